From an optimization exercise on the open Yosys and OpenROAD flow, aimed at small area; shortcuts taken in it are not production practice. RTL that was checked went through simulation tests only; none was proved equivalent to the original. Order is by start time. A run may have started before the one above it ended, and the first run may already hold edits. The series may have gaps, and a smaller design here may also do less where the tests do not look. Only the layout flow was run in runs 2 and 3; the RTL was not checked for function there. Power is estimated from default activity; no workload was simulated.

==> design.v <==
module bcdConterter
(
    input [15:0]in,
    output reg[3:0] tenThou,
    output reg[3:0] thou,
    output reg[3:0] hund,
    output reg[3:0] tens,
    output reg[3:0] ones
);
	integer i;
	reg [35:0]n;
	always@(in)
	begin
		n = 32'h00000000;
		n[15:0] = in;
		for(i = 0; i < 16; i = i + 1)
		begin
				if(n[19:16] > 4)
				begin
					n[19:16] = n[19:16] + 4'd3;
				end
				if(n[23:20] > 4)
				begin
					n[23:20] = n[23:20] + 4'd3;
				end
				if(n[27:24] > 4)
				begin
					n[27:24] = n[27:24] + 4'd3;
				end
				if(n[31:28] > 4)
				begin
					n[31:28] = n[31:28] + 4'd3;
				end
                if(n[35:32] > 4)
                begin
                    n[35:32] = n[35:32] + 4'd3;
                end
				n = n<<1;
		end
		ones = n[19:16];
		tens = n[23:20];
		hund = n[27:24];
		thou = n[31:28];
        tenThou = n[35:32];
	end
endmodule
module patternConverter
(
    input[3:0] bcdInput,
    output reg[7:0] lcdPattern
);
    localparam  zero = 4'b0000;
    localparam  one = 4'b0001;
    localparam  two = 4'b0010;
    localparam  three = 4'b0011;
    localparam  four = 4'b0100;
    localparam  five = 4'b0101;
    localparam  six = 4'b0110;
    localparam  seven = 4'b0111;
    localparam  eight = 4'b1000;
    localparam  nine = 4'b1001;
    localparam  outZero =  8'b00110000;
    localparam  outOne = 8'b00110001;
    localparam  outTwo = 8'b00110010;
    localparam  outThree = 8'b00110011;
    localparam  outFour = 8'b00110100;
    localparam  outFive = 8'b00110101;
    localparam  outSix = 8'b00110110;
    localparam  outSeven = 8'b00110111;
    localparam  outEight = 8'b00111000;
    localparam  outNine = 8'b00111001;
	localparam  error = 8'b00000000;
    always@(bcdInput)
    begin
        case(bcdInput)
            zero:
            begin
                lcdPattern = outZero;
            end
            one:
            begin
                lcdPattern = outOne;
            end
            two:
            begin
                lcdPattern = outTwo;
            end
            three:
            begin
                lcdPattern = outThree;
            end
            four:
            begin
                lcdPattern = outFour;
            end
            five:
            begin
                lcdPattern = outFive;
            end
            six:
            begin
                lcdPattern = outSix;
            end
            seven:
            begin
                lcdPattern = outSeven;
            end
            eight:
            begin
                lcdPattern = outEight;
            end
            nine:
            begin
                lcdPattern = outNine;
            end
            default:
            begin
                lcdPattern = error;
            end
        endcase
    end
endmodule
module lcdController
(
    input clk,
    input lcdOnIn,
    input[4:0] writeAddr,
    input[7:0] charCode,
    output[7:0] lcdBus,  
    output lcdOnOut,
    output lcdReadWriteSel,  
    output lcdRsSelect,  
    output lcdEnableOut,
    output errorLed
);
    wire[4:0] addrToRead_addrToRead;
    wire[7:0] dataIn_dataIn;
    lcdRegisterFile myRegisters(clk, writeAddr, charCode, addrToRead_addrToRead, dataIn_dataIn);
    lcdStateMachine myStateMachine(clk, lcdOnIn, dataIn_dataIn, lcdBus, addrToRead_addrToRead, lcdOnOut, lcdReadWriteSel, lcdRsSelect, lcdEnableOut, errorLed);
endmodule
module lcdRegisterFile
(
    input clk,
    input[4:0] writeAddr,
    input[7:0] dataIn,
    input[4:0] addrToRead,
    output reg[7:0] dataOut
);
    reg[7:0] charCode[31:0];  
    always@(posedge clk)
    begin
        charCode[writeAddr] <= dataIn;
        dataOut <= charCode[addrToRead];
    end
endmodule
module lcdStateMachine
(
    input clk,
    input lcdOnIn,  
    input[7:0] dataIn,
    output reg[7:0] lcdBus,  
    output reg[4:0] addrToRead,
    output lcdOnOut,
    output reg lcdReadWriteSel,  
    output reg lcdRsSelect,  
    output reg lcdEnableOut,
    output reg errorLed
);
    localparam  powerOn = 4'd0;
    localparam  functionSet = 4'd1;  
    localparam  displaySet = 4'd2;
    localparam  displayClear = 4'd3;
    localparam  entryModeSet = 4'd4;
    localparam  readBusyFlag = 4'd5;
    localparam  writeAddr = 4'd6;
    localparam  writeData = 4'd7;
    localparam  cursorShift = 4'd8;
    localparam  functionSet1 = 2'd0;
    localparam  functionSet2 = 2'd1;
    localparam  functionSet3 = 2'd2;
    localparam  functionSet4 = 2'd3;
    localparam  subState1 = 2'd0;
    localparam  subState2 = 2'd1;
    localparam  subState3 = 2'd2;
    localparam  FUNCTION_SET =  8'b00111000;
    localparam  DISPLAY_OFF = 8'b00001000;
    localparam  DISPLAY_ON = 8'b00001100;
    localparam  DISPLAY_CLEAR = 8'b00000001;
    localparam  ENTRY_MODE_SET = 8'b00000110;
    localparam  CURSOR_SHIFT = 8'b00010100;
    localparam  CURSOR_AT_HOME = 8'b00000010;
    localparam  wait100ms = 32'd5000000;
    localparam  wait20ms = 32'd1000000;
    localparam  wait5ms = 32'd250000;
    localparam  wait1ms = 32'd50000;
    localparam  wait50us = 32'd2500;
    localparam  wait100us = 32'd5000;
    localparam  wait150us = 32'd7500;
    localparam  wait260ns = 32'd26;
    localparam  wait40ns = 32'd2;
    reg[32:0] counter;
    reg[3:0] state;
    reg[1:0] subStates;
    reg[1:0] functionSetCase;
    reg displayOnOff;
    reg[6:0] addrCounter;
    assign lcdOnOut = lcdOnIn;
    always@(posedge clk, negedge lcdOnIn)
    begin
        if(lcdOnIn == 1'b0)
        begin
            state <= powerOn;
            counter <= 32'b0;
            displayOnOff <= 1'b0;
            lcdEnableOut <= 1'b0;
            functionSetCase <= 2'b00;
            errorLed <= 1'b0;
            lcdBus <= 8'h80;
            subStates <= 2'b00;
            addrCounter <= 7'h00;
        end
        else
        begin
            case(state)
                powerOn:
                begin
                    errorLed <= 1'b0;
                    lcdEnableOut <= 1'b0;
                    lcdRsSelect <= 1'b0;
                    lcdReadWriteSel <= 1'b0;
                    lcdBus <= lcdBus;  
                    if(counter == wait20ms)
                    begin
                        counter <= 32'b0;
                        state <= functionSet;
                    end
                    else
                    begin
                        counter <= counter + 1'b1;
                        state <= powerOn;
                    end
                end
                functionSet:
                begin
                    errorLed <= 1'b0;
                    case(functionSetCase)
                        functionSet1:
                        begin
                            lcdRsSelect <= 1'b0;
                            lcdReadWriteSel <= 1'b0;
                            case(subStates)
                                subState1:
                                begin
                                    lcdEnableOut <= 1'b0;
                                    lcdBus <= lcdBus;
                                    subStates <= subState2;
                                    functionSetCase <= functionSet1;
                                    state <= functionSet;
                                end
                                subState2:
                                begin
                                    lcdEnableOut <= 1'b1;
                                    lcdBus <= FUNCTION_SET;
                                    if(counter == wait260ns)
                                    begin
                                        counter <= 32'b0;
                                        subStates <= subState3;
                                        functionSetCase <= functionSet1;
                                        state <= functionSet;
                                    end
                                    else
                                    begin
                                        counter <= counter + 1'b1;
                                        subStates <= subState2;
                                        functionSetCase <= functionSet1;
                                        state <= functionSet;
                                    end
                                end
                                subState3:
                                begin
                                    lcdEnableOut <= 1'b0;
                                    lcdBus <= lcdBus;
                                    if(counter == wait5ms)
                                    begin
                                        counter <= 32'b0;
                                        subStates <= subState1;
                                        functionSetCase <= functionSet2;
                                        state <= functionSet;
                                    end
                                    else
                                    begin
                                        counter <= counter + 1'b1;
                                        subStates <= subState3;
                                        functionSetCase <= functionSet1;
                                        state <= functionSet;
                                    end
                                end
                            endcase
                        end
                        functionSet2:
                        begin
                            lcdRsSelect <= 1'b0;
                            lcdReadWriteSel <= 1'b0;
                            case(subStates)
                                subState1:
                                begin
                                    lcdEnableOut <= 1'b0;
                                    lcdBus <= lcdBus;
                                    subStates <= subState2;
                                    functionSetCase <= functionSet2;
                                    state <= functionSet;
                                end
                                subState2:
                                begin
                                    lcdEnableOut <= 1'b1;
                                    lcdBus <= FUNCTION_SET;
                                    if(counter == wait260ns)
                                    begin
                                        counter <= 32'b0;
                                        subStates <= subState3;
                                        functionSetCase <= functionSet2;
                                        state <= functionSet;
                                    end
                                    else
                                    begin
                                        counter <= counter + 1'b1;
                                        subStates <= subState2;
                                        functionSetCase <= functionSet2;
                                        state <= functionSet;
                                    end
                                end
                                subState3:
                                begin
                                    lcdEnableOut <= 1'b0;
                                    lcdBus <= lcdBus;
                                    if(counter == wait150us)
                                    begin
                                        counter <= 32'b0;
                                        subStates <= subState1;
                                        functionSetCase <= functionSet3;
                                        state <= functionSet;
                                    end
                                    else
                                    begin
                                        counter <= counter + 1'b1;
                                        subStates <= subState3;
                                        functionSetCase <= functionSet2;
                                        state <= functionSet;
                                    end
                                end
                            endcase
                        end
                        functionSet3:
                        begin
                            lcdRsSelect <= 1'b0;
                            lcdReadWriteSel <= 1'b0;
                            case(subStates)
                                subState1:
                                begin
                                    lcdEnableOut <= 1'b0;
                                    lcdBus <= lcdBus;
                                    subStates <= subState2;
                                    functionSetCase <= functionSet3;
                                    state <= functionSet;
                                end
                                subState2:
                                begin
                                    lcdEnableOut <= 1'b1;
                                    lcdBus <= FUNCTION_SET;
                                    if(counter == wait260ns)
                                    begin
                                        counter <= 32'b0;
                                        subStates <= subState3;
                                        functionSetCase <= functionSet3;
                                        state <= functionSet;
                                    end
                                    else
                                    begin
                                        counter <= counter + 1'b1;
                                        subStates <= subState2;
                                        functionSetCase <= functionSet3;
                                        state <= functionSet;
                                    end
                                end
                                subState3:
                                begin
                                    lcdEnableOut <= 1'b0;
                                    lcdBus <= lcdBus;
                                    if(counter == wait150us)
                                    begin
                                        counter <= 32'b0;
                                        subStates <= subState1;
                                        functionSetCase <= functionSet4;
                                        state <= functionSet;
                                    end
                                    else
                                    begin
                                        counter <= counter + 1'b1;
                                        subStates <= subState3;
                                        functionSetCase <= functionSet3;
                                        state <= functionSet;
                                    end
                                end
                            endcase
                        end
                        functionSet4:
                        begin
                            lcdRsSelect <= 1'b0;
                            lcdReadWriteSel <= 1'b0;
                            case(subStates)
                                subState1:
                                begin
                                    lcdEnableOut <= 1'b0;
                                    lcdBus <= lcdBus;
                                    subStates <= subState2;
                                    functionSetCase <= functionSet4;
                                    state <= functionSet;
                                end
                                subState2:
                                begin
                                    lcdEnableOut <= 1'b1;
                                    lcdBus <= FUNCTION_SET;
                                    if(counter == wait260ns)
                                    begin
                                        counter <= 32'b0;
                                        subStates <= subState3;
                                        functionSetCase <= functionSet4;
                                        state <= functionSet;
                                    end
                                    else
                                    begin
                                        counter <= counter + 1'b1;
                                        subStates <= subState2;
                                        functionSetCase <= functionSet4;
                                        state <= functionSet;
                                    end
                                end
                                subState3:
                                begin
                                    lcdEnableOut <= 1'b0;
                                    lcdBus <= lcdBus;
                                    if(counter == wait150us)
                                    begin
                                        counter <= 32'b0;
                                        state <= displaySet;
                                        subStates <= subState1;
                                    end
                                    else
                                    begin
                                        counter <= counter + 1'b1;
                                        subStates <= subState3;
                                        functionSetCase <= functionSet4;
                                        state <= functionSet;
                                    end
                                end
                            endcase
                        end
                    endcase
                end
                displaySet:
                begin
                    errorLed <= 1'b0;
                    lcdRsSelect <= 1'b0;
                    lcdReadWriteSel <= 1'b0;
                    if(displayOnOff == 1'b0)
                    begin
                        case(subStates)
                            subState1:
                            begin
                                lcdEnableOut <= 1'b0;
                                lcdBus <= lcdBus;
                                subStates <= subState2;
                                state <= displaySet;
                            end
                            subState2:
                            begin
                                lcdEnableOut <= 1'b1;
                                lcdBus <= DISPLAY_OFF;
                                if(counter == wait260ns)
                                begin
                                    counter <= 32'b0;
                                    subStates <= subState3;
                                    state <= displaySet;
                                end
                                else
                                begin
                                    counter <= counter + 1'b1;
                                    subStates <= subState2;
                                    state <= displaySet;
                                end
                            end
                            subState3:
                            begin
                                lcdEnableOut <= 1'b0;
                                lcdBus <= lcdBus;
                                if(counter == wait50us)
                                begin
                                    counter <= 32'b0;
                                    subStates <= subState1;
                                    state <= displayClear;
                                end
                                else
                                begin
                                    counter <= counter + 1'b1;
                                    subStates <= subState3;
                                    state <= displaySet;
                                end
                            end
                        endcase
                            end
                    else
                    begin
                        case(subStates)
                            subState1:
                            begin
                                lcdEnableOut <= 1'b0;
                                lcdBus <= lcdBus;
                                subStates <= subState2;
                                state <= displaySet;
                            end
                            subState2:
                            begin
                                lcdEnableOut <= 1'b1;
                                lcdBus <= DISPLAY_ON;
                                if(counter == wait260ns)
                                begin
                                    counter <= 32'b0;
                                    subStates <= subState3;
                                    state <= displaySet;
                                end
                                else
                                begin
                                    counter <= counter + 1'b1;
                                    subStates <= subState2;
                                    state <= displaySet;
                                end
                            end
                            subState3:
                            begin
                                lcdEnableOut <= 1'b0;
                                lcdBus <= lcdBus;
                                if(counter == wait50us)
                                begin
                                    counter <= 32'b0;
                                    subStates <= subState1;
                                    state <= displayClear;
                                end
                                else
                                begin
                                    counter <= counter + 1'b1;
                                    subStates <= subState3;
                                    state <= displaySet;
                                end
                            end
                        endcase
                    end
                end
                displayClear:
                begin
                    errorLed <= 1'b0;
                    lcdRsSelect <= 1'b0;
                    lcdReadWriteSel <= 1'b0;
                    if(displayOnOff == 1'b0)
                    begin
                        case(subStates)
                            subState1:
                            begin
                                lcdEnableOut <= 1'b0;
                                lcdBus <= lcdBus;
                                subStates <= subState2;
                                state <= displayClear;
                            end
                            subState2:
                            begin
                                lcdEnableOut <= 1'b1;
                                lcdBus <= DISPLAY_CLEAR;
                                if(counter == wait260ns)
                                begin
                                    counter <= 32'b0;
                                    subStates <= subState3;
                                    state <= displayClear;
                                end
                                else
                                begin
                                    counter <= counter + 1'b1;
                                    subStates <= subState2;
                                    state <= displayClear;
                                end
                            end
                            subState3:
                            begin
                                lcdEnableOut <= 1'b0;
                                lcdBus <= lcdBus;
                                if(counter == wait5ms)
                                begin
                                    counter <= 32'b0;
                                    subStates <= subState1;
                                    state <= entryModeSet;
                                end
                                else
                                begin
                                    counter <= counter + 1'b1;
                                    subStates <= subState3;
                                    state <= displayClear;
                                end
                            end
                        endcase
                    end
                    else
                        begin
                        case(subStates)
                            subState1:
                            begin
                                lcdEnableOut <= 1'b0;
                                lcdBus <= lcdBus;
                                subStates <= subState2;
                                state <= displayClear;
                            end
                            subState2:
                            begin
                                lcdEnableOut <= 1'b1;
                                lcdBus <= DISPLAY_CLEAR;
                                if(counter == wait260ns)
                                begin
                                    counter <= 32'b0;
                                    subStates <= subState3;
                                    state <= displayClear;
                                end
                                else
                                begin
                                    counter <= counter + 1'b1;
                                    subStates <= subState2;
                                    state <= displayClear;
                                end
                            end
                            subState3:
                            begin
                                lcdEnableOut <= 1'b0;
                                lcdBus <= lcdBus;
                                if(counter == wait5ms)
                                begin
                                    counter <= 32'b0;
                                    subStates <= subState1;
                                    state <= writeAddr;
                                end
                                else
                                begin
                                    counter <= counter + 1'b1;
                                    subStates <= subState3;
                                    state <= displayClear;
                                end
                            end
                        endcase
                    end
                end
                entryModeSet:
                begin
                    errorLed <= 1'b0;
                    lcdRsSelect <= 1'b0;
                    lcdReadWriteSel <= 1'b0;
                    case(subStates)
                        subState1:
                        begin
                            lcdEnableOut <= 1'b0;
                            lcdBus <= lcdBus;
                            subStates <= subState2;
                            state <= entryModeSet;
                        end
                        subState2:
                        begin
                            lcdEnableOut <= 1'b1;
                            lcdBus <= ENTRY_MODE_SET;
                            displayOnOff <= 1'b1;
                            if(counter == wait260ns)
                            begin
                                counter <= 32'b0;
                                subStates <= subState3;
                                state <= entryModeSet;
                            end
                            else
                            begin
                                counter <= counter + 1'b1;
                                subStates <= subState2;
                                state <= entryModeSet;
                            end
                        end
                        subState3:
                        begin
                            lcdEnableOut <= 1'b0;
                            lcdBus <= lcdBus;
                            if(counter == wait5ms)
                            begin
                                counter <= 32'b0;
                                subStates <= subState1;
                                state <= displaySet;
                            end
                            else
                            begin
                                counter <= counter + 1'b1;
                                subStates <= subState3;
                                state <= entryModeSet;
                            end
                        end
                    endcase
                end
                writeAddr:
                begin
                    errorLed <= 1'b0;
                    lcdRsSelect <= 1'b0;
                    lcdReadWriteSel <= 1'b0;
                    case(subStates)
                        subState1:
                        begin
                            lcdEnableOut <= 1'b0;
                            lcdBus <= lcdBus;
                            subStates <= subState2;
                            state <= writeAddr;
                        end
                        subState2:
                        begin
                            lcdEnableOut <= 1'b1;
                            addrToRead <= addrCounter[4:0];
                            if(addrCounter[4] == 1'b1)
                            begin
                                lcdBus <= {4'b1100, addrCounter[3:0]};
                                if(counter == wait260ns)
                                begin
                                    counter <= 32'b0;
                                    subStates <= subState3;
                                    state <= writeAddr;
                                end
                                else
                                begin
                                    counter <= counter + 1'b1;
                                    subStates <= subState2;
                                    state <= writeAddr;
                                end
                            end
                            else if(addrCounter[4] == 1'b0)
                            begin
                                lcdBus <= {1'b1, addrCounter};
                                if(counter == wait260ns)
                                begin
                                    counter <= 32'b0;
                                    subStates <= subState3;
                                    state <= writeAddr;
                                end
                                else
                                begin
                                    counter <= counter + 1'b1;
                                    subStates <= subState2;
                                    state <= writeAddr;
                                end
                            end
                        end
                        subState3:
                        begin
                            lcdEnableOut <= 1'b0;
                            lcdBus <= lcdBus;
                            if(counter == wait50us)
                            begin
                                counter <= 32'b0;
                                subStates <= subState1;
                                state <= writeData;
                            end
                            else
                            begin
                                counter <= counter + 1'b1;
                                subStates <= subState3;
                                state <= writeAddr;
                            end
                        end
                    endcase
                end
                writeData:
                begin
                    errorLed <= 1'b0;
                    lcdRsSelect <= 1'b1;
                    lcdReadWriteSel <= 1'b0;
                    case(subStates)
                        subState1:
                        begin
                            lcdEnableOut <= 1'b0;
                            lcdBus <= lcdBus;
                            subStates <= subState2;
                            state <= writeData;
                        end
                        subState2:
                        begin
                            lcdEnableOut <= 1'b1;
                            lcdBus <= dataIn;
                            if(counter == wait260ns)
                            begin
                                counter <= 32'b0;
                                subStates <= subState3;
                                state <= writeData;
                            end
                            else
                            begin
                                counter <= counter + 1'b1;
                                subStates <= subState2;
                                state <= writeData;
                            end
                        end
                        subState3:
                        begin
                            lcdEnableOut <= 1'b0;
                            lcdBus <= lcdBus;
                            if(counter == wait50us)
                            begin
                                counter <= 32'b0;
                                subStates <= subState1;
                                state <= cursorShift;
                            end
                            else
                            begin
                                counter <= counter + 1'b1;
                                subStates <= subState3;
                                state <= writeData;
                            end
                        end
                    endcase
                end
                cursorShift:
                begin
                    errorLed <= 1'b0;
                    if(addrCounter == 7'h1F)
                    begin
                        case(subStates)
                            subState1:
                            begin
                                lcdEnableOut <= 1'b0;
                                lcdBus <= lcdBus;
                                subStates <= subState2;
                                state <= cursorShift;
                            end
                            subState2:
                            begin
                                lcdEnableOut <= 1'b1;
                                lcdBus <= CURSOR_AT_HOME;
                                if(counter == wait260ns)
                                begin
                                    counter <= 32'b0;
                                    subStates <= subState3;
                                    state <= cursorShift;
                                end
                                else
                                begin
                                    counter <= counter + 1'b1;
                                    subStates <= subState2;
                                    state <= cursorShift;
                                end
                            end
                            subState3:
                            begin
                                lcdEnableOut <= 1'b0;
                                lcdBus <= lcdBus;
                                if(counter == wait50us)
                                begin
                                    counter <= 32'b0;
                                    addrCounter <= 7'h00;
                                    subStates <= subState1;
                                    state <= writeAddr;
                                end
                                else
                                begin
                                    counter <= counter + 1'b1;
                                    subStates <= subState3;
                                    state <= cursorShift;
                                end
                            end
                        endcase
                    end
                    else
                    begin
                        case(subStates)
                            subState1:
                            begin
                                lcdEnableOut <= 1'b0;
                                lcdBus <= lcdBus;
                                subStates <= subState2;
                                state <= cursorShift;
                            end
                            subState2:
                            begin
                                lcdEnableOut <= 1'b1;
                                lcdBus <= CURSOR_SHIFT;
                                if(counter == wait260ns)
                                begin
                                    counter <= 32'b0;
                                    subStates <= subState3;
                                    state <= cursorShift;
                                end
                                else
                                begin
                                    counter <= counter + 1'b1;
                                    subStates <= subState2;
                                    state <= cursorShift;
                                end
                            end
                            subState3:
                            begin
                                lcdEnableOut <= 1'b0;
                                lcdBus <= lcdBus;
                                if(counter == wait50us)
                                begin
                                    counter <= 32'b0;
                                    addrCounter <= addrCounter + 1'b1;
                                    subStates <= subState1;
                                    state <= writeAddr;
                                end
                                else
                                begin
                                    counter <= counter + 1'b1;
                                    subStates <= subState3;
                                    state <= cursorShift;
                                end
                            end
                        endcase
                    end
                end
                default:
                begin
                  errorLed <= 1'b1;
                end
            endcase
        end
    end
endmodule
module lcdControllerDemonstration
(
    input clk,
    input backLight,
    input lcdOnIn,
    input[15:0] in,
    output backLightOut,
    output[7:0] lcdBus,
    output lcdOnOut,
    output lcdReadWriteSel,
    output lcdRsSelect,
    output lcdEnableOut,
    output errorLed1,
    output errorLed2
);
    wire[3:0] tenThou_bcdInput1;
    wire[3:0] thou_bcdInput2;
    wire[3:0] hund_bcdInput3;
    wire[3:0] tens_bcdInput4;
    wire[3:0] ones_bcdInput5;
    wire[7:0] lcdPattern1_tenThou;
    wire[7:0] lcdPattern2_thou;
    wire[7:0] lcdPattern3_hund;
    wire[7:0] lcdPattern4_tens;
    wire[7:0] lcdPattern5_ones;
    wire[7:0] characterCode_charCode;
    wire[4:0] addr_writeAddr;
    assign backLightOut = backLight;
    bcdConterter myConverter(in, tenThou_bcdInput1, thou_bcdInput2, hund_bcdInput3, tens_bcdInput4, ones_bcdInput5);
    patternConverter converter1(tenThou_bcdInput1, lcdPattern1_tenThou);
    patternConverter converter2(thou_bcdInput2, lcdPattern2_thou);
    patternConverter converter3(hund_bcdInput3, lcdPattern3_hund);
    patternConverter converter4(tens_bcdInput4, lcdPattern4_tens);
    patternConverter converter5(ones_bcdInput5, lcdPattern5_ones);
    lcdInterface myInterface(clk, lcdOnIn, lcdPattern1_tenThou, lcdPattern2_thou, lcdPattern3_hund, lcdPattern4_tens, lcdPattern5_ones, characterCode_charCode, addr_writeAddr, errorLed1);
    lcdController myControler(clk, lcdOnIn, addr_writeAddr, characterCode_charCode, lcdBus, lcdOnOut, lcdReadWriteSel, lcdRsSelect, lcdEnableOut, errorLed2);
endmodule
module lcdInterface
(
    input clk,
    input rst,  
    input[7:0] tenThou,
    input[7:0] thou,
    input[7:0] hund,
    input[7:0] tens,
    input[7:0] ones,
    output reg[7:0] characterCode,
    output reg[4:0] addr,
    output reg errorLed
);
    localparam  tenThousand = 3'd0;
    localparam  thousand = 3'd1;
    localparam  hundred = 3'd2;
    localparam  ten = 3'd3;
    localparam  one = 3'd4;
    localparam  spin = 3'd5;
    reg[4:0] state;
    reg[4:0] counter;
    always @ (posedge clk, negedge rst)
    begin
        if(rst == 1'b0)
        begin
            state <= tenThousand;
            characterCode <= 8'h00;
            addr <= 5'd0;
            errorLed <= 1'b0;
        end
        else
        begin
            case(state)
                tenThousand:
                begin
                    errorLed <= 1'b0;
                    state <= thousand;
                    addr <= 5'd0;
                    characterCode <= tenThou;
                end
                thousand:
                begin
                    errorLed <= 1'b0;
                    state <= hundred;
                    addr <= 5'd1;
                    characterCode <= thou;
                end
                hundred:
                begin
                    errorLed <= 1'b0;
                    state <= ten;
                    addr <= 5'd2;
                    characterCode <= hund;
                end
                ten:
                begin
                    errorLed <= 1'b0;
                    state <= one;
                    addr <= 5'd3;
                    characterCode <= tens;
                end
                one:
                begin
                    errorLed <= 1'b0;
                    state <= spin;
                    addr <= 5'd4;
                    counter <= 5'd5;
                    characterCode <= ones;
                end
                spin:
                begin
                    if(counter == 5'd31)
                    begin
                        errorLed <= 1'b0;
                        state <= tenThousand;
                        addr <= counter;
                        characterCode <= 8'b10000000;
                    end
                    else
                    begin
                        errorLed <= 1'b0;
                        addr <= counter;
                        state <= spin;
                        counter <= counter + 1'b1;
                        characterCode <= 8'b10000000;
                    end
                end
                default:
                begin
                    errorLed <= 1'b1;
                end
            endcase
        end
    end
endmodule
==> run.sh <==
#!/bin/bash
# synth_recipe.tcl (not shown) runs the flow's synth.tcl, then flattens the netlist and writes it again
# the make line also repeats each setting of config.mk as NAME=value (left out here)
make -C /OpenROAD-flow-scripts/flow DESIGN_CONFIG=/design/flow/config.mk WORK_HOME=/design/flow/orfs CLKGATE_MAP_FILE= SYNTH_SCRIPT=/design/flow/synth_recipe.tcl finish
==> config.mk <==
export PLATFORM = sky130hd
export DESIGN_NAME = lcdControllerDemonstration
export DESIGN_NICKNAME = lcdControllerDemonstration
export VERILOG_FILES = /design/flow/design.v
export SDC_FILE = /design/flow/constraint.sdc
export NUM_CORES = 4
export LEC_CHECK = 0
export CAP_MARGIN = 20
export CORE_MARGIN = 2
export CORE_UTILIZATION = 35
export PLACE_DENSITY = 0.6
export SLEW_MARGIN = 20
==> constraint.sdc <==
create_clock -name core_clock -period 20.0 [get_ports {clk}]
set_input_delay 4.0000 -clock core_clock [delete_from_list [all_inputs] [get_ports {clk}]]
set_output_delay 4.0000 -clock core_clock [all_outputs]
set_load 0.01 [all_outputs]
==> impl_metrics.ini, run 1 <==
[run_status]
status = timing/DRC/antenna clean

[critical_path]
slowest_delay_ns = 0.80
cp_common_cell = ha_1
startpoint = in[13]
crit_slowest_cell = o22ai_1
reg2reg_slack_ns = 14.84
r2r_end = myControler.myStateMachine.counter[24]
crit_path_end_kind = register
start_kind = primary input
timing.critical_path.to = myInterface.characterCode[2]
r2r_cells = 15
critical_path_arrival_ns = 14.85
crit_type = in2reg
r2r-start = myControler.myStateMachine.counter[27]
critPathMaxFanout = 15
critPathRequiredTime_ns = 20.49

[timing]
setup_violations = 0
tightest_slew_ns = 1.04
whs_ns = 0.477
finalClockSkew_ns = 0.0211
period_needed_ns = 14.35
fin_setup_tns_ns = 0
hold_violations = 0
min_period_over_period_pct = 71.8
clock.fmax_mhz = 69.7
maxSlewViolCount = 0
rsz0062_at_grt = false
fin_ws_ns = 5.65
slew-limit-headroom_pct = 30.9

[hold_path]
hold_start = myControler.myStateMachine.lcdBus[7]
hp-class = reg2reg
min_path_cells = 2

[die]
die_x_um = 235
die_h_um = 235
rows = 84
start_util_pct = 35.4
fp.coreArea_mm2 = 0.0527
dieArea_mm2 = 0.0551
ios = 34

[synth]
post_synth_num_cell_types = 118
syn_area_mm2 = 0.0186
postSynth.asyncResetShare_pct = 26.1
seq_area_frac_synth_pct = 43.3
avgSynthCellArea_um2 = 10.2
synth_warnings = 5
syn_inst = 1825
synth_edf_count = 203
synth-main-ff-cell = edfxtp_1
ys_seq_elements = 283

[drt]
route.detailed.drc = 0
first_pass_iters = 8
num_vias = 14772
vias_per_cell = 5.91
antenna_left = 0
detail_route.wl_per_cell_um = 18.1
drt_iter0_markers = 1422
totalWireLength_mm = 45.4

[global_route]
grt_first_pass_wirelength_mm = 74.3
grtUsageTotal_pct = 16.0
overflow = 0
grt_pass1_vias = 14105
antenna_found_initial = 2
grt_start_max_net_pins = 51

[clock_network]
ctsLongestPathBuffers = 3
post_cts_resize_count = 0
cts_setup_buffers = 0
cts_tree = yes
cts.sinks = 283
clk_latency_ns = 0.57
root_buffer = clkbuf_16
htreeDepth = 1
clkTransAtPathRegs_ns = 0.06
cts_hold_buffers = 0
cts_buffers = 30

[layout]
synthToLayoutAreaGrowth_pct = 9.27
layout.nets = 1841
nFillCells = 5036
drive_gt1_share_pct = 11.3

[pwr]
p_per_area_mw_per_mm2 = 141
peakVddDrop_v = 0.0000854
p_leak_nw = 6.96

[placement]
dp_slack_ns = 5.15
hpwl_mm = 31.4
portBuffers = 30
place.gp.congestion = 0.847

[run]
drv_cap = 0
## layout by cell type (no fill, tap or decap), types with 20 or more instances in the layout
| master | instances |
|---|---|
| edfxtp_1 | 203 |
| nor2_1 | 176 |
| nand2_1 | 161 |
| o21ai_0 | 117 |
| a21oi_1 | 75 |
| dfrtp_1 | 68 |
| nand3_1 | 60 |
| mux4_2 | 60 |
| nor3_1 | 54 |
| inv_1 | 53 |
| and3_1 | 41 |
| ha_1 | 35 |
| o22ai_1 | 31 |
| clkbuf_16 | 30 |
| clkdlybuf4s50_1 | 29 |
| nand4_1 | 28 |
| mux2i_1 | 26 |
| a31oi_1 | 25 |
| xnor2_1 | 23 |
| a22oi_1 | 22 |
| nor2b_1 | 20 |
## critical path, delay by kind of cell
| family | cells | cell delay, ns |
|---|---|---|
| AND/OR/NAND/NOR | 6 | 1.51 |
| buffers and inverters | 7 | 1.21 |
| XOR/XNOR | 7 | 2.44 |
| adder cells (fa/ha/maj) | 7 | 1.79 |
| multiplexers | 1 | 0.36 |
| AO/OA/AOI/OAI | 12 | 3.54 |
## worst min path at each step
stage                                                endpoint  slack [ns]
floorplan           myControler.myStateMachine.addrCounter[6]        0.46
global placement         myControler.myStateMachine.lcdBus[6]        0.47
detailed placement       myControler.myStateMachine.lcdBus[7]        0.47
CTS                      myControler.myStateMachine.lcdBus[7]        0.48
global route             myControler.myStateMachine.lcdBus[7]        0.49
finish                   myControler.myStateMachine.lcdBus[7]        0.48
## cells in the mapped netlist (13+ instances only)
cell type	instances	area, um^2
mux4_2	60	1350
edfxtp_1	203	6100
inv_1	53	199
clkbuf_1	69	259
and3_1	41	257
o31ai_1	17	128
nor2_1	176	661
nor2b_1	20	125
dfrtp_1	73	1830
buf_2	25	125
and2_1	13	81.3
nand2_1	161	604
or3_1	16	100
nand3_1	60	300
o22ai_1	31	194
ha_1	35	438
xnor2_1	23	201
a22o_1	17	149
a21oi_1	75	375
a211oi_1	15	113
nand4_1	28	175
a22oi_1	22	165
nand2b_1	19	119
nor4_1	19	119
nor3_1	55	275
mux2i_1	26	260
o21ai_0	118	591
a31oi_1	25	156
## metal layers
metal  GRT usage [%]  wire (um)  share of wire (%)
met2            26.6      21700                 48
met1            22.5      21000                 46
met4            3.45        649                1.4
met3            1.66       2040                4.5
met5               0          0                  0
## logic make-up after synthesis
family / count (synthesis) / share of synthesized area [%]
buffers and inverters: 167 / 3.75
AOI/OAI and AO/OA: 524 / 20.4
muxes: 98 / 9.37
xor gates and xnor gates: 36 / 2.14
DFF: 283 / 43.3
and+or+nand+nor: 680 / 18.7
adders and majority gates: 36 / 2.41
other: 1 / 0.0201
## stage by stage
stage	instance area (um^2)	cells	total power [mW]	util (%)
final	20400	2501	2.87	38.7
after global routing	20400	2501	3.07	38.7
after CTS	20400	2499	2.86	38.7
after detailed placement	19400	2443	2.32	36.8
after global placement	19400	2443	2.29	36.8
after floorplan	18600	1825	2.01	-
## final cells by class
type                            count  area, um^2  share of cell area (%)
Clock buffer                       36         773                    3.80
Tap cell                          688         861                    4.23
Clock inverter                     20         183                   0.897
Sequential cell                   283        8080                    39.6
Multi-Input combinational cell   1375        9880                    48.5
Timing Repair Buffer               42         388                    1.90
Inverter                           55         206                    1.01
Antenna cell                        2        5.00                  0.0246
## registers in the layout, summed over array words and instances (netlist names)
signal,count
myControler.myRegisters.charCode,192
myControler.myStateMachine.lcdEnableOut,1
myInterface.errorLed,1
myInterface.characterCode,6
myControler.myStateMachine.counter,33
myControler.myStateMachine.addrToRead,5
myInterface.state,3
myInterface.addr,5
myInterface.counter,5
myControler.myStateMachine.subStates,2
myControler.myStateMachine.functionSetCase,2
myControler.myStateMachine.lcdRsSelect,1
myControler.myStateMachine.addrCounter,7
myControler.myRegisters.dataOut,6
myControler.myStateMachine.lcdBus,8
myControler.myStateMachine.state,4
myControler.myStateMachine.errorLed,1
myControler.myStateMachine.displayOnOff,1
## power by group
| part | internal, mW | switching [mW] |
|---|---|---|
| logic | 0.538 | 0.956 |
| clock network | 0.304 | 0.228 |
| registers | 0.759 | 0.0850 |
==> run 2, diff against run 1 <==
==> design.v (replaced) <==
module lcdControllerDemonstration
(
    input clk,
    input backLight,
    input lcdOnIn,
    input[15:0] in,
    output backLightOut,
    output[7:0] lcdBus,
    output lcdOnOut,
    output lcdReadWriteSel,
    output lcdRsSelect,
    output lcdEnableOut,
    output errorLed1,
    output errorLed2
);
    localparam KADDR = 2'd0, KDATA = 2'd1, KSHIFT = 2'd2, KINIT = 2'd3;
    localparam IPOWER = 5'd22;
    function [3:0] add3(input [3:0] x);
        reg g, c0, c1, c2;
        begin
            g = x[3] | (x[2] & (x[1] | x[0]));
            add3[0] = x[0] ^ g;
            c0 = x[0] & g;
            add3[1] = x[1] ^ g ^ c0;
            c1 = (x[1] & g) | (x[1] & c0) | (g & c0);
            add3[2] = x[2] ^ c1;
            c2 = x[2] & c1;
            add3[3] = x[3] ^ c2;
        end
    endfunction
    function [3:0] digitOf(input [15:0] v, input [2:0] s);
        integer i;
        reg[35:0] n;
        begin
            n = 36'd0;
            n[15:0] = v;
            for(i = 0; i < 16; i = i + 1)
            begin
                n[19:16] = add3(n[19:16]);
                n[23:20] = add3(n[23:20]);
                n[27:24] = add3(n[27:24]);
                n[31:28] = add3(n[31:28]);
                n[35:32] = add3(n[35:32]);
                n = n << 1;
            end
            case(s)
                3'd0: digitOf = n[35:32];
                3'd1: digitOf = n[31:28];
                3'd2: digitOf = n[27:24];
                3'd3: digitOf = n[23:20];
                default: digitOf = n[19:16];
            endcase
        end
    endfunction
    reg[19:0] cnt;
    reg[1:0]  kind;
    reg[4:0]  idx;
    reg[3:0]  dg;    
    reg[3:0]  bl;    
    wire init = (kind == KINIT);
    wire[2:0] a = idx[2:0];
    reg[19:0] last;
    always @*
    begin
        last = 20'h009E0;
        if(init)
            case(idx)
                5'd22: last = 20'hF4242;
                5'd23, 5'd28, 5'd29, 5'd31: last = 20'h3D0AC;
                5'd24, 5'd25, 5'd26: last = 20'h01D68;
                default: last = 20'h009E0;
            endcase
    end
    wire endStep = ((cnt & last) == last);
    always @(posedge clk, negedge lcdOnIn)
    begin
        if(lcdOnIn == 1'b0)
        begin
            cnt <= 20'd0;
            kind <= KINIT;
            idx <= IPOWER;
        end
        else if(endStep)
        begin
            cnt <= 20'd0;
            if(init || kind == KSHIFT)
                idx <= idx + 1'b1;
            if(kind == KSHIFT || (init && idx == 5'd31))
                kind <= KADDR;
            else if(!init)
                kind <= kind + 1'b1;
        end
        else
            cnt <= cnt + 1'b1;
    end
    reg[11:0] s1pos, s2pos, s3pos;
    always @*
        case(a)
            3'd0: begin s1pos = 12'd2508; s2pos = 12'd11; s3pos = 12'd14; end
            3'd1: begin s1pos = 12'd2510; s2pos = 12'd9;  s3pos = 12'd12; end
            3'd2: begin s1pos = 12'd2512; s2pos = 12'd7;  s3pos = 12'd10; end
            3'd3: begin s1pos = 12'd2514; s2pos = 12'd5;  s3pos = 12'd8;  end
            default: begin s1pos = 12'd2516; s2pos = 12'd3; s3pos = 12'd6; end
        endcase
    always @(posedge clk)
    begin
        if((kind == KADDR && cnt[11:0] == s1pos) ||
           (kind == KDATA && cnt[11:0] == s2pos))
            dg <= digitOf(in, a);
        if((kind == KADDR && endStep) ||
           (kind == KDATA && cnt[11:0] == s3pos))
            bl <= dg;
    end
    wire low5 = ~idx[4] & ~idx[3] & ~(idx[2] & (idx[1] | idx[0]));
    reg[7:0] bus;
    always @*
    begin
        case(kind)
            KINIT:
                case(idx)
                    5'd23, 5'd24, 5'd25, 5'd26: bus = 8'h38;
                    5'd27: bus = 8'h08;
                    5'd28, 5'd31: bus = 8'h01;
                    5'd29: bus = 8'h06;
                    5'd30: bus = 8'h0C;
                    default: bus = 8'h80;
                endcase
            KADDR: bus = {1'b1, idx[4], 2'b00, idx[3:0]};
            KDATA: bus = low5 ? {4'h3, bl} : 8'h80;
            default: bus = (idx == 5'd31) ? 8'h02 : 8'h14;
        endcase
    end
    wire early = (cnt[19:5] == 15'd0) & ~(cnt[4] & cnt[3] & (cnt[2] | (cnt[1] & cnt[0])));
    assign lcdBus = bus;
    assign lcdEnableOut = early & ~(init && idx == IPOWER);
    assign lcdRsSelect = (kind == KDATA) || (kind == KSHIFT && !endStep) ||
                         (kind == KADDR && endStep);
    assign lcdReadWriteSel = 1'b0;
    assign errorLed1 = 1'b0;
    assign errorLed2 = 1'b0;
    assign lcdOnOut = lcdOnIn;
    assign backLightOut = backLight;
endmodule
==> flow/run.sh (new file) <==
#!/bin/bash
# Layout flow: the standard flow, with two changes to synthesis only:
#  - ABC maps the logic with flow/abc_area.script (area oriented) instead of
#    ORFS's abc_area.script;
#  - adders are left to ABC (ADDER_MAP_FILE empty) instead of being mapped to
#    half/full adder cells first.
# Registers are mapped exactly as in the standard synthesis.
set -uo pipefail
WORK=$(pwd)
{
  echo 'proc abc {args} {'
  echo '  set i [lsearch -exact $args -script]'
  echo "  set args [lreplace \$args \$i [expr {\$i + 1}] -script $WORK/flow/abc_area.script]"
  echo '  yosys abc {*}$args'
  echo '}'
  cat "$WORK/synth_recipe.tcl"
} > "$WORK/my_synth.tcl"
bash standard.sh SYNTH_SCRIPT="$WORK/my_synth.tcl" ADDER_MAP_FILE= synth > "$WORK/synth.log" 2>&1 || exit 1
bash standard.sh SYNTH_SCRIPT="$WORK/my_synth.tcl" ADDER_MAP_FILE= finish > "$WORK/layout.log" 2>&1 || exit 1
==> flow/abc_area.script (new file) <==
strash
balance
rewrite
refactor
balance
rewrite
rewrite -z
balance
refactor -z
rewrite -z
balance
dch -f
amap
topo
==> standard.sh (new file) <==
#!/bin/bash
# synth_recipe.tcl (not shown) runs the flow's synth.tcl, then flattens the netlist and writes it again
# the make line also repeats each setting of config.mk as NAME=value (left out here)
make -C /OpenROAD-flow-scripts/flow DESIGN_CONFIG=/design/flow/config.mk WORK_HOME=/design/flow/orfs CLKGATE_MAP_FILE= SYNTH_SCRIPT=/design/flow/synth_recipe.tcl "${@:-finish}"
--- a/config.mk
+++ b/config.mk
@@ -5,6 +5,7 @@
 export SDC_FILE = /design/flow/constraint.sdc
 export NUM_CORES = 4
 export LEC_CHECK = 0
+export ABC_AREA = 1
 export CAP_MARGIN = 20
 export CORE_MARGIN = 2
 export CORE_UTILIZATION = 35
removed: run.sh
==> impl_metrics.ini, run 2 <==
[timing]
hold_violations = 0
setup_violations = 0
rsz0062_at_grt = false
maxSlewViolCount = 0
period_needed_ns = 14.74
finalClockSkew_ns = 0.00674
fin_setup_tns_ns = 0
whs_ns = 0.421
clock.fmax_mhz = 67.8
slew-limit-headroom_pct = 36.2
min_period_over_period_pct = 73.7
tightest_slew_ns = 0.949

[layout]
largest_reg_flops = 20
most-common-layout-cells = 168 x nor2_1, 91 x clkinv_1, 64 x a21oi_1, 41 x nand2_1, 34 x o21ai_0
num_antenna_cells = 0
top_register = cnt
nFillCells = 1052
layout_commonest_cell = nor2_1
drive_gt1_share_pct = 2.34
reg_top3 = cnt (20), idx (5)
final_area_mm2 = 0.00395
synthToLayoutAreaGrowth_pct = 15.1
finalNonFillerCells = 732
layout.nets = 617

[clock_network]
clk_latency_ns = 0.28
clkTransAtPathRegs_ns = 0.07
ctsLongestPathBuffers = 2
htreeDepth = 2
root_buffer = clkbuf_8
cts.sinks = 35
cts_setup_buffers = 0
cts_buffers = 5
cts_tree = yes
cts_hold_buffers = 0
post_cts_resize_count = 0

[die]
die_h_um = 103
start_util_pct = 35.6
rows = 36
ios = 34
fp.coreArea_mm2 = 0.00964
dieArea_mm2 = 0.0106
die_x_um = 103

[placement]
place.gp.congestion = 0.902
portBuffers = 28
place_inst = 724
hpwl_mm = 6.86
placed_cell_area_mm2 = 0.00387

[critical_path]
crit_path_end_kind = register
start_kind = primary input
crit_slowest_cell = clkdlybuf4s50_1
slowest_delay_ns = 0.46
crit_type = in2reg
critPathRequiredTime_ns = 20.13
critical_path_arrival_ns = 14.88
critPathMaxFanout = 5
cp_common_cell = nor2_1

[drt]
num_vias = 3739
route.detailed.drc = 0
antenna_left = 0
drt_iter0_markers = 152
first_pass_iters = 5
detail_route.wl_per_cell_um = 11.5
totalWireLength_mm = 8.45
vias_per_cell = 5.11

[synth]
avgSynthCellArea_um2 = 6.09
ys_seq_elements = 35
syn_inst = 564
synth_warnings = 1
synth_most_common_cell = nor2_1
synth_top_area_share_pct = 18.4
post_synth_num_cell_types = 39
postSynth.asyncResetShare_pct = 77.1
synth-main-ff-cell = dfrtp_1
netlist_top_cells_area = nor2_1 18%, dfrtp_1 16%, clkinv_1 9.9%
yosys-top-cells-count = 168 x nor2_1, 91 x clkinv_1, 64 x a21oi_1, 41 x nand2_1, 34 x o21ai_0
syn_area_mm2 = 0.00343
seq_area_frac_synth_pct = 26.9
synth_edf_count = 8
yosys.area.top_type = nor2_1

[run_status]
status = timing/DRC/antenna clean

[hold_path]
hp-class = reg2reg

[global_route]
grtUsageTotal_pct = 16.3
antenna_found_initial = 0
grt_start_max_net_pins = 29
grt_first_pass_wirelength_mm = 14.3
overflow = 0
grt_pass1_vias = 3393

[run]
drv_cap = 0
==> run 2: cell count changes in the layout (fill, tap and decap cells not counted), moves of 53 or more <==
cell      delta
nand2_1    -120
edfxtp_1   -195
nand3_1     -54
mux4_2      -60
clkinv_1    +83
inv_1       -53
o21ai_0     -83
==> run 2: critical path, delay by kind of cell <==
| family | cells | cell delay (ns) |
|---|---|---|
| AND/OR/NAND/NOR | 36 | 5.73 |
| AO/OA/AOI/OAI | 19 | 3.86 |
| buffers and inverters | 6 | 1.09 |
| XOR/XNOR | 1 | 0.23 |
==> run 2: cells by family (layout without fill, tap and decap cells) <==
kind of cell | after synthesis | in the layout | synth area share, %
flip-flops | 35 | 35 | 26.9
buffers and inverters | 96 | 129 | 11.0
XOR/XNOR | 1 | 1 | 0.255
other | 1 | 3 | 0.109
AO/OA/AOI/OAI | 160 | 160 | 28.2
AND/OR/NAND/NOR | 271 | 271 | 33.5
==> run 2: area by class of cell <==
class / instances / area [um^2] / area share, %
Clock buffer: 7 / 76.3 / 1.93
Clock inverter: 1 / 5.00 / 0.127
Inverter: 91 / 342 / 8.64
Multi-Input combinational cell: 435 / 2150 / 54.3
Sequential cell: 35 / 922 / 23.3
Tap cell: 133 / 166 / 4.21
Timing Repair Buffer: 30 / 295 / 7.47
==> run 2: metrics by stage <==
step | setup slack, ns | util [%]
global route | 3.42 | 41.0
CTS | 5.14 | 41.0
global placement | 5.35 | 40.2
floorplan | 7.06 | -
finish | 5.26 | 41.0
detailed placement | 4.88 | 40.2
==> run 2: final timing paths <==
kind | start | end | slack [ns] | cells after the start
setup / recovery | in[13] | dg[2] | 5.26 | 62
hold / removal | dg[2] | bl[2] | 0.42 | 0
setup reg to reg | idx[1] | idx[4] | 15.90 | 19
hold reg to reg | dg[2] | bl[2] | 0.42 | 0
max in group asynchronous | lcdOnIn | kind[1] | 15.61 | 2
min in group asynchronous | lcdOnIn | cnt[15] | 4.09 | 2
==> run 2: per-layer routing <==
layer | vias up | track usage (%) | share of wire [%]
li1 | 1999 | - | -
met1 | 1654 | 22.7 | 51
met2 | 70 | 26.7 | 44
met3 | 16 | 2.58 | 3.8
met4 | 0 | 3.85 | 1.6
met5 | - | 0 | 0
Power of run 2 is not shown: the default activity estimate is doubtful for this run.
==> run 3, diff against run 2 <==
--- a/config.mk
+++ b/config.mk
@@ -8,6 +8,6 @@
 export ABC_AREA = 1
 export CAP_MARGIN = 20
 export CORE_MARGIN = 2
-export CORE_UTILIZATION = 35
-export PLACE_DENSITY = 0.6
+export CORE_UTILIZATION = 65
+export PLACE_DENSITY = 0.85
 export SLEW_MARGIN = 20
==> impl_metrics.ini, run 3 <==
[run_status]
status = timing/DRC/antenna clean

[global_route]
overflow = 0
grt_start_max_net_pins = 29
grt_first_pass_wirelength_mm = 13.8
grt_pass1_vias = 3379
antenna_found_initial = 0
grtUsageTotal_pct = 28.0

[synth]
synth_edf_count = 8
syn_inst = 564
synth_warnings = 1
seq_area_frac_synth_pct = 26.9
postSynth.asyncResetShare_pct = 77.1
syn_area_mm2 = 0.00343
yosys-top-cells-count = 168 x nor2_1, 91 x clkinv_1, 64 x a21oi_1, 41 x nand2_1, 34 x o21ai_0
ys_seq_elements = 35
synth_most_common_cell = nor2_1
netlist_top_cells_area = nor2_1 18%, dfrtp_1 16%, clkinv_1 9.9%
synth-main-ff-cell = dfrtp_1
post_synth_num_cell_types = 39
synth_top_area_share_pct = 18.4
yosys.area.top_type = nor2_1
avgSynthCellArea_um2 = 6.09

[layout]
most-common-layout-cells = 168 x nor2_1, 91 x clkinv_1, 64 x a21oi_1, 41 x nand2_1, 34 x o21ai_0
layout_commonest_cell = nor2_1
num_antenna_cells = 0
multi_input_area_mm2 = 0.00215
nFillCells = 431
top_register = cnt
synthToLayoutAreaGrowth_pct = 13.1
layout.nets = 617
seq_area_um2 = 922
largest_reg_flops = 20
drive_gt1_share_pct = 2.50
reg_top3 = cnt (20), idx (5)

[timing]
period_needed_ns = 15.05
slew-limit-headroom_pct = 43.5
min_period_over_period_pct = 75.2
finalClockSkew_ns = 0.00475
clock.fmax_mhz = 66.5
rsz0062_at_grt = false
maxSlewViolCount = 0
hold_violations = 0
fin_setup_tns_ns = 0
tightest_slew_ns = 0.840
setup_violations = 0

[clock_network]
root_buffer = clkbuf_8
cts_setup_buffers = 0
htreeDepth = 2
clk_latency_ns = 0.28
cts_hold_buffers = 0
cts_buffers = 5
clkTransAtPathRegs_ns = 0.06
ctsLongestPathBuffers = 2
cts_tree = yes
post_cts_resize_count = 0
cts.sinks = 35

[drt]
vias_per_cell = 5.75
totalWireLength_mm = 7.98
num_vias = 3846
first_pass_iters = 5
drt_iter0_markers = 199
route.detailed.drc = 0
antenna_left = 0
detail_route.wl_per_cell_um = 11.9

[critical_path]
critical_path_arrival_ns = 15.17
critPathMaxFanout = 5
crit_type = in2reg
cp_common_cell = nor2_1
critPathRequiredTime_ns = 20.12
start_kind = primary input
crit_slowest_cell = clkdlybuf4s50_1
slowest_delay_ns = 0.48
crit_path_end_kind = register

[placement]
hpwl_mm = 6.48
place.gp.congestion = 0.962
portBuffers = 28

[die]
ios = 34
die_x_um = 76.7
dieArea_mm2 = 0.00588
die_h_um = 76.7
fp.coreArea_mm2 = 0.00511
start_util_pct = 67.2
rows = 26

[hold_path]
hp-class = reg2reg

[run]
drv_cap = 0
[run 3: cell counts after synthesis]
Identical to the previous run, type by type.
[run 3: kinds of logic after synthesis]
group | Yosys count | share of synthesized area [%]
XOR/XNOR | 1 | 0.255
AO/OA/AOI/OAI | 160 | 28.2
AND/OR/NAND/NOR | 271 | 33.5
flip-flops | 35 | 26.9
other | 1 | 0.109
buffers and inverters | 96 | 11.0
[run 3: worst paths after layout]
kind / from / cells past startpoint / to / slack, ns
max: in[13] / 63 / dg[2] / 4.95
min: dg[3] / 0 / bl[3] / 0.42
max reg2reg: idx[2] / 17 / idx[4] / 15.64
min reg2reg: dg[3] / 0 / bl[3] / 0.42
max in group asynchronous: lcdOnIn / 2 / idx[1] / 15.61
min in group asynchronous: lcdOnIn / 2 / cnt[14] / 4.09
[run 3: per-layer routing]
metal	global-route usage (%)	routed length, um	vias to the layer above
met2	44.1	3420	125
met3	4.12	508	26
met5	0	0	-
li1	-	-	2010
met4	8.91	187	0
met1	39.7	3870	1685
[run 3: critical path: cells and delay by family]
family | cells | cell delay [ns]
buf+inv | 7 | 1.13
compound gates | 19 | 4.08
xor+xnor | 1 | 0.21
simple gates | 36 | 5.78
[run 3: through the flow]
step | std cells | cell area, um^2 | worst slack [ns] | util [%] | hold slack [ns]
5_1_grt | 669 | 3880 | 2.99 | 76.0 | 0.428
3_5_place_dp | 661 | 3790 | 4.84 | 74.3 | 0.405
4_1_cts | 669 | 3880 | 5.10 | 76.0 | 0.421
3_3_place_gp | 661 | 3790 | 5.45 | 74.3 | 0.403
6_report | 669 | 3880 | 4.95 | 76.0 | 0.420
2_1_floorplan | 566 | 3440 | 7.06 | - | 0.400
[run 3: layout make-up]
cell class,count,share of cell area (%)
clock buffers,7,2.22
repair buffers,30,7.60
multi-input cells,435,55.3
clock inverters,1,0.129
well taps,70,2.26
inverters,91,8.80
flip-flops and latches,35,23.7
Power of run 3 is not shown: the default activity estimate is doubtful for this run.
==> run 4, diff against run 3 <==
--- a/design.v
+++ b/design.v
@@ -52,64 +52,64 @@
             endcase
         end
     endfunction
-    reg[19:0] cnt;
+    reg[19:0] cnt;   
     reg[1:0]  kind;
     reg[4:0]  idx;
-    reg[3:0]  dg;    
-    reg[3:0]  bl;    
     wire init = (kind == KINIT);
     wire[2:0] a = idx[2:0];
+    wire[3:0] bl = cnt[19:16];
     reg[19:0] last;
     always @*
     begin
         last = 20'h009E0;
         if(init)
             case(idx)
-                5'd22: last = 20'hF4242;
+                5'd22: last = 20'hF4262;
                 5'd23, 5'd28, 5'd29, 5'd31: last = 20'h3D0AC;
                 5'd24, 5'd25, 5'd26: last = 20'h01D68;
                 default: last = 20'h009E0;
             endcase
     end
     wire endStep = ((cnt & last) == last);
+    wire early = (cnt[11:5] == 7'd0) & (~init | (cnt[19:12] == 8'd0)) &
+                 ~(cnt[4] & cnt[3] & (cnt[2] | (cnt[1] & cnt[0])));
+    wire[2:0] fine = cnt[3:1] + a;
+    wire atS1 = cnt[11] & cnt[8] & cnt[7] & cnt[6] & ~cnt[4] & ~cnt[0] & (fine == 3'd6);
+    wire atS2 = early & ~cnt[4] & cnt[0] & (fine == 3'd5);
+    wire atS3 = early & ~cnt[4] & ~cnt[0] & (fine == 3'd7);
+    wire ldDg = (kind == KADDR && atS1) || (kind == KDATA && atS2);
+    wire ldBl = (kind == KADDR && endStep) || (kind == KDATA && atS3);
+    wire[19:0] inc = cnt + 1'b1;
     always @(posedge clk, negedge lcdOnIn)
     begin
         if(lcdOnIn == 1'b0)
         begin
-            cnt <= 20'd0;
+            cnt <= 20'd32;  
             kind <= KINIT;
             idx <= IPOWER;
         end
-        else if(endStep)
+        else
         begin
-            cnt <= 20'd0;
-            if(init || kind == KSHIFT)
-                idx <= idx + 1'b1;
-            if(kind == KSHIFT || (init && idx == 5'd31))
-                kind <= KADDR;
-            else if(!init)
-                kind <= kind + 1'b1;
+            if(init)
+                cnt <= endStep ? 20'd0 : inc;
+            else
+            begin
+                cnt[11:0] <= endStep ? 12'd0 : inc[11:0];
+                if(ldDg)
+                    cnt[15:12] <= digitOf(in, a);
+                if(ldBl)
+                    cnt[19:16] <= cnt[15:12];
+            end
+            if(endStep)
+            begin
+                if(init || kind == KSHIFT)
+                    idx <= idx + 1'b1;
+                if(kind == KSHIFT || (init && idx == 5'd31))
+                    kind <= KADDR;
+                else if(!init)
+                    kind <= kind + 1'b1;
+            end
         end
-        else
-            cnt <= cnt + 1'b1;
-    end
-    reg[11:0] s1pos, s2pos, s3pos;
-    always @*
-        case(a)
-            3'd0: begin s1pos = 12'd2508; s2pos = 12'd11; s3pos = 12'd14; end
-            3'd1: begin s1pos = 12'd2510; s2pos = 12'd9;  s3pos = 12'd12; end
-            3'd2: begin s1pos = 12'd2512; s2pos = 12'd7;  s3pos = 12'd10; end
-            3'd3: begin s1pos = 12'd2514; s2pos = 12'd5;  s3pos = 12'd8;  end
-            default: begin s1pos = 12'd2516; s2pos = 12'd3; s3pos = 12'd6; end
-        endcase
-    always @(posedge clk)
-    begin
-        if((kind == KADDR && cnt[11:0] == s1pos) ||
-           (kind == KDATA && cnt[11:0] == s2pos))
-            dg <= digitOf(in, a);
-        if((kind == KADDR && endStep) ||
-           (kind == KDATA && cnt[11:0] == s3pos))
-            bl <= dg;
     end
     wire low5 = ~idx[4] & ~idx[3] & ~(idx[2] & (idx[1] | idx[0]));
     reg[7:0] bus;
@@ -130,9 +130,8 @@
             default: bus = (idx == 5'd31) ? 8'h02 : 8'h14;
         endcase
     end
-    wire early = (cnt[19:5] == 15'd0) & ~(cnt[4] & cnt[3] & (cnt[2] | (cnt[1] & cnt[0])));
     assign lcdBus = bus;
-    assign lcdEnableOut = early & ~(init && idx == IPOWER);
+    assign lcdEnableOut = early;
     assign lcdRsSelect = (kind == KDATA) || (kind == KSHIFT && !endStep) ||
                          (kind == KADDR && endStep);
     assign lcdReadWriteSel = 1'b0;
--- a/flow/run.sh
+++ b/flow/run.sh
@@ -16,4 +16,4 @@
   cat "$WORK/synth_recipe.tcl"
 } > "$WORK/my_synth.tcl"
 bash standard.sh SYNTH_SCRIPT="$WORK/my_synth.tcl" ADDER_MAP_FILE= synth > "$WORK/synth.log" 2>&1 || exit 1
-bash standard.sh SYNTH_SCRIPT="$WORK/my_synth.tcl" ADDER_MAP_FILE= finish > "$WORK/layout.log" 2>&1 || exit 1
+bash standard.sh SYNTH_SCRIPT="$WORK/my_synth.tcl" ADDER_MAP_FILE= BUFFER_PORTS_ARGS="-buffer_cell sky130_fd_sc_hd__buf_1" finish > "$WORK/layout.log" 2>&1 || exit 1
==> flow/abc_area.script (replaced) <==
strash
&get -n
&deepsyn -T 60
&put
dch -f
amap
topo
--- a/config.mk
+++ b/config.mk
@@ -8,6 +8,6 @@
 export ABC_AREA = 1
 export CAP_MARGIN = 20
 export CORE_MARGIN = 2
-export CORE_UTILIZATION = 65
-export PLACE_DENSITY = 0.85
+export CORE_UTILIZATION = 35
+export PLACE_DENSITY = 0.6
 export SLEW_MARGIN = 20
==> impl_metrics.ini, run 4 <==
[run_status]
status = timing/DRC/antenna clean

[synth]
syn_inst = 536
syn_area_mm2 = 0.00315
seq_area_frac_synth_pct = 21.7
synth_top_area_share_pct = 18.3
post_synth_num_cell_types = 37
avgSynthCellArea_um2 = 5.88
synth_warnings = 1
synth_most_common_cell = nor2_1
yosys-top-cells-count = 154 x nor2_1, 72 x clkinv_1, 51 x o21ai_0, 45 x a21oi_1, 45 x nand2_1
netlist_top_cells_area = nor2_1 18%, dfrtp_1 17%, clkinv_1 8.6%
synth_edf_count = 0
yosys.area.top_type = nor2_1
postSynth.asyncResetShare_pct = 100
synth-main-ff-cell = dfrtp_1
ys_seq_elements = 27

[drt]
vias_per_cell = 5.44
detail_route.wl_per_cell_um = 12.1
totalWireLength_mm = 8.14
antenna_left = 0
drt_iter0_markers = 206
route.detailed.drc = 0
first_pass_iters = 5
num_vias = 3664

[global_route]
overflow = 0
grt_start_max_net_pins = 29
grt_pass1_vias = 3412
grt_first_pass_wirelength_mm = 14.3
antenna_found_initial = 0
grtUsageTotal_pct = 16.8

[critical_path]
crit_type = in2reg
crit_slowest_cell = o21ai_0
r2r_end = cnt[13]
critical_path_arrival_ns = 14.37
critPathRequiredTime_ns = 20.16
crit_path_end_kind = register
slowest_delay_ns = 0.48
r2r-start = idx[1]
r2r_cells = 17
critPathMaxFanout = 6
cp_common_cell = nor2_1
reg2reg_slack_ns = 15.34
start_kind = primary input

[layout]
num_antenna_cells = 0
nFillCells = 918
reg_top3 = cnt (20), idx (5), kind (2)
drive_gt1_share_pct = 1.94
layout.nets = 586
largest_reg_flops = 20
most-common-layout-cells = 154 x nor2_1, 72 x clkinv_1, 51 x o21ai_0, 45 x nand2_1, 45 x a21oi_1
layout_commonest_cell = nor2_1
utilization_pct = 39.2
synthToLayoutAreaGrowth_pct = 8.46
top_register = cnt

[die]
rows = 34
dieArea_mm2 = 0.00978
start_util_pct = 36.1
fp.coreArea_mm2 = 0.00872
ios = 34
die_x_um = 98.9
die_h_um = 98.9

[clock_network]
cts_buffers = 3
root_buffer = clkbuf_8
cts_setup_buffers = 0
clk_latency_ns = 0.28
cts.sinks = 27
post_cts_resize_count = 0
htreeDepth = 1
clkTransAtPathRegs_ns = 0.10
cts_tree = yes
cts_hold_buffers = 0
ctsLongestPathBuffers = 2

[hold_path]
min_path_cells = 1
min_to = cnt[0]
hold_start = cnt[0]
hp-class = reg2reg

[timing]
maxSlewViolCount = 0
slew-limit-headroom_pct = 49.6
rsz0062_at_grt = false
finalClockSkew_ns = 0.00866
setup_violations = 0
hold_violations = 0
fin_setup_tns_ns = 0
min_period_over_period_pct = 71.0
clock.fmax_mhz = 70.4
tightest_slew_ns = 0.747
period_needed_ns = 14.20

[placement]
place.gp.congestion = 0.893
portBuffers = 28
hpwl_mm = 6.62

[run]
drv_cap = 0
run 4: area by class of cell:
cell class	count	area, um^2	share of cell area, %
timing repair buffer	29	113	3.29
clock inverter	1	7.51	0.220
sequential	27	683	20.0
multi-input combinational	434	2170	63.4
tap	108	135	3.95
inverter	72	270	7.91
clock buffer	3	41.3	1.21
run 4: how the worst max path moves through the flow:
stage               to  startpoint  cells past startpoint  slack, ns
5_1_grt        cnt[14]      in[13]                     65       3.81
6_report       cnt[14]      in[13]                     65       5.80
3_5_place_dp   cnt[14]      in[13]                     65       5.51
4_1_cts        cnt[14]      in[13]                     65       5.77
3_3_place_gp   cnt[14]      in[13]                     65       5.98
2_1_floorplan  cnt[14]      in[13]                     64       7.13
run 4: logic make-up after synthesis:
family                 Yosys count  synth area share (%)
and+or+nand+nor                251                  33.3
AOI/OAI and AO/OA              180                  35.2
buffers and inverters           77                  9.77
DFF                             27                  21.7
other                            1                 0.119
run 4: per-layer routing:
| metal | vias up | GRT usage [%] | part of all wire [%] |
|---|---|---|---|
| met5 | - | 0 | 0 |
| met4 | 0 | 4.85 | 1.5 |
| met3 | 13 | 1.21 | 4.0 |
| met2 | 82 | 29.8 | 47 |
| met1 | 1624 | 21.9 | 47 |
| li1 | 1945 | - | - |
run 4: through the flow:
stage	area (um^2)	instances	hold WS, ns	setup slack [ns]
floorplan	3160	538	0.434	7.13
detailed placement	3370	670	0.468	5.51
CTS	3420	674	0.483	5.77
finish	3420	674	0.475	5.80
global route	3420	674	0.517	3.81
global placement	3370	670	0.467	5.98
run 4: worst max-delay path, delay by kind of cell:
family | cells | cell delay, ns
AOI/OAI and AO/OA | 24 | 4.77
and+or+nand+nor | 30 | 4.23
buffers and inverters | 11 | 1.37
Power of run 4 is not shown: the default activity estimate is doubtful for this run.
==> run 5, diff against run 4 <==
--- a/flow/run.sh
+++ b/flow/run.sh
@@ -16,4 +16,4 @@
   cat "$WORK/synth_recipe.tcl"
 } > "$WORK/my_synth.tcl"
 bash standard.sh SYNTH_SCRIPT="$WORK/my_synth.tcl" ADDER_MAP_FILE= synth > "$WORK/synth.log" 2>&1 || exit 1
-bash standard.sh SYNTH_SCRIPT="$WORK/my_synth.tcl" ADDER_MAP_FILE= BUFFER_PORTS_ARGS="-buffer_cell sky130_fd_sc_hd__buf_1" finish > "$WORK/layout.log" 2>&1 || exit 1
+bash standard.sh SYNTH_SCRIPT="$WORK/my_synth.tcl" ADDER_MAP_FILE= finish > "$WORK/layout.log" 2>&1 || exit 1
==> impl_metrics.ini, run 5 <==
[synth]
syn_inst = 536
synth_top_area_share_pct = 18.3
post_synth_num_cell_types = 37
seq_area_frac_synth_pct = 21.7
synth_edf_count = 0
synth-main-ff-cell = dfrtp_1
synth_most_common_cell = nor2_1
avgSynthCellArea_um2 = 5.88
postSynth.asyncResetShare_pct = 100
netlist_top_cells_area = nor2_1 18%, dfrtp_1 17%, clkinv_1 8.6%
yosys-top-cells-count = 154 x nor2_1, 72 x clkinv_1, 51 x o21ai_0, 45 x a21oi_1, 45 x nand2_1
syn_area_mm2 = 0.00315
ys_seq_elements = 27
yosys.area.top_type = nor2_1
synth_warnings = 1

[die]
die_h_um = 98.9
dieArea_mm2 = 0.00978
fp.coreArea_mm2 = 0.00872
die_x_um = 98.9
rows = 34
start_util_pct = 36.1
ios = 34

[placement]
place.gp.congestion = 0.884
portBuffers = 28
place_inst = 670
hpwl_mm = 6.72

[global_route]
overflow = 0
grt_start_max_net_pins = 28
antenna_found_initial = 0
grtUsageTotal_pct = 17.1
grt_first_pass_wirelength_mm = 14.4
grt_pass1_vias = 3350

[timing]
tightest_slew_ns = 0.664
finalClockSkew_ns = 0.00949
clock.fmax_mhz = 67.1
rsz0062_at_grt = false
maxSlewViolCount = 0
min_period_over_period_pct = 74.5
fin_setup_tns_ns = 0
period_needed_ns = 14.91
setup_violations = 0
slew-limit-headroom_pct = 55.2
hold_violations = 0

[layout]
nFillCells = 942
multi_input_area_mm2 = 0.00217
num_antenna_cells = 0
seq_area_um2 = 683
most-common-layout-cells = 154 x nor2_1, 72 x clkinv_1, 51 x o21ai_0, 45 x nand2_1, 45 x a21oi_1
reg_top3 = cnt (20), idx (5), kind (2)
synthToLayoutAreaGrowth_pct = 13.9
finalNonFillerCells = 674
largest_reg_flops = 20
layout_commonest_cell = nor2_1
drive_gt1_share_pct = 1.94
layout.nets = 586
top_register = cnt

[hold_path]
hp-class = reg2reg
hold_start = cnt[0]

[drt]
num_vias = 3577
totalWireLength_mm = 8.25
first_pass_iters = 4
vias_per_cell = 5.31
route.detailed.drc = 0
antenna_left = 0
drt_iter0_markers = 134
detail_route.wl_per_cell_um = 12.2

[critical_path]
crit_type = in2reg
startpoint = in[13]
r2r-start = idx[1]
crit_path_end_kind = register
start_kind = primary input
crit_slowest_cell = o21ai_0
cp_common_cell = nor2_1
critPathMaxFanout = 6
slowest_delay_ns = 0.49
critPathRequiredTime_ns = 20.15
critical_path_arrival_ns = 15.06

[run]
drv_cap = 0

[clock_network]
ctsLongestPathBuffers = 2
cts_hold_buffers = 0
clk_latency_ns = 0.28
htreeDepth = 1
cts.sinks = 27
cts_tree = yes
clkTransAtPathRegs_ns = 0.10
cts_buffers = 3
cts_setup_buffers = 0
root_buffer = clkbuf_8
post_cts_resize_count = 0

[run_status]
status = timing/DRC/antenna clean
run 5: stage by stage:
step	cell area [um^2]	util, %	hold slack, ns	worst slack (ns)
CTS	3590	41.2	0.475	5.16
detailed placement	3540	40.6	0.461	4.92
floorplan	3160	-	0.434	7.13
finish	3590	41.2	0.469	5.09
global placement	3540	40.6	0.459	5.42
global route	3590	41.2	0.498	3.24
run 5: path summary, 6_finish.rpt:
check | cells after the start | slack [ns] | end
max in group asynchronous | 2 | 15.57 | cnt[5]
min | 1 | 0.47 | cnt[0]
max reg2reg | 17 | 15.30 | cnt[13]
min reg2reg | 1 | 0.47 | cnt[0]
min in group asynchronous | 2 | 4.13 | cnt[18]
max | 65 | 5.09 | cnt[14]
run 5: area by class of cell:
cell class                      instances  area share [%]
Timing Repair Buffer                   29            8.01
Tap cell                              108            3.76
Multi-Input combinational cell        434            60.4
Clock buffer                            3            1.15
Inverter                               72            7.53
Clock inverter                          1           0.139
Sequential cell                        27            19.0
run 5: metal layers:
metal | share of wire [%] | GRT usage [%] | up-vias
met4 | 0.82 | 4.21 | 0
met5 | 0 | 0 | -
li1 | - | - | 1920
met3 | 3.2 | 1.63 | 6
met1 | 48 | 21.9 | 1588
met2 | 48 | 30.8 | 63
run 5: critical path, delay by kind of cell:
kind,cells,cell delay (ns)
buffers and inverters,11,1.76
AND/OR/NAND/NOR,30,4.33
AO/OA/AOI/OAI,24,4.94
run 5: cell families after synthesis:
kind of cell / after synthesis / synth area share (%)
and+or+nand+nor: 251 / 33.3
DFF: 27 / 21.7
buffers and inverters: 77 / 9.77
other: 1 / 0.119
AOI/OAI and AO/OA: 180 / 35.2
Power of run 5 is not shown: the default activity estimate is doubtful for this run.
==> run 6, diff against run 5 <==
--- a/flow/run.sh
+++ b/flow/run.sh
@@ -15,5 +15,5 @@
   echo '}'
   cat "$WORK/synth_recipe.tcl"
 } > "$WORK/my_synth.tcl"
-bash standard.sh SYNTH_SCRIPT="$WORK/my_synth.tcl" ADDER_MAP_FILE= synth > "$WORK/synth.log" 2>&1 || exit 1
-bash standard.sh SYNTH_SCRIPT="$WORK/my_synth.tcl" ADDER_MAP_FILE= finish > "$WORK/layout.log" 2>&1 || exit 1
+bash standard.sh SYNTH_SCRIPT="$WORK/my_synth.tcl" ADDER_MAP_FILE= MIN_BUF_CELL_AND_PORTS="sky130_fd_sc_hd__buf_1 A X" synth > "$WORK/synth.log" 2>&1 || exit 1
+bash standard.sh SYNTH_SCRIPT="$WORK/my_synth.tcl" ADDER_MAP_FILE= MIN_BUF_CELL_AND_PORTS="sky130_fd_sc_hd__buf_1 A X" BUFFER_PORTS_ARGS="-buffer_cell sky130_fd_sc_hd__buf_1" finish > "$WORK/layout.log" 2>&1 || exit 1
--- a/config.mk
+++ b/config.mk
@@ -9,5 +9,7 @@
 export CAP_MARGIN = 20
 export CORE_MARGIN = 2
 export CORE_UTILIZATION = 35
+export CTS_BUF_LIST = sky130_fd_sc_hd__clkbuf_8
+export CTS_CLUSTER_SIZE = 40
 export PLACE_DENSITY = 0.6
 export SLEW_MARGIN = 20
==> impl_metrics.ini, run 6 <==
[critical_path]
cp_common_cell = nor2_1
critical_path_arrival_ns = 14.45
critPathRequiredTime_ns = 20.16
r2r_cells = 17
crit_slowest_cell = o21ai_0
timing.critical_path.to = cnt[14]
r2r_end = cnt[13]
cp_top_family = compound AO/OA/AOI/OAI gates
crit_type = in2reg
startpoint = in[13]
start_kind = primary input
critPathBufInv = 11
crit_path_end_kind = register
cp.depth = 65
critPathMaxFanout = 6
r2r-start = idx[1]
slowest_delay_ns = 0.46
reg2reg_slack_ns = 15.24

[drt]
maxUsedRoutingLayer = met4
antenna_left = 0
first_pass_iters = 4
wl_met1_mm = 3.83
totalWireLength_mm = 8.26
drt_iter0_markers = 132
vias_per_cell = 5.41
num_vias = 3649
route.detailed.drc = 0
met3_length_um = 379
wl_met2_mm = 3.90
detail_route.wl_per_cell_um = 12.3

[synth]
syn_inst = 536
yosys.area.top_type = nor2_1
netlist_top_cells_area = nor2_1 18%, dfrtp_1 17%, clkinv_1 8.6%
yosys-top-cells-count = 154 x nor2_1, 72 x clkinv_1, 51 x o21ai_0, 45 x a21oi_1, 45 x nand2_1
avgSynthCellArea_um2 = 5.85
seq_area_frac_synth_pct = 21.8
synth_most_common_cell = nor2_1
synth_top_area_share_pct = 18.5
ys_seq_elements = 27
syn_area_mm2 = 0.00313
synth_edf_count = 0
postSynth.asyncResetShare_pct = 100
synth-main-ff-cell = dfrtp_1
post_synth_num_cell_types = 37
synth_warnings = 1

[timing]
fin_setup_tns_ns = 0
hold_violations = 0
rsz0062_at_grt = false
setup_violations = 0
finalClockSkew_ns = 0.00159
clock.fmax_mhz = 70.0
tightest_slew_ns = 0.688
whs_ns = 0.491
min_period_over_period_pct = 71.4
maxSlewViolCount = 0
slew-limit-headroom_pct = 53.5
period_needed_ns = 14.29

[placement]
place.gp.congestion = 0.955
hpwl_mm = 6.81
portBuffers = 28

[clock_network]
clk_latency_ns = 0.28
root_buffer = clkbuf_8
cts_tree = yes
cts.sinks = 27
cts_buffers = 3
clkTransAtPathRegs_ns = 0.10
cts_setup_buffers = 0
post_cts_resize_count = 0
htreeDepth = 1
ctsLongestPathBuffers = 2
cts_hold_buffers = 0

[layout]
synthToLayoutAreaGrowth_pct = 9.11
most-common-layout-cells = 154 x nor2_1, 72 x clkinv_1, 51 x o21ai_0, 45 x nand2_1, 45 x a21oi_1
num_antenna_cells = 0
reg_top3 = cnt (20), idx (5), kind (2)
drive_gt1_share_pct = 1.94
largest_reg_flops = 20
layout.nets = 586
top_register = cnt
layout_commonest_cell = nor2_1
nFillCells = 948

[hold_path]
hp-class = reg2reg

[run_status]
status = timing/DRC/antenna clean

[global_route]
grtUsageTotal_pct = 17.7
grt_pass1_vias = 3535
overflow = 0
grt_start_max_net_pins = 29
antenna_found_initial = 0
grt_first_pass_wirelength_mm = 14.9

[die]
ios = 34
dieArea_mm2 = 0.00972
die_h_um = 98.6
die_x_um = 98.6
start_util_pct = 35.9
fp.coreArea_mm2 = 0.00872
rows = 34

[run]
drv_cap = 0
## run 6: cell count changes in the layout (fill, tap and decap cells not counted)
cell	change
buf_1	+28
clkdlybuf4s50_1	-28
clkinv_2	-1
clkinvlp_4	+1
## run 6: logic make-up (layout without fill, tap and decap cells)
kind of cell / Yosys count / count (layout) / share of synthesized area [%]
AND/OR/NAND/NOR: 251 / 251 / 33.5
AO/OA/AOI/OAI: 180 / 180 / 35.4
buffers and inverters: 77 / 105 / 9.23
flip-flops: 27 / 27 / 21.8
other: 1 / 3 / 0.120
## run 6: final cells by class
| class | instances | area [um^2] | share of cell area, % |
|---|---|---|---|
| multi-input cells | 434 | 2170 | 63.4 |
| well taps | 108 | 135 | 3.95 |
| clock inverters | 1 | 7.51 | 0.220 |
| clock buffers | 3 | 41.3 | 1.21 |
| flip-flops and latches | 27 | 683 | 20.0 |
| repair buffers | 29 | 113 | 3.29 |
| inverters | 72 | 270 | 7.91 |
## run 6: worst register-to-register path, cell delays in order (launching register included)
cell       delay, ns
dfstp_2         0.59
clkinv_1        0.17
nor2_1          0.39
clkinv_1        0.28
nor2_1          0.18
nor2_1          0.06
nor3_1          0.27
nand2_1         0.15
or3_1           0.41
nor2_1          0.17
o21ai_0         0.13
o2111ai_1       0.25
clkinv_1        0.56
nor2_1          0.44
clkinv_1        0.21
a211oi_1        0.22
a21oi_1         0.06
o22ai_1         0.15
## run 6: worst min-delay path by stage
stage	slack, ns	cells past startpoint	to	startpoint
global placement	0.48	1	cnt[0]	cnt[0]
global route	0.52	1	cnt[0]	cnt[0]
CTS	0.49	1	cnt[0]	cnt[0]
finish	0.49	1	cnt[0]	cnt[0]
detailed placement	0.48	1	cnt[0]	cnt[0]
floorplan	0.43	1	cnt[0]	cnt[0]
## run 6: per-stage QoR
stage,area [um^2],setup WS [ns],std cells,utilization [%]
detailed placement,3370,5.49,670,38.6
finish,3420,5.71,674,39.2
floorplan,3140,7.13,538,-
global placement,3370,5.86,670,38.6
global route,3420,3.67,674,39.2
CTS,3420,5.73,674,39.2
## run 6: per-layer routing
metal | global-route usage [%] | vias to the layer above
li1 | - | 1931
met1 | 22.6 | 1615
met2 | 31.1 | 89
met3 | 1.84 | 14
met4 | 6.22 | 0
met5 | 0 | -
Power of run 6 is not shown: the default activity estimate is doubtful for this run.
==> run 7, diff against run 6 <==
--- a/design.v
+++ b/design.v
@@ -13,7 +13,7 @@
     output errorLed1,
     output errorLed2
 );
-    localparam KADDR = 2'd0, KDATA = 2'd1, KSHIFT = 2'd2, KINIT = 2'd3;
+    localparam KADDR = 2'd1, KDATA = 2'd3, KSHIFT = 2'd2, KINIT = 2'd0;
     localparam IPOWER = 5'd22;
     function [3:0] add3(input [3:0] x);
         reg g, c0, c1, c2;
@@ -104,10 +104,12 @@
             begin
                 if(init || kind == KSHIFT)
                     idx <= idx + 1'b1;
-                if(kind == KSHIFT || (init && idx == 5'd31))
-                    kind <= KADDR;
-                else if(!init)
-                    kind <= kind + 1'b1;
+                case(kind)
+                    KADDR: kind <= KDATA;
+                    KDATA: kind <= KSHIFT;
+                    KSHIFT: kind <= KADDR;
+                    default: kind <= (idx == 5'd31) ? KADDR : KINIT;
+                endcase
             end
         end
     end
@@ -127,7 +129,8 @@
                 endcase
             KADDR: bus = {1'b1, idx[4], 2'b00, idx[3:0]};
             KDATA: bus = low5 ? {4'h3, bl} : 8'h80;
-            default: bus = (idx == 5'd31) ? 8'h02 : 8'h14;
+            KSHIFT: bus = (idx == 5'd31) ? 8'h02 : 8'h14;
+            default: bus = 8'h80;
         endcase
     end
     assign lcdBus = bus;
==> flow/abc_area.script (replaced) <==
strash
&get -n
&deepsyn -I 3 -T 40 -t
&put
dch -f
amap
topo
--- a/config.mk
+++ b/config.mk
@@ -9,7 +9,5 @@
 export CAP_MARGIN = 20
 export CORE_MARGIN = 2
 export CORE_UTILIZATION = 35
-export CTS_BUF_LIST = sky130_fd_sc_hd__clkbuf_8
-export CTS_CLUSTER_SIZE = 40
 export PLACE_DENSITY = 0.6
 export SLEW_MARGIN = 20
==> impl_metrics.ini, run 7 <==
[critical_path]
cp_common_cell = nor2_1
start_kind = primary input
r2r-start = kind[1]
critPathMaxFanout = 7
r2r_end = cnt[18]
slowest_delay_ns = 0.34
critPathRequiredTime_ns = 20.16
cp_top_family = simple AND/OR/NAND/NOR gates
crit_path_end_kind = register
crit_type = in2reg
reg2reg_slack_ns = 15.24
crit_slowest_cell = nor2_1
critical_path_arrival_ns = 13.89
critPathBufInv = 13
r2r_cells = 21

[die]
fp.coreArea_mm2 = 0.00859
die_h_um = 97.2
ios = 34
dieArea_mm2 = 0.00945
rows = 34
die_x_um = 97.2
start_util_pct = 35.4

[synth]
synth_edf_count = 0
yosys.area.top_type = nor2_1
synth_warnings = 1
netlist_top_cells_area = nor2_1 20%, dfrtp_1 19%, a21oi_1 10%
synth_top_area_share_pct = 20.2
yosys-top-cells-count = 164 x nor2_1, 79 x clkinv_1, 62 x a21oi_1, 34 x o21ai_0, 31 x nand2_1
seq_area_frac_synth_pct = 22.4
syn_area_mm2 = 0.00304
postSynth.asyncResetShare_pct = 100
syn_inst = 523
synth-main-ff-cell = dfrtp_1
synth_most_common_cell = nor2_1
ys_seq_elements = 27
post_synth_num_cell_types = 40
avgSynthCellArea_um2 = 5.82

[global_route]
grtUsageTotal_pct = 16.5
antenna_found_initial = 0
overflow = 0
grt_first_pass_wirelength_mm = 13.6
grt_pass1_vias = 3149
grt_start_max_net_pins = 29

[clock_network]
clkTransAtPathRegs_ns = 0.10
post_cts_resize_count = 0
cts_tree = yes
clk_latency_ns = 0.28
cts.sinks = 27
cts_setup_buffers = 0
root_buffer = clkbuf_8
htreeDepth = 1
cts_hold_buffers = 0
ctsLongestPathBuffers = 2
cts_buffers = 3

[placement]
dp_slack_ns = 5.95
portBuffers = 28
place.gp.congestion = 0.883
hpwl_mm = 6.32

[drt]
route.detailed.drc = 0
first_pass_iters = 5
detail_route.wl_per_cell_um = 11.7
antenna_left = 0
wl_met1_mm = 4.08
drt_iter0_markers = 207
totalWireLength_mm = 7.75
maxUsedRoutingLayer = met4
num_vias = 3502
met3_length_um = 212
vias_per_cell = 5.30
wl_met2_mm = 3.43

[hold_path]
hp-class = reg2reg
min_to = cnt[0]
min_path_cells = 1
hold_start = cnt[0]

[timing]
clock.fmax_mhz = 72.9
fin_setup_tns_ns = 0
maxSlewViolCount = 0
fin_ws_ns = 6.27
finalClockSkew_ns = 0.00489
tightest_slew_ns = 0.821
period_needed_ns = 13.73
setup_violations = 0
min_period_over_period_pct = 68.6
rsz0062_at_grt = false
whs_ns = 0.433
slew-limit-headroom_pct = 44.6
hold_violations = 0

[layout]
synthToLayoutAreaGrowth_pct = 9.50
drive_gt1_share_pct = 1.81
layout_commonest_cell = nor2_1
num_antenna_cells = 0
most-common-layout-cells = 164 x nor2_1, 79 x clkinv_1, 62 x a21oi_1, 34 x o21ai_0, 31 x nand2_1
reg_top3 = cnt (20), idx (5), kind (2)
largest_reg_flops = 20
layout.nets = 573
top_register = cnt

[run_status]
status = timing/DRC/antenna clean

[run]
drv_cap = 0
run 7: logic make-up after synthesis:
group                  after synthesis  share of synthesized area (%)
AND/OR/NAND/NOR                    236                           32.0
buffers and inverters               85                           10.5
flip-flops                          27                           22.4
other                                1                          0.123
AO/OA/AOI/OAI                      174                           35.0
run 7: cell type report:
cell class                      instances  area, um^2
Fill cell                             967        5260
Inverter                               79         297
Tap cell                              108         135
Clock inverter                          1        7.51
Timing Repair Buffer                   30         120
Clock buffer                            3        41.3
Sequential cell                        27         681
Multi-Input combinational cell        413        2050
run 7: worst max path at each step:
stage | start | endpoint | slack, ns | depth (start not counted)
2_1_floorplan | in[13] | cnt[14] | 7.63 | 66
3_3_place_gp | in[13] | cnt[14] | 6.46 | 67
3_5_place_dp | in[13] | cnt[14] | 5.95 | 67
4_1_cts | in[13] | cnt[14] | 6.24 | 67
5_1_grt | in[13] | cnt[14] | 4.57 | 67
6_report | in[13] | cnt[14] | 6.27 | 67
run 7: metal layers:
metal / GRT usage [%] / vias up
met5: 0 / -
met4: 1.82 / 0
met3: 1.65 / 4
met2: 27.2 / 49
met1: 24.2 / 1567
li1: - / 1882
run 7: worst reg2reg max path: cells and delay by family, from the launching register on:
family	cells	cell delay [ns]
AOI/OAI and AO/OA	10	1.40
buffers and inverters	5	1.16
and+or+nand+nor	6	1.70
DFF	1	0.47
run 7: per-stage QoR:
| stage | util, % | instances | area, um^2 |
|---|---|---|---|
| global placement | 38.2 | 657 | 3280 |
| finish | 38.8 | 661 | 3330 |
| CTS | 38.8 | 661 | 3330 |
| floorplan | - | 525 | 3050 |
| detailed placement | 38.2 | 657 | 3280 |
| global route | 38.8 | 661 | 3330 |
Power of run 7 is not shown: the default activity estimate is doubtful for this run.
==> run 8, diff against run 7 <==
--- a/config.mk
+++ b/config.mk
@@ -9,5 +9,8 @@
 export CAP_MARGIN = 20
 export CORE_MARGIN = 2
 export CORE_UTILIZATION = 35
+export CTS_BUF_LIST = sky130_fd_sc_hd__clkbuf_16
+export CTS_CLUSTER_DIAMETER = 500
+export CTS_CLUSTER_SIZE = 50
 export PLACE_DENSITY = 0.6
 export SLEW_MARGIN = 20
==> impl_metrics.ini, run 8 <==
[run_status]
status = timing/DRC/antenna clean

[timing]
period_needed_ns = 13.75
rsz0062_at_grt = false
setup_violations = 0
finalClockSkew_ns = 0.00361
fin_setup_tns_ns = 0
clock.fmax_mhz = 72.7
hold_violations = 0
slew-limit-headroom_pct = 46.5
tightest_slew_ns = 0.793
maxSlewViolCount = 0
min_period_over_period_pct = 68.7

[placement]
portBuffers = 28
place.gp.congestion = 0.883
hpwl_mm = 6.32

[critical_path]
cp_common_cell = nor2_1
start_kind = primary input
crit_slowest_cell = nor2_1
crit_type = in2reg
critical_path_arrival_ns = 13.89
slowest_delay_ns = 0.34
critPathMaxFanout = 7
crit_path_end_kind = register
critPathRequiredTime_ns = 20.14

[synth]
yosys.area.top_type = nor2_1
yosys-top-cells-count = 164 x nor2_1, 79 x clkinv_1, 62 x a21oi_1, 34 x o21ai_0, 31 x nand2_1
syn_area_mm2 = 0.00304
synth_most_common_cell = nor2_1
syn_inst = 523
synth_top_area_share_pct = 20.2
synth-main-ff-cell = dfrtp_1
synth_edf_count = 0
avgSynthCellArea_um2 = 5.82
postSynth.asyncResetShare_pct = 100
netlist_top_cells_area = nor2_1 20%, dfrtp_1 19%, a21oi_1 10%
ys_seq_elements = 27
synth_warnings = 1
seq_area_frac_synth_pct = 22.4
post_synth_num_cell_types = 40

[clock_network]
cts.sinks = 27
ctsLongestPathBuffers = 2
htreeDepth = 1
cts_buffers = 3
root_buffer = clkbuf_16
post_cts_resize_count = 0
cts_hold_buffers = 0
cts_setup_buffers = 0
clkTransAtPathRegs_ns = 0.07
clk_latency_ns = 0.27
cts_tree = yes

[global_route]
grtUsageTotal_pct = 16.6
overflow = 0
grt_first_pass_wirelength_mm = 13.7
grt_pass1_vias = 3136
grt_start_max_net_pins = 29
antenna_found_initial = 0

[layout]
synthToLayoutAreaGrowth_pct = 10.6
layout.nets = 573
most-common-layout-cells = 164 x nor2_1, 79 x clkinv_1, 62 x a21oi_1, 34 x o21ai_0, 31 x nand2_1
num_antenna_cells = 0
top_register = cnt
largest_reg_flops = 20
utilization_pct = 39.2
reg_top3 = cnt (20), idx (5), kind (2)
layout_commonest_cell = nor2_1
drive_gt1_share_pct = 1.81

[drt]
vias_per_cell = 5.29
detail_route.wl_per_cell_um = 11.7
first_pass_iters = 5
antenna_left = 0
totalWireLength_mm = 7.76
num_vias = 3495
route.detailed.drc = 0
drt_iter0_markers = 199

[die]
dieArea_mm2 = 0.00945
start_util_pct = 35.4
ios = 34
rows = 34
die_h_um = 97.2
die_x_um = 97.2
fp.coreArea_mm2 = 0.00859

[hold_path]
hp-class = reg2reg

[run]
drv_cap = 0
run 8: cell counts after synthesis:
Identical to the previous run, type by type.
run 8: per-stage QoR:
stage          hold slack, ns  cells  worst slack [ns]  cell area (um^2)
2_1_floorplan           0.411    525              7.63              3050
3_3_place_gp            0.422    657              6.46              3280
3_5_place_dp            0.422    657              5.95              3280
4_1_cts                 0.432    661              6.22              3360
5_1_grt                 0.478    661              4.55              3360
6_report                0.428    661              6.25              3360
run 8: cell families after synthesis:
logic type / after synthesis / synth area share, %
flip-flops: 27 / 22.4
AO/OA/AOI/OAI: 174 / 35.0
other: 1 / 0.123
AND/OR/NAND/NOR: 236 / 32.0
buffers and inverters: 85 / 10.5
run 8: path summary, 6_finish.rpt:
kind | cells past startpoint | end | from | slack [ns]
max | 67 | cnt[14] | in[13] | 6.25
min | 1 | cnt[0] | cnt[0] | 0.43
max reg2reg | 21 | cnt[18] | kind[1] | 15.26
min reg2reg | 1 | cnt[0] | cnt[0] | 0.43
max in group asynchronous | 2 | cnt[5] | lcdOnIn | 15.96
min in group asynchronous | 2 | idx[0] | lcdOnIn | 3.71
run 8: area by class of cell:
| type | count | area (um^2) |
|---|---|---|
| clock inverters | 1 | 7.51 |
| repair buffers | 30 | 120 |
| well taps | 108 | 135 |
| inverters | 79 | 297 |
| flip-flops and latches | 27 | 681 |
| clock buffers | 3 | 75.1 |
| multi-input cells | 413 | 2050 |
| fillers | 958 | 5230 |
run 8: worst max-delay path: cells and delay by family:
kind / cells / cell delay, ns
buffers and inverters: 13 / 1.62
AOI/OAI and AO/OA: 25 / 4.03
and+or+nand+nor: 29 / 4.19
run 8: layer usage:
layer  vias to the layer above  wire [um]  global-route usage (%)
li1                       1884          -                       -
met1                      1550       4070                    24.2
met2                        52       3400                    27.2
met3                         9        216                    1.87
met4                         0         64                    2.03
met5                         -          0                       0
Power of run 8 is not shown: the default activity estimate is doubtful for this run.
==> run 9, diff against run 8 <==
==> config.mk (replaced) <==
export PLATFORM = sky130hd
export DESIGN_NAME = lcdControllerDemonstration
export DESIGN_NICKNAME = lcdControllerDemonstration
export VERILOG_FILES = /design/flow/design.v
export SDC_FILE = /design/flow/constraint.sdc
export NUM_CORES = 4
export LEC_CHECK = 0
export ABC_AREA = 1
export CAP_MARGIN = 0
export CORE_MARGIN = 2
export CORE_UTILIZATION = 35
export PLACE_DENSITY = 0.6
export SLEW_MARGIN = 0
==> impl_metrics.ini, run 9 <==
[timing]
fin_setup_tns_ns = 0
setup_violations = 0
min_period_over_period_pct = 68.6
clock.fmax_mhz = 72.9
tightest_slew_ns = 0.821
maxSlewViolCount = 0
period_needed_ns = 13.73
finalClockSkew_ns = 0.00489
hold_violations = 0
fin_ws_ns = 6.27
rsz0062_at_grt = false
slew-limit-headroom_pct = 44.6

[drt]
antenna_left = 0
num_vias = 3502
route.detailed.drc = 0
detail_route.wl_per_cell_um = 11.7
first_pass_iters = 5
drt_iter0_markers = 207
vias_per_cell = 5.30
totalWireLength_mm = 7.75

[placement]
place.gp.congestion = 0.883
dp_slack_ns = 5.95
portBuffers = 28
hpwl_mm = 6.32

[critical_path]
critPathRequiredTime_ns = 20.16
crit_type = in2reg
crit_path_end_kind = register
crit_slowest_cell = nor2_1
critical_path_arrival_ns = 13.89
cp_top_family = simple AND/OR/NAND/NOR gates
slowest_delay_ns = 0.34
start_kind = primary input
cp_common_cell = nor2_1
critPathMaxFanout = 7
critPathBufInv = 13

[clock_network]
post_cts_resize_count = 0
clkTransAtPathRegs_ns = 0.10
cts_tree = yes
root_buffer = clkbuf_8
cts_buffers = 3
ctsLongestPathBuffers = 2
htreeDepth = 1
cts_hold_buffers = 0
cts.sinks = 27
cts_setup_buffers = 0
clk_latency_ns = 0.28

[layout]
largest_reg_flops = 20
reg_top3 = cnt (20), idx (5), kind (2)
layout.nets = 573
layout_commonest_cell = nor2_1
utilization_pct = 38.8
synthToLayoutAreaGrowth_pct = 9.50
nFillCells = 967
num_antenna_cells = 0
most-common-layout-cells = 164 x nor2_1, 79 x clkinv_1, 62 x a21oi_1, 34 x o21ai_0, 31 x nand2_1
top_register = cnt
drive_gt1_share_pct = 1.81

[synth]
synth_most_common_cell = nor2_1
synth-main-ff-cell = dfrtp_1
synth_top_area_share_pct = 20.2
synth_warnings = 1
yosys.area.top_type = nor2_1
post_synth_num_cell_types = 40
yosys-top-cells-count = 164 x nor2_1, 79 x clkinv_1, 62 x a21oi_1, 34 x o21ai_0, 31 x nand2_1
netlist_top_cells_area = nor2_1 20%, dfrtp_1 19%, a21oi_1 10%
seq_area_frac_synth_pct = 22.4
syn_inst = 523
syn_area_mm2 = 0.00304
postSynth.asyncResetShare_pct = 100
ys_seq_elements = 27
synth_edf_count = 0
avgSynthCellArea_um2 = 5.82

[global_route]
grtUsageTotal_pct = 16.5
grt_pass1_vias = 3149
grt_use_met3_pct = 1.65
antenna_found_initial = 0
overflow = 0
grt_first_pass_wirelength_mm = 13.6
met1_usage_pct = 24.2
met2_usage_pct = 27.2
top_usage_layer = met2
grt_start_max_net_pins = 29

[die]
dieArea_mm2 = 0.00945
die_h_um = 97.2
die_x_um = 97.2
rows = 34
start_util_pct = 35.4
ios = 34
fp.coreArea_mm2 = 0.00859

[run]
drv_cap = 0

[run_status]
status = timing/DRC/antenna clean

[hold_path]
hp-class = reg2reg
run 9: layout make-up:
type,count,area (um^2),share of cell area [%]
Clock buffer,3,41.3,1.24
Clock inverter,1,7.51,0.225
Inverter,79,297,8.90
Multi-Input combinational cell,413,2050,61.5
Sequential cell,27,681,20.4
Tap cell,108,135,4.06
Timing Repair Buffer,30,120,3.61
run 9: routing by layer:
layer	routed length, um	vias up
met5	0	-
met4	38	0
li1	-	1882
met1	4080	1567
met3	212	4
met2	3430	49
run 9: logic make-up (layout without fill, tap and decap cells):
family	after synthesis	after routing	synth area share [%]
AOI/OAI and AO/OA	174	174	35.0
buffers and inverters	85	113	10.5
DFF	27	27	22.4
other	1	3	0.123
and+or+nand+nor	236	236	32.0
run 9: stage by stage:
step | std cells | hold slack, ns | cell area [um^2]
after floorplan | 525 | 0.411 | 3050
after global routing | 661 | 0.483 | 3330
after global placement | 657 | 0.422 | 3280
after CTS | 661 | 0.437 | 3330
after detailed placement | 657 | 0.422 | 3280
final | 661 | 0.433 | 3330
run 9: path summary, 6_finish.rpt:
path	start	end	slack (ns)	cells after the start
hold / removal	cnt[0]	cnt[0]	0.43	1
setup / recovery	in[13]	cnt[14]	6.27	67
hold reg to reg	cnt[0]	cnt[0]	0.43	1
max in group asynchronous	lcdOnIn	cnt[5]	15.98	2
setup reg to reg	kind[1]	cnt[18]	15.24	21
min in group asynchronous	lcdOnIn	idx[0]	3.70	2
run 9: worst register-to-register path: stages (launching register included):
cell and delay (ns):
dfrtp_1 0.47, nor2_1 0.55, clkinv_1 0.35, nor2_1 0.24, o21ai_0 0.23, nor3_1 0.43
nor2_1 0.14, a31oi_1 0.18, a211oi_1 0.07, o311ai_0 0.11, buf_4 0.20, clkinv_1 0.30
nor2_1 0.25, clkinv_1 0.19, a21oi_1 0.21, nor2_1 0.09, o21a_1 0.14, o21a_1 0.13
o21ai_0 0.11, clkinv_1 0.12, o21ai_0 0.08, o21a_1 0.14
Power of run 9 is not shown: the default activity estimate is doubtful for this run.
==> run 10, diff against run 9 <==
--- a/config.mk
+++ b/config.mk
@@ -6,8 +6,9 @@
 export NUM_CORES = 4
 export LEC_CHECK = 0
 export ABC_AREA = 1
-export CAP_MARGIN = 0
+export CAP_MARGIN = 20
 export CORE_MARGIN = 2
 export CORE_UTILIZATION = 35
+export GPL_TIMING_DRIVEN = 0
 export PLACE_DENSITY = 0.6
-export SLEW_MARGIN = 0
+export SLEW_MARGIN = 20
==> impl_metrics.ini, run 10 <==
[critical_path]
critPathBufInv = 13
reg2reg_slack_ns = 15.06
crit_path_end_kind = register
critPathMaxFanout = 7
slowest_delay_ns = 0.36
crit_slowest_cell = nor2_1
cp_common_cell = nor2_1
critical_path_arrival_ns = 14.08
start_kind = primary input
cp_top_family = simple AND/OR/NAND/NOR gates
critPathRequiredTime_ns = 20.16
crit_type = in2reg

[global_route]
grt_start_max_net_pins = 29
grt_pass1_vias = 3324
grt_first_pass_wirelength_mm = 14.2
overflow = 0
antenna_found_initial = 0
grtUsageTotal_pct = 16.9

[drt]
first_pass_iters = 5
drt_iter0_markers = 198
route.detailed.drc = 0
num_vias = 3557
antenna_left = 0
vias_per_cell = 5.34
totalWireLength_mm = 7.67
detail_route.wl_per_cell_um = 11.5

[die]
ios = 34
fp.coreArea_mm2 = 0.00859
die_h_um = 97.2
die_x_um = 97.2
rows = 34
dieArea_mm2 = 0.00945
start_util_pct = 35.4

[timing]
fin_setup_tns_ns = 0
maxSlewViolCount = 0
whs_ns = 0.435
rsz0062_at_grt = false
period_needed_ns = 13.92
tightest_slew_ns = 0.842
clock.fmax_mhz = 71.8
hold_violations = 0
min_period_over_period_pct = 69.6
setup_violations = 0
finalClockSkew_ns = 0.00266
slew-limit-headroom_pct = 43.2

[clock_network]
cts_tree = yes
clk_latency_ns = 0.28
ctsLongestPathBuffers = 2
post_cts_resize_count = 0
cts.sinks = 27
cts_setup_buffers = 0
clkTransAtPathRegs_ns = 0.10
cts_buffers = 3
root_buffer = clkbuf_8
cts_hold_buffers = 0
htreeDepth = 1

[layout]
num_antenna_cells = 0
layout_commonest_cell = nor2_1
largest_reg_flops = 20
synthToLayoutAreaGrowth_pct = 9.91
top_register = cnt
drive_gt1_share_pct = 1.61
layout.nets = 578
reg_top3 = cnt (20), idx (5), kind (2)
nFillCells = 971
finalNonFillerCells = 666
utilization_pct = 38.9
most-common-layout-cells = 164 x nor2_1, 79 x clkinv_1, 62 x a21oi_1, 34 x o21ai_0, 34 x buf_1

[synth]
ys_seq_elements = 27
netlist_top_cells_area = nor2_1 20%, dfrtp_1 19%, a21oi_1 10%
syn_inst = 523
synth_warnings = 1
synth_most_common_cell = nor2_1
yosys-top-cells-count = 164 x nor2_1, 79 x clkinv_1, 62 x a21oi_1, 34 x o21ai_0, 31 x nand2_1
syn_area_mm2 = 0.00304
seq_area_frac_synth_pct = 22.4
synth_edf_count = 0
yosys.area.top_type = nor2_1
avgSynthCellArea_um2 = 5.82
synth_top_area_share_pct = 20.2
postSynth.asyncResetShare_pct = 100
synth-main-ff-cell = dfrtp_1
post_synth_num_cell_types = 40

[run_status]
status = timing/DRC/antenna clean

[placement]
hpwl_mm = 6.31
place.gp.congestion = 0.966
place_inst = 662
portBuffers = 29

[run]
drv_cap = 0

[hold_path]
hp-class = reg2reg
## run 10: area by class of cell
type | instances | area, um^2 | area share, %
Multi-Input combinational cell | 413 | 2050 | 61.3
Sequential cell | 27 | 681 | 20.4
Inverter | 79 | 297 | 8.87
Tap cell | 108 | 135 | 4.04
Timing Repair Buffer | 29 | 110 | 3.29
Clock buffer | 3 | 41.3 | 1.24
Buffer | 6 | 22.5 | 0.674
Clock inverter | 1 | 7.51 | 0.225
## run 10: path summary, 6_finish.rpt
kind / to / startpoint / cells past startpoint
max: cnt[14] / in[13] / 67
max reg2reg: cnt[18] / kind[1] / 20
min reg2reg: cnt[0] / cnt[0] / 1
max in group asynchronous: cnt[14] / lcdOnIn / 1
min: cnt[0] / cnt[0] / 1
min in group asynchronous: idx[3] / lcdOnIn / 1
## run 10: logic make-up after synthesis
group	after synthesis	share of synthesized area, %
and+or+nand+nor	236	32.0
AOI/OAI and AO/OA	174	35.0
buffers and inverters	85	10.5
DFF	27	22.4
other	1	0.123
## run 10: metal layers
layer | global-route usage, % | vias up | part of all wire, %
li1 | - | 1881 | -
met1 | 23.7 | 1604 | 51
met2 | 28.6 | 64 | 45
met3 | 1.94 | 8 | 3.3
met4 | 2.99 | 0 | 1.0
met5 | 0 | - | 0
## run 10: metrics by stage
step / setup WS [ns] / instance area, um^2
floorplan: 7.63 / 3050
global placement: 6.19 / 3290
detailed placement: 5.82 / 3290
CTS: 6.07 / 3340
global route: 4.24 / 3340
finish: 6.08 / 3340
## run 10: worst register-to-register path, cell delays in order (launching register included)
cell and delay, ns:
dfrtp_1 0.46, nor2_1 0.58, clkinv_1 0.34, nor2_1 0.24, o21ai_0 0.22, nor3_1 0.38, nor2_1 0.13, a31oi_1 0.17
a211oi_1 0.06, o311ai_0 0.22, clkinv_1 0.58, nor2_1 0.27, clkinv_1 0.20, a21oi_1 0.21, nor2_1 0.10, o21a_1 0.13
o21a_1 0.12, o21ai_0 0.12, clkinv_1 0.13, o21ai_0 0.09, o21a_1 0.14
Power of run 10 is not shown: the default activity estimate is doubtful for this run.
==> run 11, diff against run 10 <==
--- a/flow/run.sh
+++ b/flow/run.sh
@@ -15,5 +15,5 @@
   echo '}'
   cat "$WORK/synth_recipe.tcl"
 } > "$WORK/my_synth.tcl"
-bash standard.sh SYNTH_SCRIPT="$WORK/my_synth.tcl" ADDER_MAP_FILE= MIN_BUF_CELL_AND_PORTS="sky130_fd_sc_hd__buf_1 A X" synth > "$WORK/synth.log" 2>&1 || exit 1
-bash standard.sh SYNTH_SCRIPT="$WORK/my_synth.tcl" ADDER_MAP_FILE= MIN_BUF_CELL_AND_PORTS="sky130_fd_sc_hd__buf_1 A X" BUFFER_PORTS_ARGS="-buffer_cell sky130_fd_sc_hd__buf_1" finish > "$WORK/layout.log" 2>&1 || exit 1
+bash standard.sh SYNTH_SCRIPT="$WORK/my_synth.tcl" ADDER_MAP_FILE= synth > "$WORK/synth.log" 2>&1 || exit 1
+bash standard.sh SYNTH_SCRIPT="$WORK/my_synth.tcl" ADDER_MAP_FILE= finish > "$WORK/layout.log" 2>&1 || exit 1
--- a/config.mk
+++ b/config.mk
@@ -9,6 +9,5 @@
 export CAP_MARGIN = 20
 export CORE_MARGIN = 2
 export CORE_UTILIZATION = 35
-export GPL_TIMING_DRIVEN = 0
 export PLACE_DENSITY = 0.6
 export SLEW_MARGIN = 20
==> impl_metrics.ini, run 11 <==
[clock_network]
cts_setup_buffers = 0
cts.sinks = 27
clkTransAtPathRegs_ns = 0.11
post_cts_resize_count = 0
cts_hold_buffers = 0
cts_tree = yes
htreeDepth = 1
clk_latency_ns = 0.28
cts_buffers = 3
root_buffer = clkbuf_8
ctsLongestPathBuffers = 2

[global_route]
antenna_found_initial = 0
grtUsageTotal_pct = 16.3
grt_first_pass_wirelength_mm = 13.6
overflow = 0
grt_pass1_vias = 3130
grt_start_max_net_pins = 29

[die]
ios = 34
rows = 34
fp.coreArea_mm2 = 0.00859
start_util_pct = 35.6
die_x_um = 97.5
die_h_um = 97.5
dieArea_mm2 = 0.00951

[drt]
totalWireLength_mm = 7.74
route.detailed.drc = 0
num_vias = 3590
first_pass_iters = 5
antenna_left = 0
drt_iter0_markers = 224
detail_route.wl_per_cell_um = 11.7
vias_per_cell = 5.43

[synth]
synth_warnings = 1
post_synth_num_cell_types = 41
yosys.area.top_type = nor2_1
synth_top_area_share_pct = 20.1
syn_inst = 523
syn_area_mm2 = 0.00306
seq_area_frac_synth_pct = 22.2
synth_most_common_cell = nor2_1
avgSynthCellArea_um2 = 5.85
netlist_top_cells_area = nor2_1 20%, dfrtp_1 19%, a21oi_1 10%
yosys-top-cells-count = 164 x nor2_1, 79 x clkinv_1, 62 x a21oi_1, 34 x o21ai_0, 31 x nand2_1
ys_seq_elements = 27
synth-main-ff-cell = dfrtp_1
postSynth.asyncResetShare_pct = 100
synth_edf_count = 0

[timing]
clock.fmax_mhz = 70.1
hold_violations = 0
finalClockSkew_ns = 0.00821
maxSlewViolCount = 0
tightest_slew_ns = 0.764
rsz0062_at_grt = false
period_needed_ns = 14.26
slew-limit-headroom_pct = 48.4
setup_violations = 0
fin_setup_tns_ns = 0
min_period_over_period_pct = 71.3

[critical_path]
critPathRequiredTime_ns = 20.16
crit_path_end_kind = register
start_kind = primary input
r2r_cells = 21
crit_slowest_cell = clkdlybuf4s50_1
slowest_delay_ns = 0.50
critPathMaxFanout = 7
crit_type = in2reg
cp_common_cell = nor2_1
critical_path_arrival_ns = 14.42

[placement]
hpwl_mm = 6.38
place.gp.congestion = 0.901
portBuffers = 28

[layout]
layout.nets = 573
drive_gt1_share_pct = 1.81
top_register = cnt
nFillCells = 925
num_antenna_cells = 0
synthToLayoutAreaGrowth_pct = 14.6
reg_top3 = cnt (20), idx (5), kind (2)
most-common-layout-cells = 164 x nor2_1, 79 x clkinv_1, 62 x a21oi_1, 34 x o21ai_0, 31 x nand2_1
layout_commonest_cell = nor2_1
largest_reg_flops = 20

[run]
drv_cap = 0

[run_status]
status = timing/DRC/antenna clean

[hold_path]
hp-class = reg2reg
min_path_cells = 1
==> run 11: changes by cell type after synthesis <==
cell	change
buf_4	+5
buf_1	-5
==> run 11: metal layers <==
metal  share of wire [%]  GRT usage, %  vias up
met3                 4.8          1.87        5
met5                   0             0        -
li1                    -             -     1892
met2                  43          26.3       75
met4                0.44          1.50        0
met1                  52          24.4     1618
==> run 11: kinds of logic after synthesis <==
kind of cell	Yosys count	share of synthesized area, %
and+or+nand+nor	236	31.8
AOI/OAI and AO/OA	174	34.8
buffers and inverters	85	11.0
DFF	27	22.2
other	1	0.123
==> run 11: through the flow <==
stage               cells  utilization [%]  setup slack (ns)  instance area, um^2  hold slack, ns
floorplan             525                -              7.63                 3070           0.411
global placement      657             40.2              5.93                 3460           0.425
detailed placement    657             40.2              5.45                 3460           0.429
CTS                   661             40.8              5.72                 3510           0.445
global route          661             40.8              4.10                 3510           0.465
finish                661             40.8              5.74                 3510           0.442
==> run 11: worst max-delay path: cells and delay by family <==
family | cells | cell delay (ns)
AOI/OAI and AO/OA | 25 | 4.11
buffers and inverters | 13 | 2.02
and+or+nand+nor | 29 | 4.26
==> run 11: final cells by class <==
cell class / count / area, um^2 / share of cell area [%]
repair buffers: 30 / 295 / 8.42
clock buffers: 3 / 41.3 / 1.18
multi-input cells: 413 / 2050 / 58.4
inverters: 79 / 297 / 8.46
well taps: 108 / 135 / 3.85
flip-flops and latches: 27 / 681 / 19.4
clock inverters: 1 / 8.76 / 0.250
==> run 11: path summary, 6_finish.rpt <==
path	startpoint	end	slack [ns]
worst max register to register	kind[1]	cnt[18]	15.18
worst max-delay path	in[13]	cnt[14]	5.74
worst min-delay path	cnt[0]	cnt[0]	0.44
max in group asynchronous	lcdOnIn	idx[2]	15.61
worst min register to register	cnt[0]	cnt[0]	0.44
min in group asynchronous	lcdOnIn	cnt[1]	4.08
Power of run 11 is not shown: the default activity estimate is doubtful for this run.

-- re-timing with driven ports --
No port has a modelled driver above. Below, the same layouts with a new extraction and two added sets of constraints.
Step 1 assumes that a clkbuf_16 drives the clock port and a buf_2 every other input.
Step 2 also shifts input and output timing later by t, the mid clock arrival at the registers, as if the neighbouring blocks saw the same clock.
Three values: no drivers, after step 1, after step 2; two values: the first two.
run	t (ns)	slack for setup (ns)	hold slack, ns	worst register clock-pin slew, ns	worst data-port slew with drivers (ns)
run 1	0.615	5.646 / 5.675 / 5.060	0.477 / 0.477 / 0.477	0.07 / 0.07	0.07
run 2	0.309	5.256 / 5.255 / 4.945	0.421 / 0.421 / 0.421	0.07 / 0.07	0.06
run 3	0.306	4.954 / 4.955 / 4.649	0.420 / 0.420 / 0.420	0.07 / 0.07	0.06
run 4	0.308	5.798 / 5.799 / 5.491	0.475 / 0.475 / 0.475	0.10 / 0.10	0.06
run 5	0.298	5.091 / 5.089 / 4.791	0.469 / 0.469 / 0.469	0.10 / 0.10	0.06
run 6	0.305	5.711 / 5.718 / 5.413	0.491 / 0.491 / 0.491	0.10 / 0.10	0.06
run 7	0.305	6.274 / 6.279 / 5.973	0.433 / 0.433 / 0.433	0.10 / 0.10	0.06
run 8	0.297	6.253 / 6.263 / 5.966	0.428 / 0.428 / 0.428	0.07 / 0.07	0.06
run 9	0.305	6.274 / 6.279 / 5.973	0.433 / 0.433 / 0.433	0.10 / 0.10	0.06
run 10	0.303	6.077 / 6.074 / 5.770	0.435 / 0.435 / 0.435	0.10 / 0.10	0.03
run 11	0.306	5.736 / 5.741 / 5.435	0.442 / 0.442 / 0.442	0.11 / 0.11	0.06
After both steps setup and hold are still met in every run listed. For run 1, which loses most, drivers alone change the setup slack by +0.029 ns; drivers and shift together by -0.586 ns.
